What follows belongs to an exercise in optimizing a design on an open flow for small area; a production flow would make more cautious choices. The RTL was checked by simulation tests, not by an equivalence proof against the original design. Runs are listed by start time; runs that overlapped did not see each other's results, and the first one shown may already differ from the original design. Not every run is shown, and edits may drop behaviour that the tests do not exercise. In runs 6 and 8 to 13 the design's own scripts or RTL, not TritonCTS, make the clock network. The clock input has no modelled driver; a real chip could not lean on it and would need a root buffer or a full tree. Power and IR drop assume default switching activity.

<file path="design/flow/config.mk">
export PLATFORM = sky130hd
export DESIGN_NAME = HighClockToLowClock
export DESIGN_NICKNAME = HighClockToLowClock
export VERILOG_FILES = /design/flow/design.v
export SDC_FILE = /design/flow/constraint.sdc
export NUM_CORES = 4
export LEC_CHECK = 0
export ABC_CLOCK_PERIOD_IN_PS = 80000
export CAP_MARGIN = 20
export CORE_MARGIN = 2
export CORE_UTILIZATION = 45
export SLEW_MARGIN = 20
</file>
<file path="design/flow/constraint.sdc">
create_clock -name core_clock -period 100.0 [get_ports {HighClock}]
set_input_delay 20.0000 -clock core_clock [delete_from_list [all_inputs] [get_ports {HighClock}]]
set_output_delay 20.0000 -clock core_clock [all_outputs]
set_load 0.01 [all_outputs]
</file>
<file path="design/flow/design.v">
module HighClockToLowClock(HighClock, resetn, HighFreq, LowFreq, LowClock);
	input HighClock;
	input resetn;
	input [31:0] HighFreq;
	input [31:0] LowFreq;
	output reg LowClock;
	reg  [31:0] rn;
	wire [32:0] c;
	wire [31:0] s;
	assign c[0] = 1'b0;
	genvar i;
	generate
		for (i = 0; i < 32; i = i + 1) begin : add
			assign s[i]   = rn[i] ^ LowFreq[i] ^ c[i];
			assign c[i+1] = (rn[i] & LowFreq[i]) | (rn[i] & c[i]) | (LowFreq[i] & c[i]);
		end
	endgenerate
	wire hit = c[32];
	wire load = hit | !resetn;
	always @(posedge HighClock)
		rn <= load ? ~HighFreq : s;
	always @(posedge HighClock or negedge resetn)
		if (!resetn)
			LowClock <= 1'b0;
		else if (hit)
			LowClock <= !LowClock;
endmodule
</file>
<file path="design/flow/run.sh">
#!/bin/bash
# synth_recipe.tcl (not shown) runs the flow's synth.tcl, then flattens the netlist and writes it again
# the make line also repeats each setting of config.mk as NAME=value (left out here)
make -C /OpenROAD-flow-scripts/flow DESIGN_CONFIG=/design/flow/config.mk WORK_HOME=/design/flow/orfs CLKGATE_MAP_FILE= SYNTH_SCRIPT=/design/flow/synth_recipe.tcl finish
</file>
==> results.yml, run 1 <==
routing:
  routedWlPerCell_um: 14.92
  route.antenna.remaining_nets: 0
  via_count: 1272
  drtPass1Iterations: 4
  totalWireLength_um: 3819
  drtIter0Drc: 84
  via_per_inst: 4.969
  drc_errors: 0
clocking:
  ctsHtreeMaxLevel: 2
  cts_made_buffers: 5
  clock_sinks: 33
  cts_resized: 0
  clk_pin_slew_ns: 0.07
  cts-root-buf: "clkbuf_8"
  insertion_delay_ns: 0.29
  holdBufCountCts: 0
  cts_buffer_depth: 2
  cts_setup_buffers: 0
  cts_tree: "built"
setup_path:
  crit_top_cell: "fa_1"
  crit_buf_inv: 3
  worstSetupPathType: "in2reg"
  required_ns: 100.22
  cp_max_fo: 32
  cp-start-kind: "input pin"
  slowest_delay_ns: 0.43
  crit_arrival_ns: 33.85
  critical_path.top_delay_family: "adder cells"
  cp_slowest_cell: "fa_1"
  worstSetupEndpointType: "flop"
floorplan:
  die_w_um: 66.24
  die_y_um: 66.24
  pin_count: 67
  fp-row-count: 22
  coreArea_mm2: 0.003689
  start_util_pct: 47.25
  dieArea_mm2: 0.004387
logic_synthesis:
  yosys_register_bits: 33
  synth_edf_count: 0
  synthTopCellsByArea: "dfxtp_1, fa_1, nand3_1"
  synth-main-ff-cell: "dfxtp_1"
  synth_top_area_share_pct: 36.76
  syn-cell-area_mm2: 0.001743
  synth.most_common_cell: "dfxtp_1"
  ys_warn_count: 1
  synth_cells: 143
  synthesis.nets: 241
  syn_avg_cell_area_um2: 12.19
  synth_top_area_cell: "dfxtp_1"
  yosysUniqueCellTypes: 15
  async_flop_share_pct: 3.030
  synth_common_cells: "dfxtp_1, fa_1, nand3_1"
  seq_area_frac_synth_pct: 38.19
sta:
  setup_violations: 0
  whs_ns: 0.4632
  slew_headroom_pct: 30.56
  setup_tns_ns: 0
  worst_pin_slew_ns: 1.038
  rsz0062_at_grt: "no"
  skew_ns: 0.005692
  finalCritPeriodShare_pct: 33.63
  finalHoldViolations: 0
  max_freq_ghz: 0.02974
  drv_slew: 0
  fin_ws_ns: 66.37
  fin_crit_ns: 33.63
power_and_ir_drop:
  max-vdd-ir-drop_mv: 0.01493
  power.density_mw_per_mm2: 20.29
  power_leakage_uw: 0.0009636
grt:
  antenna_found_initial: 0
  grt_pass1_vias: 1491
  grt_first_pass_wirelength_um: 6541
  track_usage_pct: 20.29
  grt_max_degree: 33
  gr-total-overflow: 0
run_status:
  outcome: "finished clean"
layout:
  diodes: 0
  syn_to_final_growth_pct: 41.92
  multi_input_area_um2: 970.9
  ff_latch_area_um2: 665.6
  fill_cells: 293
  fin_cells: 256
  nNetsFinal: 305
  fin_util_pct: 67.06
  layout-drive-gt1-share_pct: 4.327
placed_design:
  post-place-ws_ns: 66.08
  gp_congestion: 0.7069
  dp_cells: 248
  dp_hpwl_um: 2871
  port_buffers: 66
job:
  cap_violations: 0
hold_path:
  hold_path.class: "reg2reg"
-- final timing paths --
kind,startpoint,end,slack (ns),cells past startpoint
worst min register to register,LowClock$_DFFE_PN0P_,LowClock$_DFFE_PN0P_,0.46,1
min in group asynchronous,resetn,LowClock$_DFFE_PN0P_,20.28,1
worst max-delay path,LowFreq[0],rn[31]$_DFF_P_,66.37,37
max in group asynchronous,resetn,LowClock$_DFFE_PN0P_,79.10,1
worst max register to register,rn[0]$_DFF_P_,rn[31]$_DFF_P_,86.24,36
worst min-delay path,LowClock$_DFFE_PN0P_,LowClock$_DFFE_PN0P_,0.46,1
-- report_power, final --
part           switching (uW)  total, uW  internal (uW)
Sequential               2.35       20.0           17.6
Clock                    4.75       9.57           4.81
Combinational            10.0       20.7           10.6
Total                    17.1       50.2           33.0
-- flip-flops by register name, summed over array words and instances (netlist names) --
signal    flops
rn           32
LowClock      1
-- cell type report --
type | count | share of cell area [%]
clock inverter | 2 | 0.4047
multi-input combinational | 93 | 39.25
clock buffer | 6 | 2.934
tap | 48 | 2.428
inverter | 7 | 1.062
timing repair buffer | 67 | 27.01
sequential | 33 | 26.91
-- through the flow --
stage	area, um^2	total power, uW
final	2474	50.19
after global routing	2474	55.14
after CTS	2474	51.07
after detailed placement	2391	41.27
after global placement	2391	39.42
after floorplan	1743	34.13
-- worst reg2reg max path, delay by kind of cell, from the launching register on --
family	cells	cell delay (ns)
fa+ha+maj	32	12.36
buf+inv	2	0.39
flops	1	0.30
mux	1	0.24
simple gates	1	0.43
-- layout by cell type (no fill, tap or decap) --
cell              n
inv_1             7
o21ai_0          23
clkdlybuf4s50_1  66
o21ai_1           4
nand3_1          27
clkbuf_1          1
mux2i_1           5
fa_1             31
buf_4             1
ha_1              1
clkinv_2          2
dfrtp_1           1
clkbuf_8          5
dfxtp_1          32
xnor2_1           1
and2_4            1
-- cells by family after synthesis --
group                    count (synthesis)  share of synthesized area, %
adder cells (fa/ha/maj)                 32                         36.32
flip-flops                              33                         38.19
AND/OR/NAND/NOR                         28                         8.256
multiplexers                             5                         2.872
AO/OA/AOI/OAI                           27                         7.753
buffers and inverters                   17                         6.102
XOR/XNOR                                 1                        0.5026
-- layer usage --
layer	track usage [%]	part of all wire, %	wire, um	vias to the layer above
met3	7.496	7.2	275	5
li1	-	-	-	600
met5	0	0	0	-
met1	23.69	40	1526	630
met4	5.612	1.2	46	0
met2	34.88	52	1971	37
==> run 2, diff against run 1 <==
==> design/flow/flow/run.sh (new file) <==
#!/bin/bash
# Standard ORFS layout, with the smallest buffer on every port and a
# smaller clock tree.
set -e
cp standard.sh standard_sh.log
export BUFFER_PORTS_ARGS="-buffer_cell sky130_fd_sc_hd__buf_1"
export CTS_ARGS="-sink_clustering_enable -repair_clock_nets -dont_use_dummy_load -root_buf sky130_fd_sc_hd__clkbuf_4 -buf_list sky130_fd_sc_hd__clkbuf_4"
bash standard.sh > standard.log 2>&1
==> design/flow/standard.sh (new file) <==
#!/bin/bash
# synth_recipe.tcl (not shown) runs the flow's synth.tcl, then flattens the netlist and writes it again
# the make line also repeats each setting of config.mk as NAME=value (left out here)
make -C /OpenROAD-flow-scripts/flow DESIGN_CONFIG=/design/flow/config.mk WORK_HOME=/design/flow/orfs CLKGATE_MAP_FILE= SYNTH_SCRIPT=/design/flow/synth_recipe.tcl "${@:-finish}"
removed: design/flow/run.sh
==> run 2 against run 1 <==
Power shrank 12%. Sequential power is essentially flat. Critical path depth is the same. Register-to-register slack gained 0.13 ns. Still clean. Highest routed layer unchanged.
==> results.yml, run 2 <==
clocking:
  cts_made_buffers: 5
  cts_buffer_depth: 2
  holdBufCountCts: 0
  clk_pin_slew_ns: 0.10
  insertion_delay_ns: 0.33
  cts_setup_buffers: 0
  cts-root-buf: "clkbuf_4"
  cts_tree: "built"
  cts_resized: 0
  ctsHtreeMaxLevel: 2
  clock_sinks: 33
setup_path:
  cp-start-kind: "input pin"
  required_ns: 100.24
  cp_slowest_cell: "fa_1"
  crit_arrival_ns: 33.37
  cp_max_fo: 32
  worstSetupEndpointType: "flop"
  worstSetupPathType: "in2reg"
  r2r_setup_slack_ns: 86.37
  crit_top_cell: "fa_1"
  slowest_delay_ns: 0.42
logic_synthesis:
  synth_top_area_share_pct: 36.76
  syn_avg_cell_area_um2: 12.19
  yosysUniqueCellTypes: 15
  synth.most_common_cell: "dfxtp_1"
  synth_edf_count: 0
  synth_top_family_by_area: "adder cells"
  async_flop_share_pct: 3.030
  synth-compound-area-share_pct: 7.753
  synthesis.nets: 241
  seq_area_frac_synth_pct: 38.19
  synthTopCellsByArea: "dfxtp_1, fa_1, nand3_1"
  synthMuxAreaShare_pct: 2.872
  synth-main-ff-cell: "dfxtp_1"
  synth_top_area_cell: "dfxtp_1"
  synth_common_cells: "dfxtp_1, fa_1, nand3_1"
  syn-cell-area_mm2: 0.001743
  synth_cells: 143
  synth_xor_area_share_pct: 0.5025
  yosys.area_share.simple_pct: 8.256
  ys_warn_count: 1
  yosys_register_bits: 33
  synth_adder_area_share_pct: 36.32
sta:
  worst_pin_slew_ns: 0.3432
  setup_tns_ns: 0
  finalCritPeriodShare_pct: 33.13
  setup_violations: 0
  slew_headroom_pct: 77.12
  rsz0062_at_grt: "no"
  skew_ns: 0.02136
  drv_slew: 0
  fin_crit_ns: 33.13
  max_freq_ghz: 0.03018
  finalHoldViolations: 0
routing:
  drc_errors: 0
  totalWireLength_um: 3373
  drtIter0Drc: 62
  route.antenna.remaining_nets: 0
  via_count: 1253
  via_per_inst: 4.933
  routedWlPerCell_um: 13.28
  drtPass1Iterations: 4
layout:
  final_common_cell: "buf_1"
  fin_cells: 254
  reg.largest.list: "rn: 32 flops, LowClock: 1 flops"
  diodes: 0
  nNetsFinal: 306
  fill_cells: 366
  syn_to_final_growth_pct: 16.08
  fin_util_pct: 54.85
  mostFrequentLayoutCells: "buf_1, dfxtp_1, fa_1"
  largest_reg_flops: 32
  top_register: "rn"
  layout-drive-gt1-share_pct: 3.883
floorplan:
  start_util_pct: 47.25
  die_y_um: 66.24
  die_w_um: 66.24
  pin_count: 67
  fp-row-count: 22
  dieArea_mm2: 0.004387
  coreArea_mm2: 0.003689
hold_path:
  hold_path.class: "reg2reg"
grt:
  grt_max_degree: 33
  antenna_found_initial: 0
  grt_first_pass_wirelength_um: 6078
  gr-total-overflow: 0
  track_usage_pct: 18.44
  grt_pass1_vias: 1416
placed_design:
  port_buffers: 66
  dp_hpwl_um: 2618
  gp_congestion: 0.7312
  dp_cells: 249
power_and_ir_drop:
  power_leakage_uw: 0.0007662
  max-vdd-ir-drop_mv: 0.01128
  power.density_mw_per_mm2: 21.95
run_status:
  outcome: "finished clean"
job:
  cap_violations: 0
-- run 2: cell types whose count changed in the layout (fill, tap and decap cells not counted), moves of 2 or more --
cell / previous run / this run
clkinv_2: 2 / 0
clkbuf_4: 0 / 5
buf_1: 0 / 66
clkdlybuf4s50_1: 66 / 0
clkbuf_8: 5 / 0
-- run 2: critical path: cells and delay by family --
| kind | cells | cell delay [ns] |
|---|---|---|
| multiplexers | 1 | 0.24 |
| buffers and inverters | 3 | 0.47 |
| AND/OR/NAND/NOR | 1 | 0.42 |
| adder cells (fa/ha/maj) | 32 | 12.25 |
-- run 2: worst paths after layout --
path / start / to / depth (start not counted)
setup / recovery: LowFreq[0] / rn[27]$_DFF_P_ / 37
hold / removal: LowClock$_DFFE_PN0P_ / LowClock$_DFFE_PN0P_ / 1
setup reg to reg: rn[0]$_DFF_P_ / rn[27]$_DFF_P_ / 36
hold reg to reg: LowClock$_DFFE_PN0P_ / LowClock$_DFFE_PN0P_ / 1
max in group asynchronous: resetn / LowClock$_DFFE_PN0P_ / 2
min in group asynchronous: resetn / LowClock$_DFFE_PN0P_ / 2
-- run 2: power breakdown --
group          switching (uW)  total (uW)  leakage [uW]  internal [uW]
logic                    9.70        18.3      0.000462           8.58
registers                2.35        19.9      0.000282           17.6
clock network            3.84        6.19     0.0000230           2.35
total                    15.9        44.4      0.000766           28.5
-- run 2: per-stage QoR --
| step | total power [uW] | hold WS [ns] | instance area (um^2) | setup WS, ns |
|---|---|---|---|---|
| floorplan | 34.13 | 0.4987 | 1743 | 67.56 |
| global placement | 37.64 | 0.4534 | 1986 | 66.78 |
| detailed placement | 38.87 | 0.4550 | 1986 | 66.59 |
| CTS | 45.19 | 0.4732 | 2023 | 66.83 |
| global route | 49.92 | 0.4898 | 2023 | 66.32 |
| finish | 44.40 | 0.4746 | 2023 | 66.87 |
-- run 2: cell type report --
cell class                 instances  area (um^2)  share of cell area, %
tap                               48        60.06                  2.968
timing repair buffer              68        262.8                  12.99
multi-input combinational         93        970.9                  47.99
inverter                           7        26.28                  1.299
sequential                        33        665.6                  32.90
clock buffer                       5        37.54                  1.855
-- run 2: logic make-up (layout without fill, tap and decap cells) --
group | count (synthesis) | count (layout)
simple gates | 28 | 28
flops | 33 | 33
fa+ha+maj | 32 | 32
mux | 5 | 5
compound gates | 27 | 27
xor+xnor | 1 | 1
buf+inv | 17 | 80
-- run 2: routing by layer --
metal | up-vias | global-route usage, % | part of all wire [%]
met5 | - | 0 | 0
met1 | 610 | 22.80 | 41
li1 | 600 | - | -
met2 | 39 | 31.00 | 51
met3 | 4 | 5.111 | 7.0
met4 | 0 | 6.122 | 1.1
==> run 3, diff against run 2 <==
==> design/flow/flow/run.sh (replaced) <==
#!/bin/bash
# Standard ORFS layout, with the smallest buffer on every port and a
# smaller clock tree.
set -e
cp standard.sh standard_sh.log
export BUFFER_PORTS_ARGS="-buffer_cell sky130_fd_sc_hd__buf_1"
export CTS_ARGS="-sink_clustering_enable -sink_clustering_size 50 -sink_clustering_max_diameter 500 -repair_clock_nets -dont_use_dummy_load -root_buf sky130_fd_sc_hd__clkbuf_4 -buf_list sky130_fd_sc_hd__clkbuf_4"
bash standard.sh > standard.log 2>&1
==> run 3 against run 2 <==
Clock-buffer cell count unchanged. Synthesized cell count unchanged. Flip-flop and latch count unchanged. Sequential share of layout area unchanged. Power unchanged. Hold slack unchanged. Area after synthesis unchanged.
==> results.yml, run 3 <==
sta:
  setup_tns_ns: 0
  finalCritPeriodShare_pct: 33.13
  fin_ws_ns: 66.87
  whs_ns: 0.4746
  fin_crit_ns: 33.13
  max_freq_ghz: 0.03018
  finalHoldViolations: 0
  skew_ns: 0.02136
  drv_slew: 0
  worst_pin_slew_ns: 0.3432
  slew_headroom_pct: 77.12
  setup_violations: 0
  rsz0062_at_grt: "no"
clocking:
  ctsHtreeMaxLevel: 2
  cts_buffer_depth: 2
  cts-root-buf: "clkbuf_4"
  insertion_delay_ns: 0.33
  cts_resized: 0
  cts_tree: "built"
  holdBufCountCts: 0
  clk_pin_slew_ns: 0.10
  cts_made_buffers: 5
  clock_sinks: 33
  cts_setup_buffers: 0
placed_design:
  gp_congestion: 0.7312
  post-place-ws_ns: 66.59
  dp_hpwl_um: 2618
  port_buffers: 66
logic_synthesis:
  seq_area_frac_synth_pct: 38.19
  synthesis.nets: 241
  syn-cell-area_mm2: 0.001743
  synth_top_area_cell: "dfxtp_1"
  synth_top_area_share_pct: 36.76
  yosysUniqueCellTypes: 15
  synth-main-ff-cell: "dfxtp_1"
  yosys_register_bits: 33
  synth_cells: 143
  synthTopCellsByArea: "dfxtp_1, fa_1, nand3_1"
  synth_edf_count: 0
  synth.most_common_cell: "dfxtp_1"
  synth_common_cells: "dfxtp_1, fa_1, nand3_1"
  async_flop_share_pct: 3.030
  syn_avg_cell_area_um2: 12.19
  ys_warn_count: 1
routing:
  totalWireLength_um: 3373
  via_count: 1253
  drtPass1Iterations: 4
  routedWlPerCell_um: 13.28
  route.antenna.remaining_nets: 0
  drtIter0Drc: 62
  drc_errors: 0
  via_per_inst: 4.933
layout:
  diodes: 0
  largest_reg_flops: 32
  syn_to_final_growth_pct: 16.08
  reg.largest.list: "rn: 32 flops, LowClock: 1 flops"
  fin_util_pct: 54.85
  top_register: "rn"
  mostFrequentLayoutCells: "buf_1, dfxtp_1, fa_1"
  final_common_cell: "buf_1"
  layout-drive-gt1-share_pct: 3.883
  nNetsFinal: 306
setup_path:
  cp_slowest_cell: "fa_1"
  slowest_delay_ns: 0.42
  worstSetupPathType: "in2reg"
  crit_top_cell: "fa_1"
  cp_max_fo: 32
  cp-start-kind: "input pin"
  worstSetupEndpointType: "flop"
  crit_arrival_ns: 33.37
  required_ns: 100.24
job:
  cap_violations: 0
floorplan:
  coreArea_mm2: 0.003689
  die_y_um: 66.24
  dieArea_mm2: 0.004387
  pin_count: 67
  start_util_pct: 47.25
  die_w_um: 66.24
  fp-row-count: 22
grt:
  grt_max_degree: 33
  antenna_found_initial: 0
  grt_first_pass_wirelength_um: 6078
  track_usage_pct: 18.44
  gr-total-overflow: 0
  grt_pass1_vias: 1416
power_and_ir_drop:
  power.density_mw_per_mm2: 21.95
  power_leakage_uw: 0.0007662
  max-vdd-ir-drop_mv: 0.01128
hold_path:
  hold_path.class: "reg2reg"
run_status:
  outcome: "finished clean"
[run 3: cell counts after synthesis]
Identical to the previous run, type by type.
[run 3: worst max-delay path: cells and delay by family]
family                     cells  cell delay, ns
adders and majority gates     32           12.25
muxes                          1            0.24
and+or+nand+nor                1            0.42
buffers and inverters          3            0.47
[run 3: final timing paths]
| path | from | endpoint | slack, ns | depth (start not counted) |
|---|---|---|---|---|
| worst max-delay path | LowFreq[0] | rn[27]$_DFF_P_ | 66.87 | 37 |
| worst min-delay path | LowClock$_DFFE_PN0P_ | LowClock$_DFFE_PN0P_ | 0.47 | 1 |
| worst max register to register | rn[0]$_DFF_P_ | rn[27]$_DFF_P_ | 86.37 | 36 |
| worst min register to register | LowClock$_DFFE_PN0P_ | LowClock$_DFFE_PN0P_ | 0.47 | 1 |
| max in group asynchronous | resetn | LowClock$_DFFE_PN0P_ | 80.15 | 2 |
| min in group asynchronous | resetn | LowClock$_DFFE_PN0P_ | 19.63 | 2 |
[run 3: final cells by class]
cell class                      count  area [um^2]
Timing Repair Buffer               68        262.8
Clock buffer                        5        37.54
Inverter                            7        26.28
Multi-Input combinational cell     93        970.9
Fill cell                         366         1665
Tap cell                           48        60.06
Sequential cell                    33        665.6
[run 3: logic make-up after synthesis]
| kind of cell | count (synthesis) | synth area share (%) |
|---|---|---|
| AO/OA/AOI/OAI | 27 | 7.753 |
| XOR/XNOR | 1 | 0.5026 |
| adder cells (fa/ha/maj) | 32 | 36.32 |
| buffers and inverters | 17 | 6.102 |
| flip-flops | 33 | 38.19 |
| multiplexers | 5 | 2.872 |
| AND/OR/NAND/NOR | 28 | 8.256 |
[run 3: power breakdown]
group | switching [uW] | total [uW] | internal (uW)
Sequential | 2.35 | 19.9 | 17.6
Clock | 3.84 | 6.19 | 2.35
Combinational | 9.70 | 18.3 | 8.58
[run 3: layer usage]
metal / vias to the layer above / GRT usage (%) / wire length (um)
met2: 39 / 31.00 / 1712
met4: 0 / 6.122 / 36
met3: 4 / 5.111 / 235
met1: 610 / 22.80 / 1388
met5: - / 0 / 0
li1: 600 / - / -
[run 3: stage by stage]
stage	total power, uW	area (um^2)	instances
3_3_place_gp	37.64	1986	249
4_1_cts	45.19	2023	254
6_report	44.40	2023	254
2_1_floorplan	34.13	1743	143
5_1_grt	49.92	2023	254
3_5_place_dp	38.87	1986	249
==> run 4, diff against run 3 <==
==> design/flow/flow/run.sh (replaced) <==
#!/bin/bash
# Standard ORFS layout, with the smallest buffer on every port and a
# smaller clock tree.
set -e
cp standard.sh standard_sh.log
export BUFFER_PORTS_ARGS="-buffer_cell sky130_fd_sc_hd__buf_1"
export CTS_ARGS="-sink_clustering_enable -sink_clustering_size 50 -sink_clustering_max_diameter 500 -repair_clock_nets -dont_use_dummy_load -root_buf sky130_fd_sc_hd__clkbuf_8 -buf_list sky130_fd_sc_hd__clkbuf_8"
bash standard.sh > standard.log 2>&1
==> run 4 against run 3 <==
Still clean on timing, DRC and antenna. Combinational power barely moved. Final area rose by 1.5%. First-iteration DRC count shrank 26%. Hold slack worse by 0.0074 ns. Critical path type unchanged. Critical endpoint unchanged. Largest cell class unchanged.
==> results.yml, run 4 <==
routing:
  wl_met3_um: 236
  via_per_inst: 4.929
  wl_met1_um: 1357
  via_count: 1252
  drc_errors: 0
  drtPass1Iterations: 4
  route.antenna.remaining_nets: 0
  top_layer_used: "met4"
  drtIter0Drc: 46
  totalWireLength_um: 3344
  routedWlPerCell_um: 13.17
  dr_wl_met2_um: 1688
clocking:
  clock_sinks: 33
  ctsHtreeMaxLevel: 2
  cts_resized: 0
  holdBufCountCts: 0
  cts_made_buffers: 5
  cts_setup_buffers: 0
  insertion_delay_ns: 0.28
  cts_buffer_depth: 2
  clk_pin_slew_ns: 0.06
  cts_tree: "built"
  cts-root-buf: "clkbuf_8"
layout:
  fill_cells: 361
  nNetsFinal: 306
  largest_reg_flops: 32
  fin_cells: 254
  final_common_cell: "buf_1"
  diodes: 0
  mostFrequentLayoutCells: "buf_1, dfxtp_1, fa_1"
  top_register: "rn"
  syn_to_final_growth_pct: 17.88
  reg.largest.list: "rn: 32 flops, LowClock: 1 flops"
  layout-drive-gt1-share_pct: 3.883
sta:
  fin_ws_ns: 66.83
  whs_ns: 0.4673
  slew_headroom_pct: 77.26
  setup_tns_ns: 0
  finalHoldViolations: 0
  fin_crit_ns: 33.17
  drv_slew: 0
  setup_violations: 0
  max_freq_ghz: 0.03015
  worst_pin_slew_ns: 0.3412
  skew_ns: 0.01287
  finalCritPeriodShare_pct: 33.17
  rsz0062_at_grt: "no"
setup_path:
  crit_buf_inv: 3
  crit_arrival_ns: 33.37
  crit_start: "LowFreq[0]"
  slowest_delay_ns: 0.42
  cp_slowest_cell: "fa_1"
  critical_path.top_delay_family: "adder cells"
  cp-start-kind: "input pin"
  worstSetupPathType: "in2reg"
  crit_top_cell: "fa_1"
  cp_max_fo: 32
  required_ns: 100.20
  worstSetupEndpointType: "flop"
  r2r-start: "rn[0]$_DFF_P_"
logic_synthesis:
  synth_cells: 143
  syn_avg_cell_area_um2: 12.19
  async_flop_share_pct: 3.030
  syn-cell-area_mm2: 0.001743
  synth.most_common_cell: "dfxtp_1"
  ys_warn_count: 1
  seq_area_frac_synth_pct: 38.19
  yosys_register_bits: 33
  yosysUniqueCellTypes: 15
  synth_common_cells: "dfxtp_1, fa_1, nand3_1"
  synth_edf_count: 0
  synth_top_area_cell: "dfxtp_1"
  synth-main-ff-cell: "dfxtp_1"
  synth_top_area_share_pct: 36.76
  synthTopCellsByArea: "dfxtp_1, fa_1, nand3_1"
  synthesis.nets: 241
power_and_ir_drop:
  power.density_mw_per_mm2: 22.76
  max-vdd-ir-drop_mv: 0.009814
  power_leakage_uw: 0.0007791
floorplan:
  die_w_um: 66.24
  fp-row-count: 22
  start_util_pct: 47.25
  pin_count: 67
  coreArea_mm2: 0.003689
  die_y_um: 66.24
  dieArea_mm2: 0.004387
grt:
  gr-total-overflow: 0
  grt_pass1_vias: 1421
  antenna_found_initial: 0
  grt_max_degree: 33
  track_usage_pct: 18.73
  grt_first_pass_wirelength_um: 6078
placed_design:
  post-place-ws_ns: 66.59
  gp_congestion: 0.7312
  dp_hpwl_um: 2618
  port_buffers: 66
  dp_cells: 249
job:
  cap_violations: 0
hold_path:
  hold_path.class: "reg2reg"
  min-delay-start: "LowClock$_DFFE_PN0P_"
run_status:
  outcome: "finished clean"
-- run 4: path summary, 6_finish.rpt --
path                                             end  slack, ns  cells after the start
worst max register to register        rn[27]$_DFF_P_      86.38                     36
max in group asynchronous       LowClock$_DFFE_PN0P_      80.10                      2
worst min-delay path            LowClock$_DFFE_PN0P_       0.47                      1
worst max-delay path                  rn[27]$_DFF_P_      66.83                     37
min in group asynchronous       LowClock$_DFFE_PN0P_      19.68                      2
worst min register to register  LowClock$_DFFE_PN0P_       0.47                      1
-- run 4: report_power, final --
part           internal (uW)  total [uW]  switching [uW]
sequential              17.6        20.0            2.35
combinational           8.59        18.3            9.68
clock                   4.46        8.52            4.06
total                   30.7        46.8            16.1
-- run 4: cell type report --
class,instances,area [um^2],share of cell area [%]
repair buffers,68,262.8,12.79
multi-input cells,93,970.9,47.26
clock buffers,5,68.82,3.350
inverters,7,26.28,1.279
flip-flops and latches,33,665.6,32.40
well taps,48,60.06,2.923
-- run 4: logic make-up after synthesis --
group / Yosys count / share of synthesized area (%)
AOI/OAI and AO/OA: 27 / 7.753
xor gates and xnor gates: 1 / 0.5026
adders and majority gates: 32 / 36.32
buffers and inverters: 17 / 6.102
DFF: 33 / 38.19
muxes: 5 / 2.872
and+or+nand+nor: 28 / 8.256
-- run 4: metal layers --
layer	track usage [%]	up-vias
met1	22.69	605
met3	5.111	8
met5	0	-
met4	8.418	0
li1	-	600
met2	31.00	39
-- run 4: worst reg2reg max path: cells and delay by family, from the launching register on --
family / cells / cell delay [ns]
buf+inv: 2 / 0.38
mux: 1 / 0.24
flops: 1 / 0.30
fa+ha+maj: 32 / 12.25
simple gates: 1 / 0.43
-- run 4: per-stage QoR --
| step | cell area, um^2 | utilization [%] | total power [uW] |
|---|---|---|---|
| 5_1_grt | 2054 | 55.70 | 52.40 |
| 3_3_place_gp | 1986 | 53.83 | 37.64 |
| 6_report | 2054 | 55.70 | 46.76 |
| 4_1_cts | 2054 | 55.70 | 47.68 |
| 3_5_place_dp | 1986 | 53.83 | 38.87 |
| 2_1_floorplan | 1743 | - | 34.13 |
==> run 5, diff against run 4 <==
==> design/flow/flow/run.sh (replaced) <==
#!/bin/bash
# Standard ORFS layout, with the smallest buffer on every port and a
# smaller clock tree.
set -e
cp standard.sh standard_sh.log
export BUFFER_PORTS_ARGS="-buffer_cell sky130_fd_sc_hd__buf_1"
export CTS_ARGS="-sink_clustering_enable -repair_clock_nets -dont_use_dummy_load -root_buf sky130_fd_sc_hd__clkbuf_4 -buf_list sky130_fd_sc_hd__clkbuf_4"
bash standard.sh > standard.log 2>&1
--- a/design/flow/config.mk
+++ b/design/flow/config.mk
@@ -6,7 +6,7 @@
 export NUM_CORES = 4
 export LEC_CHECK = 0
 export ABC_CLOCK_PERIOD_IN_PS = 80000
-export CAP_MARGIN = 20
+export CAP_MARGIN = 0
 export CORE_MARGIN = 2
 export CORE_UTILIZATION = 45
-export SLEW_MARGIN = 20
+export SLEW_MARGIN = 0
==> run 5 against run 4 <==
Combinational power barely moved. Clock-buffer cell count unchanged. Area after synthesis stayed put. Hold slack improved by 0.0074 ns. Clock skew rose by 0.0085 ns. First-iteration DRC count rose by 35%. Critical endpoint unchanged. Critical path depth unchanged. Synthesized cell count unchanged. Power down 5.0%. Non-clock buffer count unchanged. Largest cell class unchanged. Fmax is 0.10% higher. Cell count stayed put.
==> results.yml, run 5 <==
sta:
  fin_crit_ns: 33.13
  finalHoldViolations: 0
  worst_pin_slew_ns: 0.3432
  rsz0062_at_grt: "no"
  setup_tns_ns: 0
  finalCritPeriodShare_pct: 33.13
  skew_ns: 0.02136
  drv_slew: 0
  slew_headroom_pct: 77.12
  max_freq_ghz: 0.03018
  setup_violations: 0
setup_path:
  cp_slowest_cell: "fa_1"
  crit_top_cell: "fa_1"
  worstSetupEndpointType: "flop"
  slowest_delay_ns: 0.42
  worstSetupPathType: "in2reg"
  crit_buf_inv: 3
  crit_arrival_ns: 33.37
  required_ns: 100.24
  cp-start-kind: "input pin"
  cp_max_fo: 32
  critical_path.top_delay_family: "adder cells"
logic_synthesis:
  yosys_register_bits: 33
  yosysUniqueCellTypes: 15
  synthesis.nets: 241
  async_flop_share_pct: 3.030
  synth.most_common_cell: "dfxtp_1"
  synth_edf_count: 0
  ys_warn_count: 1
  syn_avg_cell_area_um2: 12.19
  synth_common_cells: "dfxtp_1, fa_1, nand3_1"
  synth-main-ff-cell: "dfxtp_1"
  syn-cell-area_mm2: 0.001743
  synth_top_area_share_pct: 36.76
  synth_cells: 143
  seq_area_frac_synth_pct: 38.19
  synthTopCellsByArea: "dfxtp_1, fa_1, nand3_1"
  synth_top_area_cell: "dfxtp_1"
clocking:
  cts_resized: 0
  clk_pin_slew_ns: 0.10
  cts_tree: "built"
  clock_sinks: 33
  cts_made_buffers: 5
  cts_buffer_depth: 2
  holdBufCountCts: 0
  ctsHtreeMaxLevel: 2
  insertion_delay_ns: 0.33
  cts-root-buf: "clkbuf_4"
  cts_setup_buffers: 0
layout:
  nNetsFinal: 306
  reg.largest.list: "rn: 32 flops, LowClock: 1 flops"
  multi_input_area_um2: 970.9
  fill_cells: 366
  ff_latch_area_um2: 665.6
  fin_cells: 254
  top_register: "rn"
  layout-drive-gt1-share_pct: 3.883
  largest_reg_flops: 32
  final_common_cell: "buf_1"
  mostFrequentLayoutCells: "buf_1, dfxtp_1, fa_1"
  diodes: 0
  syn_to_final_growth_pct: 16.08
floorplan:
  die_w_um: 66.24
  dieArea_mm2: 0.004387
  die_y_um: 66.24
  fp-row-count: 22
  start_util_pct: 47.25
  pin_count: 67
  coreArea_mm2: 0.003689
grt:
  grt_max_degree: 33
  antenna_found_initial: 0
  gr-total-overflow: 0
  track_usage_pct: 18.44
  grt_first_pass_wirelength_um: 6078
  grt_pass1_vias: 1416
routing:
  route.antenna.remaining_nets: 0
  routedWlPerCell_um: 13.28
  via_per_inst: 4.933
  totalWireLength_um: 3373
  via_count: 1253
  drtPass1Iterations: 4
  drc_errors: 0
  drtIter0Drc: 62
run_status:
  outcome: "finished clean"
placed_design:
  port_buffers: 66
  dp_cells: 249
  gp_congestion: 0.7312
  dp_hpwl_um: 2618
power_and_ir_drop:
  power.density_mw_per_mm2: 21.95
  power_leakage_uw: 0.0007662
  max-vdd-ir-drop_mv: 0.01128
hold_path:
  hold_path.class: "reg2reg"
job:
  cap_violations: 0
[run 5: kinds of logic (layout without fill, tap and decap cells)]
group           count (synthesis)  count (layout)  synth area share (%)
flops                          33              33                 38.19
fa+ha+maj                      32              32                 36.32
simple gates                   28              28                 8.256
compound gates                 27              27                 7.753
buf+inv                        17              80                 6.102
mux                             5               5                 2.872
xor+xnor                        1               1                0.5026
[run 5: power by group]
group	internal, uW	switching [uW]	total (uW)	leakage [uW]
clock	2.35	3.84	6.19	0.0000230
combinational	8.58	9.70	18.3	0.000462
sequential	17.6	2.35	19.9	0.000282
[run 5: worst paths after layout]
kind | cells after the start | start | to | slack (ns)
max | 37 | LowFreq[0] | rn[27]$_DFF_P_ | 66.87
min | 1 | LowClock$_DFFE_PN0P_ | LowClock$_DFFE_PN0P_ | 0.47
max reg2reg | 36 | rn[0]$_DFF_P_ | rn[27]$_DFF_P_ | 86.37
min reg2reg | 1 | LowClock$_DFFE_PN0P_ | LowClock$_DFFE_PN0P_ | 0.47
max in group asynchronous | 2 | resetn | LowClock$_DFFE_PN0P_ | 80.15
min in group asynchronous | 2 | resetn | LowClock$_DFFE_PN0P_ | 19.63
[run 5: final cells by class]
cell class                      instances  area share, %
Tap cell                               48          2.968
Inverter                                7          1.299
Clock buffer                            5          1.855
Multi-Input combinational cell         93          47.99
Sequential cell                        33          32.90
Timing Repair Buffer                   68          12.99
[run 5: worst register-to-register path, delay by kind of cell, from the launching register on]
family	cells	cell delay, ns
adder cells (fa/ha/maj)	32	12.24
AND/OR/NAND/NOR	1	0.43
multiplexers	1	0.24
flip-flops	1	0.31
buffers and inverters	2	0.38
[run 5: metal layers]
layer | vias up | GRT usage [%] | wire (um)
li1 | 600 | - | -
met1 | 610 | 22.80 | 1388
met2 | 39 | 31.00 | 1712
met3 | 4 | 5.111 | 235
met4 | 0 | 6.122 | 36
met5 | - | 0 | 0
[run 5: through the flow]
stage                     utilization, %  power, uW  area [um^2]  worst slack, ns  hold slack (ns)
after global placement             53.83      37.64         1986            66.78           0.4534
after global routing               54.85      49.92         2023            66.32           0.4898
after CTS                          54.85      45.19         2023            66.83           0.4732
final                              54.85      44.40         2023            66.87           0.4746
after floorplan                        -      34.13         1743            67.56           0.4987
after detailed placement           53.83      38.87         1986            66.59           0.4550
==> run 6, diff against run 5 <==
==> design/flow/flow/run.sh (replaced) <==
#!/bin/bash
# Standard ORFS layout with two changes: every port gets the smallest
# buffer (buf_1), and the clock tree is one clkbuf_8 placed at the centre of
# the flip-flops (see cts_one_buffer.tcl), instead of an H-tree.
set -e
here=$(pwd)
export BUFFER_PORTS_ARGS="-buffer_cell sky130_fd_sc_hd__buf_1"
export CLK_BUF_CELL=sky130_fd_sc_hd__clkbuf_16
export PRE_CTS_TCL="$here/flow/cts_one_buffer.tcl"
bash standard.sh > standard.log 2>&1
==> design/flow/flow/cts_one_buffer.tcl (new file) <==
# Clock tree of a single buffer: HighClock drives one clock buffer, which
# drives every clock sink. Runs before ORFS's CTS step, which is then skipped.
set clk_buf_cell $::env(CLK_BUF_CELL)
set block [ord::get_db_block]
set clk_net [$block findNet HighClock]
set master [[ord::get_db] findMaster $clk_buf_cell]
set buf_inst [odb::dbInst_create $block $master clkbuf_root]
set leaf_net [odb::dbNet_create $block clknet_leaf]
$leaf_net setSigType CLOCK
set sx 0
set sy 0
set n 0
foreach iterm [$clk_net getITerms] {
  set inst [$iterm getInst]
  set loc [$inst getLocation]
  set sx [expr {$sx + [lindex $loc 0]}]
  set sy [expr {$sy + [lindex $loc 1]}]
  incr n
  $iterm disconnect
  $iterm connect $leaf_net
}
[$buf_inst findITerm A] connect $clk_net
[$buf_inst findITerm X] connect $leaf_net
$buf_inst setLocation [expr {$sx / $n}] [expr {$sy / $n}]
$buf_inst setPlacementStatus PLACED
puts "cts_one_buffer: $clk_buf_cell drives $n clock sinks"

proc clock_tree_synthesis { args } {
  puts "clock_tree_synthesis skipped: the clock tree was built by cts_one_buffer.tcl"
}
--- a/design/flow/config.mk
+++ b/design/flow/config.mk
@@ -6,7 +6,7 @@
 export NUM_CORES = 4
 export LEC_CHECK = 0
 export ABC_CLOCK_PERIOD_IN_PS = 80000
-export CAP_MARGIN = 0
+export CAP_MARGIN = 20
 export CORE_MARGIN = 2
 export CORE_UTILIZATION = 45
-export SLEW_MARGIN = 0
+export SLEW_MARGIN = 20
==> run 6 against run 5 <==
Flip-flop and latch count did not move. Fmax is 0.31% lower. Combinational power hardly changed. Sequential power about the same. Largest power group unchanged. Register-to-register slack is essentially flat. Global-route usage down 1.4 points.
==> results.yml, run 6 <==
logic_synthesis:
  seq_area_frac_synth_pct: 38.19
  synthesis.nets: 241
  yosysUniqueCellTypes: 15
  synth_top_area_share_pct: 36.76
  synthTopCellsByArea: "dfxtp_1, fa_1, nand3_1"
  synth.most_common_cell: "dfxtp_1"
  synth-main-ff-cell: "dfxtp_1"
  ys_warn_count: 1
  yosys_register_bits: 33
  synth_edf_count: 0
  synth_cells: 143
  syn_avg_cell_area_um2: 12.19
  syn-cell-area_mm2: 0.001743
  synth_top_area_cell: "dfxtp_1"
  synth_common_cells: "dfxtp_1, fa_1, nand3_1"
  async_flop_share_pct: 3.030
layout:
  reg.largest.list: "rn: 32 flops, LowClock: 1 flops"
  fill_cells: 366
  diodes: 0
  final_area_mm2: 0.002011
  final_common_cell: "buf_1"
  multi_input_area_um2: 970.9
  layout-drive-gt1-share_pct: 1.980
  mostFrequentLayoutCells: "buf_1, dfxtp_1, fa_1"
  largest_reg_flops: 32
  ff_latch_area_um2: 665.6
  top_register: "rn"
  nNetsFinal: 302
  syn_to_final_growth_pct: 15.36
routing:
  drtIter0Drc: 50
  totalWireLength_um: 3286
  via_per_inst: 4.908
  drtPass1Iterations: 3
  route.antenna.remaining_nets: 0
  routedWlPerCell_um: 13.14
  drc_errors: 0
  via_count: 1227
placed_design:
  dp_hpwl_um: 2618
  post-place-ws_ns: 66.59
  gp_congestion: 0.7312
  port_buffers: 66
  place_area_mm2: 0.001986
setup_path:
  worstSetupPathType: "in2reg"
  crit_top_cell: "fa_1"
  crit_arrival_ns: 33.35
  slowest_delay_ns: 0.43
  cp_max_fo: 32
  r2r-start: "rn[0]$_DFF_P_"
  required_ns: 100.11
  critical_path.top_delay_family: "adder cells"
  cp_slowest_cell: "fa_1"
  worstSetupEndpointType: "flop"
  cp-start-kind: "input pin"
  crit_start: "LowFreq[0]"
  crit_buf_inv: 3
sta:
  setup_tns_ns: 0
  drv_slew: 0
  finalHoldViolations: 0
  finalCritPeriodShare_pct: 33.24
  max_freq_ghz: 0.03009
  setup_violations: 0
  slew_headroom_pct: 77.46
  fin_ws_ns: 66.76
  worst_pin_slew_ns: 0.3382
  skew_ns: 0.003862
  fin_crit_ns: 33.24
  rsz0062_at_grt: "no"
power_and_ir_drop:
  max-vdd-ir-drop_mv: 0.01230
  clockPowerShare_pct: 12.0
  power_leakage_uw: 0.0007555
  intPower_uw: 27.99
  p_seq_share_pct: 46.0
  pwr-share-comb_pct: 42.1
  swShare_pct: 35.33
  power.density_mw_per_mm2: 21.53
  p_switching_uw: 15.29
floorplan:
  die_y_um: 66.24
  start_util_pct: 47.25
  pin_count: 67
  dieArea_mm2: 0.004387
  fp-row-count: 22
  coreArea_mm2: 0.003689
  die_w_um: 66.24
grt:
  grt_pass1_vias: 1363
  grt_max_degree: 34
  antenna_found_initial: 0
  grt_first_pass_wirelength_um: 5975
  track_usage_pct: 17.02
  gr-total-overflow: 0
run_status:
  outcome: "finished clean"
clocking:
  clk_pin_slew_ns: 0.12
  cts_setup_buffers: 0
  cts_resized: 0
  insertion_delay_ns: 0.18
  holdBufCountCts: 0
hold_path:
  min-delay-start: "LowClock$_DFFE_PN0P_"
  hold_path.class: "reg2reg"
job:
  cap_violations: 0
[run 6: per-stage QoR]
step	hold WS [ns]	power [uW]	utilization, %	instances
after global routing	0.4919	48.62	54.51	250
after global placement	0.4534	37.64	53.83	249
after detailed placement	0.4550	38.87	53.83	249
final	0.4707	43.29	54.51	250
after floorplan	0.4987	34.13	-	143
after CTS	0.4595	42.91	54.51	250
[run 6: final cells by class]
class | count | area share [%]
multi-input cells | 93 | 48.29
flip-flops and latches | 33 | 33.11
repair buffers | 68 | 13.07
inverters | 7 | 1.307
well taps | 48 | 2.987
plain buffers | 1 | 1.245
[run 6: cell families (layout without fill, tap and decap cells)]
group                      Yosys count  count (layout)  synth area share, %
muxes                                5               5                2.872
DFF                                 33              33                38.19
xor gates and xnor gates             1               1               0.5026
and+or+nand+nor                     28              28                8.256
AOI/OAI and AO/OA                   27              27                7.753
adders and majority gates           32              32                36.32
buffers and inverters               17              76                6.102
[run 6: worst paths after layout]
path	end	slack [ns]	cells past startpoint
max	rn[27]$_DFF_P_	66.76	37
min	LowClock$_DFFE_PN0P_	0.47	1
max reg2reg	rn[27]$_DFF_P_	86.38	36
min reg2reg	LowClock$_DFFE_PN0P_	0.47	1
max in group asynchronous	LowClock$_DFFE_PN0P_	80.01	2
min in group asynchronous	LowClock$_DFFE_PN0P_	19.77	2
[run 6: power by group through the flow]
stage / Sequential [uW] / Clock (uW) / Combinational [uW]
floorplan: 20.0 / 0 / 14.1
global placement: 20.1 / 0 / 17.5
detailed placement: 20.3 / 0 / 18.5
CTS: 20.4 / 3.83 / 18.7
global route: 20.5 / 5.76 / 22.3
finish: 19.9 / 5.19 / 18.2
[run 6: routing by layer]
metal | up-vias | routed length, um | GRT usage (%)
li1 | 591 | - | -
met2 | 34 | 1682 | 31.00
met5 | - | 0 | 0
met3 | 2 | 206 | 1.533
met1 | 600 | 1380 | 23.14
met4 | 0 | 17 | 0.7653
==> run 7, diff against run 6 <==
==> design/flow/flow/run.sh (replaced) <==
#!/bin/bash
# ORFS layout (standard.sh) with these changes:
#  - after the standard synthesis, its next-state logic is re-mapped by hand
#    (flow/remap.py), keeping every register instance as synthesis made it; a
#    yosys equivalence check (flow/equiv.ys) against the standard netlist must
#    pass before the re-mapped netlist is used;
#  - every port gets the smallest buffer (buf_1);
#  - the clock tree is one clkbuf_16 at the centre of the flip-flops
#    (flow/cts_one_buffer.tcl) instead of an H-tree.
set -euo pipefail
here=$(pwd)
export BUFFER_PORTS_ARGS="-buffer_cell sky130_fd_sc_hd__buf_1"
export CLK_BUF_CELL=sky130_fd_sc_hd__clkbuf_16
export PRE_CTS_TCL="$here/flow/cts_one_buffer.tcl"
YOSYS=$(command -v yosys || echo "$FLOW_HOME/../tools/install/yosys/bin/yosys")

bash standard.sh synth > synth.log 2>&1

res=$here/orfs/results/$FLOW_PLATFORM/HighClockToLowClock/base
cp "$res/1_2_yosys.v" "$here/standard_netlist.v"
python3 flow/remap.py "$here/standard_netlist.v" "$here/remapped.v" > remap.log 2>&1
sed -e "s|GOLD_V|$here/standard_netlist.v|" -e "s|GATE_V|$here/remapped.v|" \
  flow/equiv.ys > equiv_run.ys
"$YOSYS" -l equiv.log equiv_run.ys > /dev/null 2>&1
cp "$here/remapped.v" "$res/1_2_yosys.v"
rm -f "$res/1_synth.odb" "$res/1_synth.sdc"
echo "remapped netlist is equivalent to the standard synthesis; using it"

bash standard.sh > standard.log 2>&1
==> design/flow/flow/equiv.ys (new file) <==
# Formal check: the remapped netlist (gate) against the standard synthesis (gold).
read_liberty -ignore_miss_func -ignore_miss_dir /OpenROAD-flow-scripts/flow/platforms/sky130hd/lib/sky130_fd_sc_hd__tt_025C_1v80.lib
read_verilog GOLD_V
rename HighClockToLowClock gold
read_verilog GATE_V
rename HighClockToLowClock gate
hierarchy -check
flatten gold gate
proc
opt_clean
async2sync
equiv_make gold gate equiv
hierarchy -top equiv
equiv_simple -seq 2
equiv_induct
equiv_status -assert
==> design/flow/flow/remap.py (new file) <==
#!/usr/bin/env python3
"""Rewrite the combinational logic of the standard synthesis netlist.

Reads the standard synthesis netlist (argv[1]) only to copy its register
instances (names, cell types and nets unchanged), and writes (argv[2]) a
netlist with the same registers and a hand-mapped next-state logic:

  ripple adder      {hit, s} = rn + LowFreq      (ha_1 + 31 fa_1)
  nsel              = resetn & ~hit              (nor2b_1)
  rn[i] next        = nsel ? s[i] : ~HighFreq[i] (nand2_1 + o21ai_0)
  LowClock next     = LowClock ^ hit             (xor2_1)

The flow checks the result against the standard netlist with a formal
equivalence check before using it.
"""
import re
import sys

src = open(sys.argv[1]).read()

# register instances of the standard netlist, copied verbatim
regs = {}
for m in re.finditer(r'\n(\s*sky130_fd_sc_hd__(df\w+)\s+(\S+)\s*\((.*?)\);)', src, re.S):
    body = m.group(4)
    pins = dict(re.findall(r'\.(\w+)\(([^()]*?)\s*\)', body))
    regs[m.group(3)] = (m.group(2), pins)

def find_reg(q):
    for name, (cell, pins) in regs.items():
        if pins.get('Q', '').strip() == q:
            return name, cell, pins
    raise SystemExit('remap: no register drives ' + q)

out = []
w = out.append
w('module HighClockToLowClock(HighClock, resetn, HighFreq, LowFreq, LowClock);')
w('  input HighClock;')
w('  input resetn;')
w('  input [31:0] HighFreq;')
w('  input [31:0] LowFreq;')
w('  output LowClock;')
w('  wire [32:1] c;')
w('  wire [31:0] s;')
w('  wire [31:0] t;')
w('  wire [31:0] d;')
w('  wire nsel;')
w('  wire lc_d;')
for i in range(32):
    w('  wire \\rn[%d] ;' % i)
w('  sky130_fd_sc_hd__ha_1 add_0 (.A(LowFreq[0]), .B(\\rn[0] ), .COUT(c[1]), .SUM(s[0]));')
for i in range(1, 32):
    w('  sky130_fd_sc_hd__fa_1 add_%d (.A(LowFreq[%d]), .B(\\rn[%d] ), .CIN(c[%d]), .COUT(c[%d]), .SUM(s[%d]));'
      % (i, i, i, i, i + 1, i))
w('  sky130_fd_sc_hd__nor2b_1 nsel_g (.A(c[32]), .B_N(resetn), .Y(nsel));')
for i in range(32):
    w('  sky130_fd_sc_hd__nand2_1 mux_a_%d (.A(nsel), .B(s[%d]), .Y(t[%d]));' % (i, i, i))
    w('  sky130_fd_sc_hd__o21ai_0 mux_b_%d (.A1(HighFreq[%d]), .A2(nsel), .B1(t[%d]), .Y(d[%d]));'
      % (i, i, i, i))
w('  sky130_fd_sc_hd__xor2_1 lc_g (.A(LowClock), .B(c[32]), .X(lc_d));')
for i in range(32):
    name, cell, pins = find_reg('\\rn[%d]' % i)
    if cell != 'dfxtp_1':
        raise SystemExit('remap: unexpected register cell ' + cell)
    w('  sky130_fd_sc_hd__dfxtp_1 %s  (.CLK(HighClock), .D(d[%d]), .Q(\\rn[%d] ));' % (name, i, i))
name, cell, pins = find_reg('LowClock')
if cell != 'dfrtp_1':
    raise SystemExit('remap: unexpected register cell ' + cell)
w('  sky130_fd_sc_hd__dfrtp_1 %s  (.CLK(HighClock), .D(lc_d), .Q(LowClock), .RESET_B(resetn));' % name)
if len(regs) != 33:
    raise SystemExit('remap: expected 33 registers, found %d' % len(regs))
w('endmodule')
open(sys.argv[2], 'w').write('\n'.join(out) + '\n')
--- a/design/flow/config.mk
+++ b/design/flow/config.mk
@@ -8,5 +8,6 @@
 export ABC_CLOCK_PERIOD_IN_PS = 80000
 export CAP_MARGIN = 20
 export CORE_MARGIN = 2
-export CORE_UTILIZATION = 45
+export CORE_UTILIZATION = 75
+export PLACE_DENSITY = 0.85
 export SLEW_MARGIN = 20
==> run 7 against run 6 <==
The run now fails in global routing (5_1_grt). Synthesized cell count down 8.4%. Area after synthesis down 8.5%.
==> results.yml, run 7 <==
logic_synthesis:
  syn_avg_cell_area_um2: 12.17
  synth_cells: 131
  ys_warn_count: 1
  syn-cell-area_mm2: 0.001594
  synthesis.nets: 229
clocking:
  cts_setup_buffers: 0
  cts_resized: 0
  holdBufCountCts: 0
grt:
  grt_max_degree: 65
  track_usage_pct: 66.07
  gr-total-overflow: 19
placed_design:
  dp_cells: 224
  gp_congestion: 0.6588
  port_buffers: 66
  post-place-ws_ns: 66.00
  dp_hpwl_um: 3470
floorplan:
  start_util_pct: 80.43
  die_w_um: 50.10
  die_y_um: 50.10
  pin_count: 67
  fp-row-count: 16
run_status:
  first-error: "[ERROR GRT-0232] Routing congestion too high. Check the congestion heatmap in the GUI."
  outcome: "did not finish"
  haltStage: "global routing (5_1_grt)"
==> run 7: per-layer routing <==
layer / GRT overflow / track usage [%]
met5: 0 / 0
met4: 10 / 75.00
met3: 0 / 38.48
met2: 9 / 88.60
met1: 0 / 65.38
==> run 7: per-stage QoR <==
step	instance area [um^2]	total power, uW
2_1_floorplan	1594	31.44
3_3_place_gp	1883	34.84
3_5_place_dp	1883	38.18
4_1_cts	1908	45.55
==> run 7: power by group through the flow <==
stage	logic, uW	clock network (uW)	registers [uW]
floorplan	11.3	0	20.1
detailed placement	17.6	0	20.6
global placement	14.6	0	20.3
CTS	20.8	3.83	20.9
==> run 7: how the worst min path moves through the flow <==
stage / start / to / cells past startpoint
after CTS: LowClock$_DFFE_PN0P_ / LowClock$_DFFE_PN0P_ / 1
after floorplan: LowClock$_DFFE_PN0P_ / LowClock$_DFFE_PN0P_ / 1
after detailed placement: LowClock$_DFFE_PN0P_ / LowClock$_DFFE_PN0P_ / 1
after global placement: LowClock$_DFFE_PN0P_ / LowClock$_DFFE_PN0P_ / 1
==> run 8, diff against run 7 <==
--- a/design/flow/config.mk
+++ b/design/flow/config.mk
@@ -8,6 +8,5 @@
 export ABC_CLOCK_PERIOD_IN_PS = 80000
 export CAP_MARGIN = 20
 export CORE_MARGIN = 2
-export CORE_UTILIZATION = 75
-export PLACE_DENSITY = 0.85
+export CORE_UTILIZATION = 55
 export SLEW_MARGIN = 20
==> run 8 against run 7 <==
Synthesized cell count is the same. The run now finishes clean. Area after synthesis is the same.
==> results.yml, run 8 <==
power_and_ir_drop:
  total_power_uw: 41.66
  power_leakage_uw: 0.0007271
  max-vdd-ir-drop_mv: 0.01510
  power.density_mw_per_mm2: 21.47
hold_path:
  min_to: "LowClock$_DFFE_PN0P_"
  holdPathStages: 1
  min-delay-start: "LowClock$_DFFE_PN0P_"
  hold_path.class: "reg2reg"
placed_design:
  gp_congestion: 0.6621
  dp_hpwl_um: 2306
  port_buffers: 66
  post-place-ws_ns: 66.11
sta:
  skew_ns: 0.003820
  slew_headroom_pct: 68.45
  fin_ws_ns: 66.69
  fin_crit_ns: 33.31
  finalHoldViolations: 0
  whs_ns: 0.4798
  max_freq_ghz: 0.03002
  drv_slew: 0
  worst_pin_slew_ns: 0.4722
  finalCritPeriodShare_pct: 33.31
  rsz0062_at_grt: "no"
  setup_violations: 0
  setup_tns_ns: 0
layout:
  syn_to_final_growth_pct: 21.74
  reg.largest.list: "rn: 32 flops, LowClock: 1 flops"
  layout-drive-gt1-share_pct: 1.508
  final_common_cell: "buf_1"
  nNetsFinal: 299
  largest_reg_flops: 32
  diodes: 0
  fill_cells: 233
  mostFrequentLayoutCells: "buf_1, nand2_1, o21ai_0, dfxtp_1, fa_1"
  fin_util_pct: 70.37
  top_register: "rn"
floorplan:
  pin_count: 67
  die_y_um: 57.84
  coreArea_mm2: 0.002758
  start_util_pct: 57.80
  fp-row-count: 19
  dieArea_mm2: 0.003345
  die_w_um: 57.84
clocking:
  clk_pin_slew_ns: 0.11
  holdBufCountCts: 0
  cts_resized: 0
  cts_setup_buffers: 0
  insertion_delay_ns: 0.17
routing:
  routedWlPerCell_um: 12.02
  via_count: 1111
  route.antenna.remaining_nets: 0
  totalWireLength_um: 2765
  via_per_inst: 4.830
  drc_errors: 0
  drtIter0Drc: 32
  drtPass1Iterations: 4
setup_path:
  r2r_setup_slack_ns: 86.29
  crit_top_cell: "fa_1"
  slowest_delay_ns: 0.44
  cp_slowest_cell: "fa_1"
  r2r-start: "rn[0]$_DFF_P_"
  crit_arrival_ns: 33.41
  worstSetupPathType: "in2reg"
  timing.rr.end: "rn[6]$_DFF_P_"
  worstSetupEndpointType: "flop"
  cp_max_fo: 42
  cp-start-kind: "input pin"
  r2r_cells: 36
  required_ns: 100.11
grt:
  track_usage_pct: 18.27
  grt_max_degree: 65
  grt_pass1_vias: 1153
  gr-total-overflow: 0
  antenna_found_initial: 0
  grt_first_pass_wirelength_um: 4816
logic_synthesis:
  ys_warn_count: 1
  synth_cells: 131
  syn-cell-area_mm2: 0.001594
  syn_avg_cell_area_um2: 12.17
  synthesis.nets: 229
job:
  cap_violations: 0
run_status:
  outcome: "finished clean"
-- run 8: power breakdown --
group,switching [uW],internal (uW),leakage (uW)
Combinational,8.51,8.08,0.000433
Sequential,2.42,17.6,0.000281
Clock,3.16,1.87,0.0000123
Total,14.1,27.6,0.000727
-- run 8: per-stage QoR --
stage               cells  instance area, um^2
floorplan             131                 1594
global placement      228                 1888
detailed placement    228                 1888
CTS                   229                 1913
global route          230                 1941
finish                230                 1941
-- run 8: metal layers --
layer	global-route usage [%]	vias up	wire, um
met5	0	-	0
met4	0.6645	0	12
met3	1.116	2	154
met2	34.09	34	1474
met1	25.00	511	1123
li1	-	564	-
-- run 8: how the worst max path moves through the flow --
stage | startpoint | endpoint | slack [ns]
2_1_floorplan | LowFreq[0] | rn[0]$_DFF_P_ | 65.88
3_3_place_gp | LowFreq[0] | rn[5]$_DFF_P_ | 66.35
3_5_place_dp | LowFreq[0] | rn[30]$_DFF_P_ | 66.11
4_1_cts | LowFreq[0] | rn[5]$_DFF_P_ | 66.07
5_1_grt | LowFreq[0] | rn[0]$_DFF_P_ | 66.10
6_report | LowFreq[0] | rn[6]$_DFF_P_ | 66.69
-- run 8: area by class of cell --
type | count | area, um^2 | area share (%)
timing repair buffer | 67 | 275.3 | 14.18
tap | 31 | 38.79 | 1.999
sequential | 33 | 665.6 | 34.30
multi-input combinational | 98 | 935.9 | 48.23
buffer | 1 | 25.02 | 1.289
-- run 8: worst max-delay path, delay by kind of cell --
| kind | cells | cell delay, ns |
|---|---|---|
| AOI/OAI and AO/OA | 1 | 0.07 |
| buffers and inverters | 2 | 0.31 |
| adders and majority gates | 32 | 12.49 |
| and+or+nand+nor | 2 | 0.51 |
==> run 9, diff against run 8 <==
--- a/design/flow/config.mk
+++ b/design/flow/config.mk
@@ -8,5 +8,5 @@
 export ABC_CLOCK_PERIOD_IN_PS = 80000
 export CAP_MARGIN = 20
 export CORE_MARGIN = 2
-export CORE_UTILIZATION = 55
+export CORE_UTILIZATION = 45
 export SLEW_MARGIN = 20
==> run 9 against run 8 <==
Clock power increased by 5.4%. Core utilization down 12 points. Critical path depth stayed put. Sequential share of layout area is 0.33 points lower. Critical path type unchanged. Combinational power hardly changed. Clock skew shrank 0.0021 ns. Area after synthesis stayed put.
==> results.yml, run 9 <==
logic_synthesis:
  syn_avg_cell_area_um2: 12.17
  ys_warn_count: 1
  syn-cell-area_mm2: 0.001594
  synthesis.nets: 229
  synth_cells: 131
sta:
  worst_pin_slew_ns: 0.6364
  rsz0062_at_grt: "no"
  skew_ns: 0.001763
  fin_crit_ns: 33.42
  slew_headroom_pct: 57.48
  finalHoldViolations: 0
  drv_slew: 0
  setup_tns_ns: 0
  finalCritPeriodShare_pct: 33.42
  setup_violations: 0
  max_freq_ghz: 0.02992
  whs_ns: 0.4783
power_and_ir_drop:
  total_power_uw: 41.70
  max-vdd-ir-drop_mv: 0.01214
  power.density_mw_per_mm2: 21.28
  power_leakage_uw: 0.0007271
routing:
  routedWlPerCell_um: 11.38
  totalWireLength_um: 2787
  via_per_inst: 4.527
  drtPass1Iterations: 3
  drc_errors: 0
  via_count: 1109
  drtIter0Drc: 16
  route.antenna.remaining_nets: 0
job:
  cap_violations: 0
layout:
  diodes: 0
  fin_cells: 245
  syn_to_final_growth_pct: 22.92
  largest_reg_flops: 32
  top_register: "rn"
  layout-drive-gt1-share_pct: 1.508
  reg.largest.list: "rn: 32 flops, LowClock: 1 flops"
  mostFrequentLayoutCells: "buf_1, nand2_1, o21ai_0, dfxtp_1, fa_1"
  fill_cells: 324
  final_common_cell: "buf_1"
  fin_util_pct: 58.26
  nNetsFinal: 299
setup_path:
  r2r-start: "rn[0]$_DFF_P_"
  r2r_setup_slack_ns: 86.17
  cp-start-kind: "input pin"
  r2r_cells: 36
  crit_top_cell: "fa_1"
  required_ns: 100.10
  crit_start: "LowFreq[0]"
  cp_slowest_cell: "nor2b_4"
  crit_arrival_ns: 33.52
  slowest_delay_ns: 0.55
  worstSetupPathType: "in2reg"
  cp_max_fo: 33
  timing.rr.end: "rn[4]$_DFF_P_"
  crit_path_end: "rn[4]$_DFF_P_"
  worstSetupEndpointType: "flop"
grt:
  grt_pass1_vias: 1188
  antenna_found_initial: 0
  grt_max_degree: 65
  track_usage_pct: 15.15
  grt_first_pass_wirelength_um: 5002
  gr-total-overflow: 0
hold_path:
  hold_path.class: "reg2reg"
floorplan:
  die_y_um: 63.52
  die_w_um: 63.52
  pin_count: 67
  fp-row-count: 21
  coreArea_mm2: 0.003363
  dieArea_mm2: 0.004034
  start_util_pct: 47.40
run_status:
  outcome: "finished clean"
clocking:
  cts_resized: 0
  clk_pin_slew_ns: 0.12
  insertion_delay_ns: 0.18
  holdBufCountCts: 0
  cts_setup_buffers: 0
placed_design:
  dp_hpwl_um: 2297
  gp_congestion: 0.6871
  port_buffers: 66
  dp_cells: 243
-- run 9: cell counts in the layout (fill, tap and decap cells not counted) --
Identical to the previous run, type by type.
-- run 9: worst max-delay path: cells and delay by family --
kind	cells	cell delay, ns
compound gates	1	0.08
buf+inv	2	0.31
fa+ha+maj	32	12.49
simple gates	2	0.61
-- run 9: area by class of cell --
cell class              count  area (um^2)  share of cell area, %
flip-flops and latches     33        665.6                  33.97
multi-input cells          98        935.9                  47.77
plain buffers               1        25.02                  1.277
repair buffers             67        275.3                  14.05
well taps                  46        57.56                  2.937
-- run 9: per-layer routing --
layer / wire, um / global-route usage, %
met4: 18 / 0.8152
met3: 199 / 1.607
met5: 0 / 0
met1: 1229 / 20.60
met2: 1339 / 27.50
-- run 9: through the flow --
step,instance area (um^2),worst slack (ns)
6_report,1959,66.58
5_1_grt,1959,66.02
4_1_cts,1932,66.04
3_5_place_dp,1907,66.08
3_3_place_gp,1907,66.37
2_1_floorplan,1594,65.88
-- run 9: power by group --
| group | switching [uW] | internal, uW |
|---|---|---|
| Clock | 3.42 | 1.88 |
| Combinational | 8.36 | 8.01 |
| Sequential | 2.41 | 17.6 |
| Total | 14.2 | 27.5 |
-- run 9: worst min path at each step --
| stage | start | cells after the start | slack [ns] | endpoint |
|---|---|---|---|---|
| CTS | LowClock$_DFFE_PN0P_ | 1 | 0.46 | LowClock$_DFFE_PN0P_ |
| finish | LowClock$_DFFE_PN0P_ | 1 | 0.48 | LowClock$_DFFE_PN0P_ |
| global route | LowClock$_DFFE_PN0P_ | 1 | 0.49 | LowClock$_DFFE_PN0P_ |
| detailed placement | LowClock$_DFFE_PN0P_ | 1 | 0.46 | LowClock$_DFFE_PN0P_ |
| floorplan | LowClock$_DFFE_PN0P_ | 1 | 0.50 | LowClock$_DFFE_PN0P_ |
| global placement | LowClock$_DFFE_PN0P_ | 1 | 0.45 | LowClock$_DFFE_PN0P_ |
==> run 10, diff against run 9 <==
--- a/design/flow/flow/remap.py
+++ b/design/flow/flow/remap.py
@@ -6,7 +6,7 @@
 netlist with the same registers and a hand-mapped next-state logic:
 
   ripple adder      {hit, s} = rn + LowFreq      (ha_1 + 31 fa_1)
-  nsel              = resetn & ~hit              (nor2b_1)
+  nsel              = resetn & ~hit              (nor2b_1, then buf_2)
   rn[i] next        = nsel ? s[i] : ~HighFreq[i] (nand2_1 + o21ai_0)
   LowClock next     = LowClock ^ hit             (xor2_1)
 
@@ -43,6 +43,7 @@
 w('  wire [31:0] s;')
 w('  wire [31:0] t;')
 w('  wire [31:0] d;')
+w('  wire nsel_n;')
 w('  wire nsel;')
 w('  wire lc_d;')
 for i in range(32):
@@ -51,7 +52,8 @@
 for i in range(1, 32):
     w('  sky130_fd_sc_hd__fa_1 add_%d (.A(LowFreq[%d]), .B(\\rn[%d] ), .CIN(c[%d]), .COUT(c[%d]), .SUM(s[%d]));'
       % (i, i, i, i, i + 1, i))
-w('  sky130_fd_sc_hd__nor2b_1 nsel_g (.A(c[32]), .B_N(resetn), .Y(nsel));')
+w('  sky130_fd_sc_hd__nor2b_1 nsel_g (.A(c[32]), .B_N(resetn), .Y(nsel_n));')
+w('  sky130_fd_sc_hd__buf_2 nsel_buf (.A(nsel_n), .X(nsel));')
 for i in range(32):
     w('  sky130_fd_sc_hd__nand2_1 mux_a_%d (.A(nsel), .B(s[%d]), .Y(t[%d]));' % (i, i, i))
     w('  sky130_fd_sc_hd__o21ai_0 mux_b_%d (.A1(HighFreq[%d]), .A2(nsel), .B1(t[%d]), .Y(d[%d]));'
==> run 10 against run 9 <==
Critical path type unchanged. Sequential share of layout area is the same. Power grew 0.45%. Highest routed layer unchanged. Clock power shrank 5.3%. Clock skew grew 0.0015 ns. Sequential power is essentially flat. Final area is the same. Largest cell class unchanged. Critical path depth is the same. Still clean.
==> results.yml, run 10 <==
run_status:
  outcome: "finished clean"
grt:
  grt_max_degree: 65
  grt_pass1_vias: 1198
  track_usage_pct: 16.03
  gr-total-overflow: 0
  antenna_found_initial: 0
  grt_first_pass_wirelength_um: 5237
routing:
  via_count: 1115
  route.antenna.remaining_nets: 0
  routedWlPerCell_um: 12.00
  drtPass1Iterations: 4
  drc_errors: 0
  totalWireLength_um: 2939
  via_per_inst: 4.551
  drtIter0Drc: 18
power_and_ir_drop:
  power.density_mw_per_mm2: 21.38
  power_leakage_uw: 0.0007271
  max-vdd-ir-drop_mv: 0.008742
sta:
  whs_ns: 0.4909
  finalCritPeriodShare_pct: 33.42
  drv_slew: 0
  setup_tns_ns: 0
  finalHoldViolations: 0
  setup_violations: 0
  fin_ws_ns: 66.58
  slew_headroom_pct: 63.29
  max_freq_ghz: 0.02992
  fin_crit_ns: 33.42
  skew_ns: 0.003220
  worst_pin_slew_ns: 0.5496
  rsz0062_at_grt: "no"
setup_path:
  crit_top_cell: "fa_1"
  required_ns: 100.10
  slowest_delay_ns: 0.48
  worstSetupEndpointType: "flop"
  crit_arrival_ns: 33.52
  worstSetupPathType: "in2reg"
  cp-start-kind: "input pin"
  cp_max_fo: 39
  cp_slowest_cell: "nor2b_4"
layout:
  top_register: "rn"
  diodes: 0
  mostFrequentLayoutCells: "buf_1, nand2_1, o21ai_0, dfxtp_1, fa_1"
  ff_latch_area_um2: 665.6
  fin_util_pct: 58.26
  nNetsFinal: 299
  final_common_cell: "buf_1"
  multi_input_area_um2: 935.9
  reg.largest.list: "rn: 32 flops, LowClock: 1 flops"
  syn_to_final_growth_pct: 22.54
  fill_cells: 328
  layout-drive-gt1-share_pct: 1.508
  largest_reg_flops: 32
  final_area_mm2: 0.001959
floorplan:
  coreArea_mm2: 0.003363
  dieArea_mm2: 0.004046
  die_w_um: 63.61
  die_y_um: 63.61
  fp-row-count: 21
  start_util_pct: 47.54
  pin_count: 67
logic_synthesis:
  synth_cells: 132
  syn_avg_cell_area_um2: 12.11
  synthesis.nets: 230
  ys_warn_count: 1
  syn-cell-area_mm2: 0.001599
placed_design:
  dp_hpwl_um: 2398
  port_buffers: 66
  place_area_mm2: 0.001907
  post-place-ws_ns: 66.03
  gp_congestion: 0.7092
clocking:
  cts_resized: 0
  insertion_delay_ns: 0.17
  cts_setup_buffers: 0
  clk_pin_slew_ns: 0.11
  holdBufCountCts: 0
hold_path:
  hold_path.class: "reg2reg"
job:
  cap_violations: 0
## run 10: cell counts in the layout (fill, tap and decap cells not counted)
No cell type changed its count.
## run 10: layout make-up
type	count	area share, %
Multi-Input combinational cell	98	47.77
Sequential cell	33	33.97
Timing Repair Buffer	67	14.05
Tap cell	46	2.937
Buffer	1	1.277
## run 10: report_power, final
| group | switching, uW | internal [uW] | leakage (uW) | total, uW |
|---|---|---|---|---|
| combinational | 8.60 | 8.16 | 0.000433 | 16.8 |
| sequential | 2.48 | 17.6 | 0.000281 | 20.1 |
| clock | 3.15 | 1.87 | 0.0000123 | 5.02 |
## run 10: final timing paths
| kind | start | slack, ns | cells past startpoint | endpoint |
|---|---|---|---|---|
| min in group asynchronous | resetn | 19.58 | 1 | LowClock$_DFFE_PN0P_ |
| worst min-delay path | LowClock$_DFFE_PN0P_ | 0.49 | 1 | LowClock$_DFFE_PN0P_ |
| max in group asynchronous | resetn | 80.30 | 1 | LowClock$_DFFE_PN0P_ |
| worst max register to register | rn[0]$_DFF_P_ | 86.18 | 36 | rn[4]$_DFF_P_ |
| worst min register to register | LowClock$_DFFE_PN0P_ | 0.49 | 1 | LowClock$_DFFE_PN0P_ |
| worst max-delay path | LowFreq[0] | 66.58 | 37 | rn[4]$_DFF_P_ |
## run 10: per-stage QoR
step / instances / power, uW
2_1_floorplan: 132 / 31.31
4_1_cts: 244 / 40.97
5_1_grt: 245 / 46.94
6_report: 245 / 41.89
3_3_place_gp: 243 / 35.12
3_5_place_dp: 243 / 36.85
## run 10: routing by layer
metal	wire (um)	up-vias	global-route usage (%)
met1	1203	514	21.73
met3	175	2	0.8929
li1	-	562	-
met5	0	-	0
met4	33	0	1.359
met2	1526	37	29.47
## run 10: worst max-delay path, delay by kind of cell
family / cells / cell delay, ns
buffers and inverters: 2 / 0.31
adder cells (fa/ha/maj): 32 / 12.57
AO/OA/AOI/OAI: 1 / 0.08
AND/OR/NAND/NOR: 2 / 0.54
==> run 11, diff against run 10 <==
--- a/design/flow/config.mk
+++ b/design/flow/config.mk
@@ -9,4 +9,5 @@
 export CAP_MARGIN = 20
 export CORE_MARGIN = 2
 export CORE_UTILIZATION = 45
+export GPL_TIMING_DRIVEN = 0
 export SLEW_MARGIN = 20
==> run 11 against run 10 <==
Cell count stayed put. Sequential power is essentially flat. Synthesized cell count stayed put. First-iteration DRC count up 5.6%. Fmax is 0.33% lower. Sequential share of layout area is 0.53 points higher. Flip-flop and latch count stayed put. Area after synthesis is the same. Combinational power fell by 5%. Hold slack better by 0.00053 ns. Critical path depth decreased by 1.
==> results.yml, run 11 <==
placed_design:
  gp_congestion: 0.6992
  dp_hpwl_um: 2303
  port_buffers: 66
  dp_cells: 244
routing:
  via_per_inst: 4.604
  via_count: 1128
  drc_errors: 0
  totalWireLength_um: 2793
  drtPass1Iterations: 2
  routedWlPerCell_um: 11.40
  route.antenna.remaining_nets: 0
  drtIter0Drc: 19
sta:
  worst_pin_slew_ns: 0.8938
  setup_tns_ns: 0
  max_freq_ghz: 0.02982
  skew_ns: 0.007909
  drv_slew: 0
  finalHoldViolations: 0
  finalCritPeriodShare_pct: 33.53
  rsz0062_at_grt: "no"
  fin_crit_ns: 33.53
  slew_headroom_pct: 40.41
  setup_violations: 0
logic_synthesis:
  syn-cell-area_mm2: 0.001599
  synth_cells: 132
  syn_avg_cell_area_um2: 12.11
  ys_warn_count: 1
  synthesis.nets: 230
clocking:
  holdBufCountCts: 0
  cts_resized: 0
  clk_pin_slew_ns: 0.12
  insertion_delay_ns: 0.18
  cts_setup_buffers: 0
setup_path:
  crit_arrival_ns: 33.57
  worstSetupPathType: "in2reg"
  cp-start-kind: "input pin"
  crit_top_cell: "fa_1"
  cp_slowest_cell: "buf_2"
  slowest_delay_ns: 0.69
  required_ns: 100.04
  cp_max_fo: 64
  worstSetupEndpointType: "flop"
layout:
  nNetsFinal: 299
  largest_reg_flops: 32
  mostFrequentLayoutCells: "buf_1, nand2_1, o21ai_0, dfxtp_1, fa_1"
  fill_cells: 307
  diodes: 0
  final_common_cell: "buf_1"
  reg.largest.list: "rn: 32 flops, LowClock: 1 flops"
  top_register: "rn"
  fin_cells: 245
  syn_to_final_growth_pct: 20.66
  layout-drive-gt1-share_pct: 1.005
floorplan:
  die_y_um: 63.61
  die_w_um: 63.61
  dieArea_mm2: 0.004046
  pin_count: 67
  fp-row-count: 21
  start_util_pct: 47.54
  coreArea_mm2: 0.003363
grt:
  grt_first_pass_wirelength_um: 5057
  grt_max_degree: 65
  track_usage_pct: 15.17
  grt_pass1_vias: 1220
  gr-total-overflow: 0
  antenna_found_initial: 0
hold_path:
  hold_path.class: "reg2reg"
power_and_ir_drop:
  max-vdd-ir-drop_mv: 0.01330
  power_leakage_uw: 0.0007145
  power.density_mw_per_mm2: 21.28
job:
  cap_violations: 0
run_status:
  outcome: "finished clean"
-- run 11: final cells by class --
cell class	instances	area [um^2]	share of cell area [%]
multi-input combinational	98	928.4	48.12
sequential	33	665.6	34.50
timing repair buffer	66	247.7	12.84
tap	46	57.56	2.983
buffer	2	30.03	1.556
-- run 11: path summary, 6_finish.rpt --
kind	end	from	cells past startpoint	slack [ns]
max	rn[16]$_DFF_P_	LowFreq[0]	36	66.47
min	LowClock$_DFFE_PN0P_	LowClock$_DFFE_PN0P_	1	0.49
max reg2reg	rn[16]$_DFF_P_	rn[0]$_DFF_P_	35	86.06
min reg2reg	LowClock$_DFFE_PN0P_	LowClock$_DFFE_PN0P_	1	0.49
max in group asynchronous	LowClock$_DFFE_PN0P_	resetn	1	80.33
min in group asynchronous	LowClock$_DFFE_PN0P_	resetn	1	19.57
-- run 11: critical path, delay by kind of cell --
family                     cells  cell delay, ns
adders and majority gates     32           12.46
buffers and inverters          2            0.76
and+or+nand+nor                1            0.12
AOI/OAI and AO/OA              1            0.18
-- run 11: routing by layer --
layer | track usage (%) | share of wire (%) | up-vias
met1 | 20.73 | 41 | 526
met4 | 0.8152 | 0.68 | 0
li1 | - | - | 563
met2 | 27.89 | 51 | 37
met5 | 0 | 0 | -
met3 | 0.8929 | 6.8 | 2
-- run 11: through the flow --
step                      area [um^2]  total power (uW)  setup slack (ns)  hold WS [ns]  utilization (%)
after global routing             1929             46.12             65.84        0.5102            57.37
after CTS                        1929             40.63             66.17        0.4793            57.37
final                            1929             41.06             66.47        0.4915            57.37
after detailed placement         1904             36.43             66.21        0.4738            56.62
after global placement           1904             34.87             66.45        0.4555            56.62
after floorplan                  1599             31.31             67.12        0.5039                -
-- run 11: power by group --
| part | internal (uW) | switching (uW) | total, uW |
|---|---|---|---|
| combinational | 7.61 | 8.31 | 15.9 |
| clock | 1.87 | 3.23 | 5.11 |
| sequential | 17.6 | 2.42 | 20.0 |
==> run 12, diff against run 11 <==
--- a/design/flow/flow/run.sh
+++ b/design/flow/flow/run.sh
@@ -5,13 +5,13 @@
 #    yosys equivalence check (flow/equiv.ys) against the standard netlist must
 #    pass before the re-mapped netlist is used;
 #  - every port gets the smallest buffer (buf_1);
-#  - the clock tree is one clkbuf_16 at the centre of the flip-flops
-#    (flow/cts_one_buffer.tcl) instead of an H-tree.
+#  - the clock tree is three clkbuf_4, each at the centre of its group of flip-flops
+#    (flow/cts_small_tree.tcl), instead of an H-tree.
 set -euo pipefail
 here=$(pwd)
 export BUFFER_PORTS_ARGS="-buffer_cell sky130_fd_sc_hd__buf_1"
-export CLK_BUF_CELL=sky130_fd_sc_hd__clkbuf_16
-export PRE_CTS_TCL="$here/flow/cts_one_buffer.tcl"
+export CLK_BUF_CELLS="sky130_fd_sc_hd__clkbuf_8 sky130_fd_sc_hd__clkbuf_4"
+export PRE_CTS_TCL="$here/flow/cts_small_tree.tcl"
 YOSYS=$(command -v yosys || echo "$FLOW_HOME/../tools/install/yosys/bin/yosys")
 
 bash standard.sh synth > synth.log 2>&1
==> design/flow/flow/cts_small_tree.tcl (new file) <==
# Small clock tree: HighClock drives a few clock buffers ($::env(CLK_BUF_CELLS)),
# each driving one group of clock sinks. The sinks are sorted by x and split
# into contiguous groups sized in proportion to each buffer's drive strength;
# each buffer is placed at the centre of its group. Runs before ORFS's CTS
# step, which is then skipped.
set block [ord::get_db_block]
set clk_net [$block findNet HighClock]
set cells $::env(CLK_BUF_CELLS)

set sinks {}
foreach iterm [$clk_net getITerms] {
  set loc [[$iterm getInst] getLocation]
  lappend sinks [list [lindex $loc 0] [lindex $loc 1] $iterm]
}
set sinks [lsort -integer -index 0 $sinks]
set n [llength $sinks]

set total 0
foreach c $cells { incr total [lindex [split $c _] end] }

set start 0
set k 0
foreach c $cells {
  set drive [lindex [split $c _] end]
  incr k
  if { $k == [llength $cells] } {
    set end $n
  } else {
    set end [expr {$start + int(round(double($n) * $drive / $total))}]
  }
  set master [[ord::get_db] findMaster $c]
  set buf_inst [odb::dbInst_create $block $master clkbuf_$k]
  set leaf_net [odb::dbNet_create $block clknet_leaf_$k]
  $leaf_net setSigType CLOCK
  set sx 0
  set sy 0
  foreach s [lrange $sinks $start [expr {$end - 1}]] {
    set sx [expr {$sx + [lindex $s 0]}]
    set sy [expr {$sy + [lindex $s 1]}]
    set iterm [lindex $s 2]
    $iterm disconnect
    $iterm connect $leaf_net
  }
  set m [expr {$end - $start}]
  [$buf_inst findITerm A] connect $clk_net
  [$buf_inst findITerm X] connect $leaf_net
  $buf_inst setLocation [expr {$sx / $m}] [expr {$sy / $m}]
  $buf_inst setPlacementStatus PLACED
  puts "clock tree: $c drives $m clock sinks"
  set start $end
}

proc clock_tree_synthesis { args } {
  puts "clock_tree_synthesis skipped: the clock tree was built by cts_small_tree.tcl"
}
removed: design/flow/flow/cts_one_buffer.tcl
==> run 12 against run 11 <==
Still clean. Critical path depth unchanged. Clock skew about the same. Global-route usage is 0.23 points higher. Flip-flop and latch count unchanged.
==> results.yml, run 12 <==
floorplan:
  coreArea_mm2: 0.003363
  die_w_um: 63.61
  die_y_um: 63.61
  pin_count: 67
  dieArea_mm2: 0.004046
  start_util_pct: 47.54
  fp-row-count: 21
layout:
  largest_reg_flops: 32
  nNetsFinal: 300
  diodes: 0
  reg.largest.list: "rn: 32 flops, LowClock: 1 flops"
  syn_to_final_growth_pct: 20.42
  mostFrequentLayoutCells: "buf_1, nand2_1, o21ai_0, dfxtp_1, fa_1"
  fin_util_pct: 57.25
  layout-drive-gt1-share_pct: 1.500
  top_register: "rn"
  final_common_cell: "buf_1"
setup_path:
  worstSetupEndpointType: "flop"
  critical_path.top_delay_family: "adder cells"
  r2r_setup_slack_ns: 86.07
  cp_slowest_cell: "buf_2"
  cp-start-kind: "input pin"
  crit_arrival_ns: 33.57
  crit_top_cell: "fa_1"
  required_ns: 100.04
  slowest_delay_ns: 0.68
  worstSetupPathType: "in2reg"
  r2r-start: "rn[0]$_DFF_P_"
  crit_buf_inv: 2
  r2r_cells: 35
  cp_max_fo: 64
  timing.rr.end: "rn[16]$_DFF_P_"
placed_design:
  post-place-ws_ns: 66.21
  dp_hpwl_um: 2303
  gp_congestion: 0.6992
  port_buffers: 66
routing:
  via_per_inst: 4.654
  drc_errors: 0
  via_count: 1145
  drtPass1Iterations: 3
  routedWlPerCell_um: 11.37
  drtIter0Drc: 26
  totalWireLength_um: 2798
  route.antenna.remaining_nets: 0
power_and_ir_drop:
  intPower_uw: 26.63
  max-vdd-ir-drop_mv: 0.01320
  p_seq_share_pct: 49.4
  power_leakage_uw: 0.0007140
  power.density_mw_per_mm2: 21.08
  swShare_pct: 34.39
  p_switching_uw: 13.96
  pwr-share-comb_pct: 39.1
  clockPowerShare_pct: 11.6
clocking:
  cts_resized: 0
  clk_pin_slew_ns: 0.12
  holdBufCountCts: 0
  insertion_delay_ns: 0.18
  cts_setup_buffers: 0
logic_synthesis:
  synthesis.nets: 230
  synth_cells: 132
  ys_warn_count: 1
  syn-cell-area_mm2: 0.001599
  syn_avg_cell_area_um2: 12.11
sta:
  drv_slew: 0
  finalCritPeriodShare_pct: 33.53
  slew_headroom_pct: 41.75
  skew_ns: 0.007793
  finalHoldViolations: 0
  worst_pin_slew_ns: 0.8738
  whs_ns: 0.4967
  setup_tns_ns: 0
  fin_crit_ns: 33.53
  fin_ws_ns: 66.47
  max_freq_ghz: 0.02983
  rsz0062_at_grt: "no"
  setup_violations: 0
grt:
  grt_first_pass_wirelength_um: 5119
  antenna_found_initial: 0
  grt_max_degree: 65
  gr-total-overflow: 0
  grt_pass1_vias: 1236
  track_usage_pct: 15.40
job:
  cap_violations: 0
hold_path:
  min-delay-start: "LowClock$_DFFE_PN0P_"
  min_to: "LowClock$_DFFE_PN0P_"
  hold_path.class: "reg2reg"
  holdPathStages: 1
run_status:
  outcome: "finished clean"
==> run 12: power groups by stage <==
stage | sequential, uW | clock (uW) | combinational [uW]
final | 20.0 | 4.70 | 15.9
after global routing | 20.8 | 5.50 | 19.4
after CTS | 20.5 | 3.40 | 16.3
after detailed placement | 20.5 | 0 | 16.0
after global placement | 20.2 | 0 | 14.7
after floorplan | 20.1 | 0 | 11.2
==> run 12: metrics by stage <==
| step | cells | area, um^2 | power (uW) |
|---|---|---|---|
| floorplan | 132 | 1599 | 31.31 |
| global placement | 244 | 1904 | 34.87 |
| detailed placement | 244 | 1904 | 36.43 |
| CTS | 246 | 1926 | 40.21 |
| global route | 246 | 1926 | 45.71 |
| finish | 246 | 1926 | 40.59 |
==> run 12: area by class of cell <==
| cell class | count | area [um^2] |
|---|---|---|
| Fill cell | 309 | 1438 |
| Buffer | 3 | 26.28 |
| Multi-Input combinational cell | 98 | 928.4 |
| Tap cell | 46 | 57.56 |
| Timing Repair Buffer | 66 | 247.7 |
| Sequential cell | 33 | 665.6 |
==> run 12: worst reg2reg max path, delay by kind of cell, from the launching register on <==
family          cells  cell delay [ns]
compound gates      1             0.21
simple gates        1             0.12
buf+inv             1             0.68
fa+ha+maj          32            12.47
flops               1             0.32
==> run 12: how the worst max path moves through the flow <==
stage / end / cells after the start / startpoint / slack, ns
after global routing: rn[5]$_DFF_P_ / 36 / LowFreq[0] / 65.83
after CTS: rn[5]$_DFF_P_ / 36 / LowFreq[0] / 66.17
after detailed placement: rn[31]$_DFF_P_ / 36 / LowFreq[0] / 66.21
after floorplan: rn[0]$_DFF_P_ / 35 / LowFreq[0] / 67.12
after global placement: rn[4]$_DFF_P_ / 36 / LowFreq[0] / 66.45
final: rn[16]$_DFF_P_ / 36 / LowFreq[0] / 66.47
==> run 12: metal layers <==
layer,wire [um],GRT usage [%]
met3,208,1.607
met1,1130,20.26
met4,38,1.630
met2,1421,28.29
met5,0,0
==> run 13, diff against run 12 <==
--- a/design/flow/flow/run.sh
+++ b/design/flow/flow/run.sh
@@ -10,7 +10,7 @@
 set -euo pipefail
 here=$(pwd)
 export BUFFER_PORTS_ARGS="-buffer_cell sky130_fd_sc_hd__buf_1"
-export CLK_BUF_CELLS="sky130_fd_sc_hd__clkbuf_8 sky130_fd_sc_hd__clkbuf_4"
+export CLK_BUF_CELLS="sky130_fd_sc_hd__clkbuf_4 sky130_fd_sc_hd__clkbuf_4 sky130_fd_sc_hd__clkbuf_4"
 export PRE_CTS_TCL="$here/flow/cts_small_tree.tcl"
 YOSYS=$(command -v yosys || echo "$FLOW_HOME/../tools/install/yosys/bin/yosys")
 
==> run 13 against run 12 <==
Clock power about the same. Hold slack worse by 0.0052 ns. Register-to-register slack is essentially flat. Wire length decreased by 0.61%. Highest routed layer unchanged. Global-route usage unchanged. Combinational power about the same. Sequential share of layout area about the same. Power is 0.16% higher. Largest cell class unchanged. Worst setup slack got worse by 0.014 ns. Still clean.
==> results.yml, run 13 <==
run_status:
  outcome: "finished clean"
floorplan:
  dieArea_mm2: 0.004046
  coreArea_mm2: 0.003363
  start_util_pct: 47.54
  fp-row-count: 21
  pin_count: 67
  die_w_um: 63.61
  die_y_um: 63.61
placed_design:
  dp_hpwl_um: 2303
  gp_congestion: 0.6992
  port_buffers: 66
  dp_cells: 244
setup_path:
  crit_buf_inv: 2
  timing.rr.end: "rn[10]$_DFF_P_"
  r2r-start: "rn[0]$_DFF_P_"
  worstSetupPathType: "in2reg"
  r2r_cells: 35
  required_ns: 100.02
  r2r_setup_slack_ns: 86.06
  crit_top_cell: "fa_1"
  critical_path.top_delay_family: "adder cells"
  cp_max_fo: 64
  worstSetupEndpointType: "flop"
  crit_arrival_ns: 33.57
  cp-start-kind: "input pin"
  slowest_delay_ns: 0.69
  cp_slowest_cell: "buf_2"
job:
  cap_violations: 0
layout:
  largest_reg_flops: 32
  diodes: 0
  top_register: "rn"
  mostFrequentLayoutCells: "buf_1, nand2_1, o21ai_0, dfxtp_1, fa_1"
  fin_cells: 247
  reg.largest.list: "rn: 32 flops, LowClock: 1 flops"
  nNetsFinal: 301
  syn_to_final_growth_pct: 20.50
  fin_util_pct: 57.29
  layout-drive-gt1-share_pct: 1.990
  final_common_cell: "buf_1"
sta:
  finalHoldViolations: 0
  slew_headroom_pct: 41.16
  whs_ns: 0.4915
  skew_ns: 0.005839
  fin_crit_ns: 33.54
  finalCritPeriodShare_pct: 33.54
  max_freq_ghz: 0.02981
  setup_violations: 0
  rsz0062_at_grt: "no"
  setup_tns_ns: 0
  drv_slew: 0
  worst_pin_slew_ns: 0.8826
clocking:
  holdBufCountCts: 0
  insertion_delay_ns: 0.17
  cts_resized: 0
  clk_pin_slew_ns: 0.11
  cts_setup_buffers: 0
power_and_ir_drop:
  p_seq_share_pct: 49.3
  power_leakage_uw: 0.0007160
  clockPowerShare_pct: 11.6
  p_switching_uw: 13.98
  swShare_pct: 34.38
  intPower_uw: 26.68
  pwr-share-comb_pct: 39.2
  power.density_mw_per_mm2: 21.10
  max-vdd-ir-drop_mv: 0.01323
routing:
  drc_errors: 0
  via_count: 1144
  route.antenna.remaining_nets: 0
  via_per_inst: 4.632
  drtIter0Drc: 27
  drtPass1Iterations: 3
  routedWlPerCell_um: 11.26
  totalWireLength_um: 2781
grt:
  grt_pass1_vias: 1239
  grt_first_pass_wirelength_um: 5133
  gr-total-overflow: 0
  grt_max_degree: 65
  track_usage_pct: 15.40
  antenna_found_initial: 0
hold_path:
  min-delay-start: "LowClock$_DFFE_PN0P_"
  hold_path.class: "reg2reg"
  holdPathStages: 1
  min_to: "LowClock$_DFFE_PN0P_"
logic_synthesis:
  syn-cell-area_mm2: 0.001599
  synthesis.nets: 230
  ys_warn_count: 1
  syn_avg_cell_area_um2: 12.11
  synth_cells: 132
-- run 13: layout make-up --
| cell class | instances | area [um^2] |
|---|---|---|
| plain buffers | 4 | 27.53 |
| fillers | 307 | 1436 |
| multi-input cells | 98 | 928.4 |
| flip-flops and latches | 33 | 665.6 |
| well taps | 46 | 57.56 |
| repair buffers | 66 | 247.7 |
-- run 13: power by group through the flow --
stage	clock network (uW)	logic [uW]	registers, uW
4_1_cts	3.44	16.3	20.5
3_3_place_gp	0	14.7	20.2
6_report	4.71	15.9	20.0
5_1_grt	5.52	19.4	20.8
3_5_place_dp	0	16.0	20.5
2_1_floorplan	0	11.2	20.1
-- run 13: worst max path at each step --
stage	cells past startpoint	startpoint	slack [ns]	endpoint
global route	36	LowFreq[0]	65.83	rn[5]$_DFF_P_
global placement	36	LowFreq[0]	66.45	rn[4]$_DFF_P_
finish	36	LowFreq[0]	66.46	rn[10]$_DFF_P_
CTS	36	LowFreq[0]	66.17	rn[5]$_DFF_P_
floorplan	35	LowFreq[0]	67.12	rn[0]$_DFF_P_
detailed placement	36	LowFreq[0]	66.21	rn[31]$_DFF_P_
-- run 13: per-layer routing --
metal	share of wire, %	GRT usage [%]	up-vias
met5	0	0	-
met4	1.3	1.630	0
met3	7.5	1.607	4
met2	51	28.42	41
met1	40	20.14	531
li1	-	-	568
-- run 13: worst reg2reg max path, delay by kind of cell, from the launching register on --
family | cells | cell delay, ns
buffers and inverters | 1 | 0.69
DFF | 1 | 0.32
adders and majority gates | 32 | 12.46
AOI/OAI and AO/OA | 1 | 0.21
and+or+nand+nor | 1 | 0.12
-- run 13: per-stage QoR --
| step | cell area [um^2] | worst slack (ns) | total power, uW |
|---|---|---|---|
| after floorplan | 1599 | 67.12 | 31.31 |
| after global placement | 1904 | 66.45 | 34.87 |
| after detailed placement | 1904 | 66.21 | 36.43 |
| after CTS | 1927 | 66.17 | 40.24 |
| after global routing | 1927 | 65.83 | 45.74 |
| final | 1927 | 66.46 | 40.66 |

what the ideal ports hide:
How much do the figures lean on ideal ports? The routed layouts below were timed once more, with nothing changed but the port constraints.
Step 1 (the two cells are an assumption about what drives the block):
set clk [get_ports {HighClock}]
set_driving_cell -lib_cell sky130_fd_sc_hd__clkbuf_16 $clk
set_driving_cell -lib_cell sky130_fd_sc_hd__buf_2 [delete_from_list [all_inputs] $clk]
Step 2 times the ports against the registers' clock, not the clock port: input delays grow and output delays shrink by t, the midpoint of the rising clock arrivals with the driver on.
Three values: ideal ports, drivers, drivers and shift; two values: the first two.
run	t (ns)	setup slack, ns	worst setup path at the end	clock arrival spread, ns	pins driven straight from the clock port
run 1	0.312	66.374 / 66.378 / 66.066	input to register	0.005 / 0.006	1
run 2	0.338	66.867 / 66.868 / 66.530	input to register	0.021 / 0.022	1
run 3	0.338	66.867 / 66.868 / 66.530	input to register	0.021 / 0.022	1
run 4	0.297	66.832 / 66.835 / 66.538	input to register	0.013 / 0.013	1
run 5	0.338	66.867 / 66.868 / 66.530	input to register	0.021 / 0.022	1
run 6	0.204	66.764 / 66.772 / 66.568	input to register	0.004 / 0.003	1
run 8	0.199	66.692 / 66.698 / 66.499	input to register	0.004 / 0.004	1
run 9	0.205	66.581 / 66.588 / 66.383	input to register	0.002 / 0.002	1
run 10	0.202	66.579 / 66.590 / 66.388	input to register	0.003 / 0.003	1
run 11	0.201	66.467 / 66.473 / 66.272	input to register	0.008 / 0.008	1
run 12	0.205	66.471 / 66.480 / 66.276	input to register	0.008 / 0.007	2
run 13	0.199	66.457 / 66.466 / 66.268	input to register	0.006 / 0.005	3
After both steps setup and hold are still met in every run listed.
